Background: an optimization exercise with open tools, aiming at small area. Do not read the settings as production practice.
RTL that was checked went through simulation tests only; none was proved equivalent to the original.
Runs are listed by start time; runs that overlapped did not see each other's results, and the first one shown may already differ from the original design.
Some runs may be left out. An edit can pass the tests and still lose a function that they never use.
Only the layout flow was run in runs 2, 6 to 8 and 10 to 12; the RTL was not checked for function there.
Power is estimated from default activity; no workload was simulated.

### design.v
module EF
#(
    parameter TAP_N     = 17,  
    parameter DI_IL_W   = 2,  
    parameter DI_FL_W   = 5,  
    parameter DI_W      = DI_IL_W + DI_FL_W + 1,
    parameter C_IL_W    = 2,  
    parameter C_FL_W    = 5,  
    parameter C_W       = C_IL_W + C_FL_W + 1,
    parameter DO_IL_W   = 2,  
    parameter DO_FL_W   = 5,  
    parameter DO_W      = DO_IL_W + DO_FL_W + 1
)
(
    input  wire                 clk, 
    input  wire                 rst_n,
    input  wire                 valid_i,
    input  wire signed [DI_W-1:0]      data_i,
    input  wire  [TAP_N*C_W-1:0] coeff_i,
    output reg                  valid_o,  
    output reg  signed [DO_W-1:0]      data_o    
);
reg [4:0] cnt;
reg signed [7:0] buffer [16:0];
reg signed [19:0] result; 
wire signed [19:0] round;
reg signed [15:0] mut; 
reg signed [7:0] num_i; 
reg signed [7:0] num_c; 
assign round = (20'h00010 & result) + result;
always@(posedge clk or negedge rst_n) 
begin
	if(!rst_n) cnt <= 0;
	else if(cnt == 19) cnt <= 0;
	else if(cnt == 0 && valid_i == 1) cnt <= cnt + 1;
	else if(cnt == 0 && valid_i == 0) cnt <= cnt;
	else cnt <= cnt + 1;
end
always@(posedge clk or negedge rst_n) 
begin
	if(!rst_n)
	begin
	buffer[0] <= 0;
	buffer[1] <= 0;
	buffer[2] <= 0;
	buffer[3] <= 0;
	buffer[4] <= 0;
	buffer[5] <= 0;
	buffer[6] <= 0;
	buffer[7] <= 0;
	buffer[8] <= 0;
	buffer[9] <= 0;
	buffer[10] <= 0;
	buffer[11] <= 0;
	buffer[12] <= 0;
	buffer[13] <= 0;
	buffer[14] <= 0;
	buffer[15] <= 0;
	buffer[16] <= 0;
	end
	else if(cnt == 0 && valid_i == 1) 
			begin
				buffer[0] <= data_i;
				buffer[1] <= buffer[0];
				buffer[2] <= buffer[1];
				buffer[3] <= buffer[2];
				buffer[4] <= buffer[3];
				buffer[5] <= buffer[4];
				buffer[6] <= buffer[5];
				buffer[7] <= buffer[6];
				buffer[8] <= buffer[7];
				buffer[9] <= buffer[8];
				buffer[10] <= buffer[9];
				buffer[11] <= buffer[10];
				buffer[12] <= buffer[11];
				buffer[13] <= buffer[12];
				buffer[14] <= buffer[13];
				buffer[15] <= buffer[14];
				buffer[16] <= buffer[15];
			end
	else begin
		buffer[0] <= buffer[0];
		buffer[1] <= buffer[1];
		buffer[2] <= buffer[2];
		buffer[3] <= buffer[3];
		buffer[4] <= buffer[4];
		buffer[5] <= buffer[5];
		buffer[6] <= buffer[6];
		buffer[7] <= buffer[7];
		buffer[8] <= buffer[8];
		buffer[9] <= buffer[9];
		buffer[10] <= buffer[10];
		buffer[11] <= buffer[11];
		buffer[12] <= buffer[12];
		buffer[13] <= buffer[13];
		buffer[14] <= buffer[14];
		buffer[15] <= buffer[15];
		buffer[16] <= buffer[16];
	end
end
always@(posedge clk or negedge rst_n) 
begin
	if(!rst_n) result <= 0;
	else if(cnt == 2) result <= mut;
	else if(cnt >= 3 && cnt <= 18)
		begin
			result <= result + mut;
		end
 	else result <= result;
end
always@(posedge clk or negedge rst_n) 
begin
	if(!rst_n) valid_o <= 0;
	else if(cnt == 19) valid_o <= 1;
	else valid_o <= 0;
end
always@(posedge clk or negedge rst_n) 
begin
	if(!rst_n) data_o <= 0;
	else if(cnt == 19) 
		begin
			if(round[19] == 1) begin  
				if(round[18:12] == 7'b111_1111) 
				begin
					data_o[6:0] <= round[11:5]; 
					data_o[7] <= 1;
				end
				else begin 
					data_o <= 8'b1000_0000;
				end
			end
			else if(round[19] == 0) begin  
				if(round[18:12] == 7'b000_0000) 
				begin
					data_o[6:0] <= round[11:5]; 
					data_o[7] <= 0;
				end
				else begin 
					data_o <= 8'b0111_1111;
				end
			end
		end
	else data_o <= data_o;
end
always@(posedge clk or negedge rst_n) 
begin
	if(!rst_n) mut <= 0;
    else if(cnt >= 1 && cnt <= 17) mut <=  num_i * num_c;
    else mut <= 0;
end
always@(posedge clk or negedge rst_n) 
begin
	if(!rst_n) num_i <= 0;
	else if(cnt == 0 && valid_i == 1) num_i <= data_i;
	else if(cnt >= 1 && cnt <= 16) num_i <= buffer[cnt];
	else num_i <= 0;
end
always@(posedge clk or negedge rst_n) 
begin
	if(!rst_n) num_c <= 0;
	else if(cnt == 0 && valid_i == 1) num_c <= $signed(coeff_i[C_W*cnt+:C_W]);
	else if(cnt >= 1 && cnt <= 16) num_c <= $signed(coeff_i[C_W*cnt+:C_W]);
	else num_c <= 0;
end
endmodule
### run.sh
#!/bin/bash
# synth_recipe.tcl (not shown) runs the flow's synth.tcl, then flattens the netlist and writes it again
# the make line also repeats each setting of config.mk as NAME=value (left out here)
make -C /OpenROAD-flow-scripts/flow DESIGN_CONFIG=/design/flow/config.mk WORK_HOME=/design/flow/orfs CLKGATE_MAP_FILE= SYNTH_SCRIPT=/design/flow/synth_recipe.tcl finish
### config.mk
export PLATFORM = sky130hd
export DESIGN_NAME = EF
export DESIGN_NICKNAME = EF
export VERILOG_FILES = /design/flow/design.v
export SDC_FILE = /design/flow/constraint.sdc
export NUM_CORES = 4
export LEC_CHECK = 0
export CAP_MARGIN = 20
export CORE_MARGIN = 2
export CORE_UTILIZATION = 40
export SLEW_MARGIN = 20
### constraint.sdc
create_clock -name core_clock -period 5.0 [get_ports {clk}]
set_input_delay 1.0000 -clock core_clock [delete_from_list [all_inputs] [get_ports {clk}]]
set_output_delay 1.0000 -clock core_clock [all_outputs]
set_load 0.01 [all_outputs]
==> flow_metrics.env, run 1 <==
export IMPL_status="timing/DRC/antenna clean"
export IMPL_clockBufferDepth=3
export IMPL_grt_pass1_wl_mm=61.89
export IMPL_worstRegToRegCells=16
export IMPL_dp_cells=2081
export IMPL_ys_seq_elements=202
export IMPL_hold_viol_final=0
export IMPL_gp_congestion=0.8806
export IMPL_n_antenna_cell=0
export IMPL_multi_input_area_um2=7751
export IMPL_tns_ns=0
export IMPL_crit_chain="and2_1, fa_1, inv_1, fa_1, inv_1, fa_1, inv_1, fa_1, inv_1, ha_1, a21oi_1, o21bai_1, a2111oi_1, nor2_1, xor2_1, and2_1"
export IMPL_root_buffer="clkbuf_16"
export IMPL_fin_crit_sh_pct=92.83
export IMPL_routed_wirelength_mm=38.68
export IMPL_cts_tree="built"
export IMPL_worst_path_stages=16
export IMPL_nets=1916
export IMPL_slowest_stage="fa_1"
export IMPL_syn_nets=1792
export IMPL_mostFrequentLayoutCells="nand2_1, dfrtp_1, clkdlybuf4s50_1"
export IMPL_ys_types=68
export IMPL_syn_avg_cell_area_um2=8.775
export IMPL_vdd_drop_max_mv=0.2769
export IMPL_max_cap_viol_count=0
export IMPL_whs_ns=0.4704
export IMPL_drt_iter0_drc=691
export IMPL_setup_violations=0
export IMPL_finClkSkew_ns=0.02542
export IMPL_die_y_um=187.5
export IMPL_cellLeakagePower_nw=7.887
export IMPL_track_usage_pct=22.00
export IMPL_wl_per_cell_um=18.20
export IMPL_area_delta_synth_final_pct=20.60
export IMPL_fill_cells=3268
export IMPL_critPathMaxStageDelay_ns=0.53
export IMPL_clkTransAtPathRegs_ns=0.07
export IMPL_dieArea_um2=35160
export IMPL_cts_max_level=1
export IMPL_final_common_cell="nand2_1"
export IMPL_rows=67
export IMPL_cts_hold_buf=0
export IMPL_worstPathRequired_ns=5.41
export IMPL_cp_end_kind="register"
export IMPL_viasPerCell=5.240
export IMPL_initial_utilization_pct=40.37
export IMPL_grt_pass1_vias=11118
export IMPL_dp_hpwl_mm=28.41
export IMPL_hold_path_class="in2async"
export IMPL_die_w_um=187.5
export IMPL_p_total_mw=7.888
export IMPL_async_flop_share_pct=100.0
export IMPL_ys_seq_area_share_pct=37.53
export IMPL_io_buffers=155
export IMPL_top_level_ports=156
export IMPL_slew_headroom_pct=34.93
export IMPL_grt_ovfl_total=0
export IMPL_critical_path_top_delay_family="adder cells"
export IMPL_syn_area_um2=13470
export IMPL_crit_fanout=8
export IMPL_cts_sinks=202
export IMPL_critPathArrivalTime_ns=5.05
export IMPL_vias=11134
export IMPL_crit_reg2reg_launch="num_i[3]$_DFF_PN0_"
export IMPL_drc=0
export IMPL_synth_main_ff_cell="dfrtp_1"
export IMPL_dpl_cell_area_um2=15450
export IMPL_startpoint_type="register"
export IMPL_rsz0062_at_grt="no"
export IMPL_final_area_um2=16240
export IMPL_fmax_mhz=215.4
export IMPL_core_area_um2=33360
export IMPL_register_area_um2=5057
export IMPL_drive_gt1_share_pct=7.036
export IMPL_ant_nets=0
export IMPL_numCtsBuffers=24
export IMPL_crit_buf_inv=4
export IMPL_tightest_slew_ns=0.9741
export IMPL_fin_util_pct=48.69
export IMPL_post_place_ws_ns=0.2935
export IMPL_grt_max_degree=87
export IMPL_drv_slew=0
export IMPL_ys_warn_count=2
export IMPL_insertion_delay_ns=0.54
export IMPL_syn_inst=1535
export IMPL_setup_ws_ns=0.3585
export IMPL_min_period_ns=4.642
export IMPL_antenna_found_initial=0
export IMPL_instances_no_fill=2125
export IMPL_drt_pass1_iterations=8
export IMPL_postCtsSetupRepairBufs=0
export IMPL_crit_path_start="num_i[3]$_DFF_PN0_"
export IMPL_path_class="reg2reg"
export IMPL_synth_edf_count=0
export IMPL_power_density_nw_per_um2=485.6
-- where the power goes --
group	switching (mW)	internal, mW	total [mW]
Combinational	2.17	1.55	3.71
Clock	0.749	0.989	1.74
Sequential	0.472	1.97	2.44
-- final cells by class --
cell class | instances | area share [%]
multi-input combinational | 1155 | 47.72
sequential | 202 | 31.13
timing repair buffer | 172 | 10.44
clock buffer | 35 | 4.321
tap | 448 | 3.451
inverter | 104 | 2.403
clock inverter | 9 | 0.5392
-- timing repair --
item                                   4_1_cts  5_1_grt
endpoints found under the hold margin        0        0
setup endpoints to repair                    0        2
resized for setup                            0        1
-- synthesized netlist by cell type, types with 15 or more instances --
cell type / n / area, um^2
o21ai_0: 17 / 85.08
nor2b_1: 16 / 100.1
inv_1: 103 / 386.6
a21oi_1: 53 / 265.3
clkbuf_1: 50 / 187.7
ha_1: 54 / 675.7
dfrtp_1: 202 / 5055
a22oi_1: 16 / 120.1
nand2_1: 528 / 1982
and2_1: 51 / 319.1
nor3_1: 18 / 90.09
mux2i_1: 15 / 150.1
xnor2_1: 24 / 210.2
buf_2: 15 / 75.07
nand3_1: 28 / 140.1
mux4_2: 35 / 788.3
nor2_1: 56 / 210.2
fa_1: 56 / 1121
-- layer usage --
metal | wire [um] | share of wire, % | vias to the layer above | GRT usage (%)
li1 | - | - | 5371 | -
met1 | 17880 | 46 | 5524 | 31.26
met2 | 18780 | 49 | 195 | 36.87
met3 | 1329 | 3.4 | 44 | 2.096
met4 | 688 | 1.8 | 0 | 4.391
met5 | 0 | 0 | - | 0
-- path summary, 6_finish.rpt --
kind                                        endpoint  slack (ns)
hold reg to reg            buffer[16][4]$_DFFE_PN0P_        0.48
min in group core_clock    buffer[16][4]$_DFFE_PN0P_        0.48
hold / removal             buffer[13][6]$_DFFE_PN0P_        0.47
max in group asynchronous      data_o[6]$_DFFE_PN0P_        3.46
setup reg to reg                   mut[12]$_DFF_PN0_        0.36
setup / recovery                   mut[12]$_DFF_PN0_        0.36
-- sequential cells by signal, indices dropped and copies added, names as in the netlist --
register and cells:
cnt 5, num_c 8, result 20, num_i 8, buffer 136, valid_o 1
data_o 8, mut 16
-- cell families after synthesis --
family / count (synthesis) / share of synthesized area, %
buf+inv: 178 / 5.100
fa+ha+maj: 110 / 13.34
compound gates: 212 / 10.72
simple gates: 738 / 23.23
xor+xnor: 35 / 2.276
flops: 202 / 37.53
mux: 60 / 7.803
==> inputs of run 2 (changes only) <==
==> design.v (replaced) <==
module EF
#(
    parameter TAP_N     = 17,
    parameter DI_IL_W   = 2,
    parameter DI_FL_W   = 5,
    parameter DI_W      = DI_IL_W + DI_FL_W + 1,
    parameter C_IL_W    = 2,
    parameter C_FL_W    = 5,
    parameter C_W       = C_IL_W + C_FL_W + 1,
    parameter DO_IL_W   = 2,
    parameter DO_FL_W   = 5,
    parameter DO_W      = DO_IL_W + DO_FL_W + 1
)
(
    input  wire                    clk,
    input  wire                    rst_n,
    input  wire                    valid_i,
    input  wire signed [DI_W-1:0]  data_i,
    input  wire [TAP_N*C_W-1:0]    coeff_i,
    output reg                     valid_o,
    output reg  signed [DO_W-1:0]  data_o
);
reg [7:0] ring [0:15];    
reg [7:0] xn;             
reg [3:0] d;              
reg [3:0] cnt;            
reg       busy;           
reg       primed;         
reg signed [19:0] acc;
wire       last = busy & (cnt == 4'd15);
wire       ins  = busy & (d == 4'd0);
wire [7:0] head = primed ? ring[0] : 8'd0;
integer i;
always @(posedge clk) begin
    for (i = 0; i < 15; i = i + 1) ring[i] <= ring[i+1];
    ring[15] <= ins ? xn : head;
    if (valid_i) xn <= data_i;
end
always @(posedge clk or negedge rst_n) begin
    if (!rst_n) begin
        d       <= 4'd0;
        cnt     <= 4'd0;
        busy    <= 1'b0;
        primed  <= 1'b0;
        valid_o <= 1'b0;
    end else begin
        if (!last) d <= d + 4'd1;
        if (busy) cnt <= cnt + 4'd1;
        if (valid_i) busy <= 1'b1;
        else if (last) busy <= 1'b0;
        if (last) primed <= 1'b1;
        valid_o <= last;
    end
end
wire [3:0]        ci  = ~d;             
wire [127:0]      chi = coeff_i[135:8];
wire signed [7:0] cr  = chi[8*ci +: 8];
wire signed [7:0] ma  = valid_i ? data_i : head;
wire signed [7:0] mb  = valid_i ? coeff_i[7:0] : (busy ? cr : 8'd0);
wire signed [15:0] prod = ma * mb;
always @(posedge clk)
    acc <= (valid_i ? 20'sd16 : acc) + prod;
always @(*) begin
    if (!acc[19] && acc[18:12] != 7'h00)      data_o = 8'h7f;
    else if (acc[19] && acc[18:12] != 7'h7f)  data_o = 8'h80;
    else                                      data_o = acc[12:5];
end
endmodule
==> run 2 against run 1 <==
  * Routed wire length down 42%
  * Core utilization up 11 points
  * Worst hold slack worse by 0.15 ns
  * Sequential cell count down 35
  * Clock skew down 0.013 ns
  * Highest routed layer unchanged
  * Synthesized area down 35%
  * Setup slack worse by 1.3 ns
  * Cell count down 38%
  * Maximum frequency down 22%
  * Synthesized cell count down 53%
  * Global-route usage down 1.6 points
  * Register-to-register slack worse by 1.3 ns
  * Now fails the layout checks on setup timing
==> flow_metrics.env, run 2 <==
export IMPL_yosysTopAreaCell="dfxtp_1"
export IMPL_largest_reg_flops=128
export IMPL_numCtsBuffers=17
export IMPL_drv_slew=0
export IMPL_ys_types=52
export IMPL_root_buffer="clkbuf_16"
export IMPL_dieArea_um2=23080
export IMPL_drive_gt1_share_pct=32.40
export IMPL_cts_hold_buf=0
export IMPL_wl_per_cell_um=17.01
export IMPL_reg_top3="ring (128), acc (20), xn (8)"
export IMPL_die_y_um=151.9
export IMPL_grt_pass1_wl_mm=36.92
export IMPL_drc=0
export IMPL_core_area_um2=21620
export IMPL_setup_violations=13
export IMPL_die_w_um=151.9
export IMPL_synth_top_area_share_pct=33.86
export IMPL_top_usage_layer="met2"
export IMPL_ys_warn_count=2
export IMPL_rsz0062_at_grt="yes"
export IMPL_gp_congestion=0.8868
export IMPL_syn_inst=720
export IMPL_top_level_ports=156
export IMPL_synthSimpleGateAreaFrac_pct=8.293
export IMPL_hold_path_class="reg2reg"
export IMPL_ys_seq_area_share_pct=39.75
export IMPL_area_delta_synth_final_pct=47.43
export IMPL_finClkSkew_ns=0.01194
export IMPL_antenna_found_initial=1
export IMPL_met1_usage_pct=29.28
export IMPL_vias=6208
export IMPL_routed_wirelength_mm=22.36
export IMPL_use_met3_pct=3.565
export IMPL_grt_ovfl_total=0
export IMPL_fin_crit_sh_pct=119.6
export IMPL_synth_edf_count=8
export IMPL_cts_sinks=167
export IMPL_viasPerCell=4.725
export IMPL_startpoint_type="input port"
export IMPL_cts_max_level=4
export IMPL_syn_avg_cell_area_um2=12.15
export IMPL_fmax_mhz=167.2
export IMPL_tightest_slew_ns=0.8236
export IMPL_clkTransAtPathRegs_ns=0.07
export IMPL_slew_headroom_pct=44.86
export IMPL_mostFrequentLayoutCells="dfxtp_1, buf_4, dlygate4sd2_1"
export IMPL_io_buffers=155
export IMPL_synth_main_ff_cell="dfxtp_1"
export IMPL_synth_area_top_cells="dfxtp_1, fa_1, ha_1, mux4_1, mux4_2"
export IMPL_n_antenna_cell=0
export IMPL_critPathArrivalTime_ns=6.29
export IMPL_grt_pass1_vias=6856
export IMPL_status="complete, but fails checks"
export IMPL_syn_area_um2=8751
export IMPL_worstPathRequired_ns=5.31
export IMPL_cp_end_kind="register"
export IMPL_crit_fanout=4
export IMPL_synth_top_cells_by_count="dfxtp_1, fa_1, inv_1"
export IMPL_cts_tree="built"
export IMPL_synth_top_family_by_area="adder cells"
export IMPL_insertion_delay_ns=0.42
export IMPL_synth_fa_ha_area_share_pct=27.22
export IMPL_so_violations="setup timing"
export IMPL_use_met2_pct=31.96
export IMPL_async_flop_share_pct=6.587
export IMPL_path_class="in2reg"
export IMPL_drt_pass1_iterations=4
export IMPL_max_cap_viol_count=0
export IMPL_min_period_ns=5.980
export IMPL_setup_ws_ns=-0.9797
export IMPL_final_common_cell="dfxtp_1"
export IMPL_synth_mux_area_share_pct=11.00
export IMPL_track_usage_pct=20.38
export IMPL_synth_most_common_cell="dfxtp_1"
export IMPL_dp_hpwl_mm=17.76
export IMPL_ant_nets=0
export IMPL_clockBufferDepth=2
export IMPL_rows=54
export IMPL_nets=1305
export IMPL_initial_utilization_pct=40.47
export IMPL_synth_compound_area_share_pct=6.034
export IMPL_whs_ns=0.3201
export IMPL_top_register="ring"
export IMPL_syn_nets=1004
export IMPL_grt_max_degree=21
export IMPL_hold_viol_final=0
export IMPL_synth_xor_area_share_pct=2.602
export IMPL_ys_seq_elements=167
export IMPL_drt_iter0_drc=280
-- run 2: worst max-delay path, stage by stage --
cell and delay, ns:
dlygate4sd2_1 0.23, mux4_2 0.49, mux2i_4 0.19, o22ai_2 0.11, a21oi_2 0.20, buf_6 0.16, buf_12 0.10, nor2_4 0.03
fa_1 0.51, fa_1 0.56, fa_1 0.46, fa_1 0.52, ha_4 0.30, ha_4 0.19, a21o_1 0.19, a31o_2 0.25
a31o_4 0.23, a2111oi_4 0.35, nor3_2 0.07, xor2_1 0.16
-- run 2: logic make-up (layout without fill, tap and decap cells) --
group,Yosys count,after routing
AOI/OAI and AO/OA,79,79
xor gates and xnor gates,26,26
adders and majority gates,137,137
buffers and inverters,104,418
DFF,167,167
muxes,50,50
and+or+nand+nor,157,157
-- run 2: layer usage --
layer	vias up	share of wire, %
li1	2987	-
met1	3079	48
met2	112	47
met3	30	3.4
met4	0	1.9
met5	-	0
-- run 2: cell type report --
| type | instances | area (um^2) |
|---|---|---|
| Clock buffer | 17 | 425.4 |
| Clock inverter | 15 | 180.2 |
| Fill cell | 1806 | 8720 |
| Inverter | 82 | 307.8 |
| Multi-Input combinational cell | 449 | 5475 |
| Sequential cell | 167 | 3480 |
| Tap cell | 280 | 350.3 |
| Timing Repair Buffer | 304 | 2683 |
-- run 2: stage by stage --
stage / TNS (ns) / std cells / area (um^2) / util [%] / worst slack [ns]
after global placement: -21.91 / 1246 / 11520 / 53.29 / -1.819
final: -9.519 / 1314 / 12900 / 59.67 / -0.9797
after detailed placement: -22.28 / 1246 / 11520 / 53.29 / -1.820
after global routing: -11.48 / 1314 / 12900 / 59.67 / -1.131
after floorplan: -8.101 / 720 / 8866 / - / -0.9396
after CTS: -10.33 / 1306 / 12640 / 58.44 / -1.012
-- run 2: what timing repair did --
| action | 4_1_cts | 5_1_grt |
|---|---|---|
| endpoints found under the setup margin | 15 | 14 |
| cloned | 1 | 1 |
| gates resized for setup | 267 | 54 |
| setup buffers | 28 | 9 |
| hold endpoints to repair | 0 | 0 |
| pin swaps | 72 | 33 |
-- run 2: worst paths after layout --
path	to	slack, ns	cells past startpoint	startpoint
min reg2reg	ring[10][7]$_DFF_P_	0.32	0	ring[11][7]$_DFF_P_
max reg2reg	acc[14]$_DFF_P_	-0.93	22	d[0]$_DFFE_PN0N_
max in group asynchronous	d[0]$_DFFE_PN0N_	3.67	1	rst_n
min in group asynchronous	cnt[2]$_DFFE_PN0P_	0.93	1	rst_n
min	ring[10][7]$_DFF_P_	0.32	0	ring[11][7]$_DFF_P_
max	acc[14]$_DFF_P_	-0.98	20	coeff_i[132]
Power of run 2 is not shown: default switching activity piles up to over one toggle a cycle in this logic, so the estimate is an artifact.
==> inputs of run 3 (changes only) <==
--- a/design.v
+++ b/design.v
@@ -22,9 +22,11 @@
 );
-reg [7:0] ring [0:15];    
-reg [7:0] xn;             
-reg [3:0] d;              
-reg [3:0] cnt;            
-reg       busy;           
-reg       primed;         
-reg signed [19:0] acc;
+reg [7:0]  ring [0:15];    
+reg [7:0]  xn;             
+reg [7:0]  cb;             
+reg [3:0]  d;              
+reg [3:0]  cnt;            
+reg        v1;             
+reg        busy;           
+reg        primed;         
+reg [19:0] acc;
 wire       last = busy & (cnt == 4'd15);
@@ -42,2 +44,3 @@
         cnt     <= 4'd0;
+        v1      <= 1'b0;
         busy    <= 1'b0;
@@ -48,3 +51,4 @@
         if (busy) cnt <= cnt + 4'd1;
-        if (valid_i) busy <= 1'b1;
+        v1 <= valid_i;
+        if (v1) busy <= 1'b1;
         else if (last) busy <= 1'b0;
@@ -54,10 +58,610 @@
 end
-wire [3:0]        ci  = ~d;             
-wire [127:0]      chi = coeff_i[135:8];
-wire signed [7:0] cr  = chi[8*ci +: 8];
-wire signed [7:0] ma  = valid_i ? data_i : head;
-wire signed [7:0] mb  = valid_i ? coeff_i[7:0] : (busy ? cr : 8'd0);
-wire signed [15:0] prod = ma * mb;
+wire [3:0] ci  = ~(d + 4'd1);
+wire       cgo = 1'b1;
+wire [127:0] chi = coeff_i[135:8];
+wire [7:0]   csel = chi[8*ci +: 8];
+wire [7:0]   cb_d = valid_i ? coeff_i[7:0] : (cgo ? csel : 8'd0);
 always @(posedge clk)
-    acc <= (valid_i ? 20'sd16 : acc) + prod;
+    cb <= cb_d;
+wire [7:0]  ma     = v1 ? xn : head;
+wire [19:0] acc_in = v1 ? 20'h79110 : acc;
+wire [19:0] sum;
+wire pp1;
+wire pp2;
+wire pp3;
+wire pp4;
+wire pp5;
+wire pp6;
+wire pp7;
+wire pp8;
+wire pp9;
+wire pp10;
+wire pp11;
+wire pp12;
+wire pp13;
+wire pp14;
+wire pp15;
+wire pp16;
+wire pp17;
+wire pp18;
+wire pp19;
+wire pp20;
+wire pp21;
+wire pp22;
+wire pp23;
+wire pp24;
+wire pp25;
+wire pp26;
+wire pp27;
+wire pp28;
+wire pp29;
+wire pp30;
+wire pp31;
+wire pp32;
+wire pp33;
+wire pp34;
+wire pp35;
+wire pp36;
+wire pp37;
+wire pp38;
+wire pp39;
+wire pp40;
+wire pp41;
+wire pp42;
+wire pp43;
+wire pp44;
+wire pp45;
+wire pp46;
+wire pp47;
+wire pp48;
+wire pp49;
+wire pp50;
+wire pp51;
+wire pp52;
+wire pp53;
+wire pp54;
+wire pp55;
+wire pp56;
+wire pp57;
+wire pp58;
+wire pp59;
+wire pp60;
+wire pp61;
+wire pp62;
+wire pp63;
+wire pp64;
+wire s65;
+wire c66;
+wire s67;
+wire c68;
+wire s69;
+wire c70;
+wire s71;
+wire c72;
+wire s73;
+wire c74;
+wire s75;
+wire c76;
+wire s77;
+wire c78;
+wire s79;
+wire c80;
+wire s81;
+wire c82;
+wire s83;
+wire c84;
+wire s85;
+wire c86;
+wire s87;
+wire c88;
+wire s89;
+wire c90;
+wire s91;
+wire c92;
+wire s93;
+wire c94;
+wire s95;
+wire c96;
+wire s97;
+wire c98;
+wire s99;
+wire c100;
+wire s101;
+wire c102;
+wire s103;
+wire c104;
+wire s105;
+wire c106;
+wire s107;
+wire c108;
+wire s109;
+wire c110;
+wire s111;
+wire c112;
+wire s113;
+wire c114;
+wire s115;
+wire c116;
+wire s117;
+wire c118;
+wire s119;
+wire c120;
+wire s121;
+wire c122;
+wire s123;
+wire c124;
+wire s125;
+wire c126;
+wire s127;
+wire c128;
+wire s129;
+wire c130;
+wire s131;
+wire c132;
+wire s133;
+wire c134;
+wire s135;
+wire c136;
+wire s137;
+wire c138;
+wire s139;
+wire c140;
+wire s141;
+wire c142;
+wire s143;
+wire c144;
+wire s145;
+wire c146;
+wire s147;
+wire c148;
+wire s149;
+wire c150;
+wire s151;
+wire c152;
+wire s153;
+wire c154;
+wire s155;
+wire c156;
+wire s157;
+wire c158;
+wire s159;
+wire c160;
+wire s161;
+wire c162;
+wire s163;
+wire c164;
+wire s165;
+wire c166;
+wire s167;
+wire c168;
+wire s169;
+wire c170;
+wire s171;
+wire c172;
+wire s173;
+wire c174;
+wire s175;
+wire c176;
+wire g177;
+wire p178;
+wire g179;
+wire p180;
+wire g181;
+wire p182;
+wire g183;
+wire p184;
+wire g185;
+wire p186;
+wire g187;
+wire p188;
+wire g189;
+wire p190;
+wire g191;
+wire p192;
+wire g193;
+wire p194;
+wire g195;
+wire p196;
+wire g197;
+wire p198;
+wire g199;
+wire p200;
+wire g201;
+wire p202;
+wire g203;
+wire p204;
+wire g205;
+wire p206;
+wire g207;
+wire p208;
+wire G209;
+wire P210;
+wire G211;
+wire P212;
+wire G213;
+wire P214;
+wire G215;
+wire P216;
+wire G217;
+wire P218;
+wire G219;
+wire P220;
+wire G221;
+wire P222;
+wire G223;
+wire P224;
+wire G225;
+wire P226;
+wire G227;
+wire P228;
+wire G229;
+wire P230;
+wire G231;
+wire P232;
+wire G233;
+wire P234;
+wire G235;
+wire P236;
+wire G237;
+wire P238;
+wire G239;
+wire P240;
+wire G241;
+wire P242;
+wire G243;
+wire P244;
+wire G245;
+wire P246;
+wire G247;
+wire P248;
+wire G249;
+wire P250;
+wire G251;
+wire P252;
+wire G253;
+wire P254;
+wire G255;
+wire P256;
+wire G257;
+wire P258;
+wire G259;
+wire P260;
+wire G261;
+wire P262;
+wire G263;
+wire P264;
+wire G265;
+wire P266;
+wire G267;
+wire P268;
+wire G269;
+wire P270;
+wire G271;
+wire P272;
+wire G273;
+wire P274;
+wire G275;
+wire P276;
+wire G277;
+wire P278;
+wire G279;
+wire P280;
+wire G281;
+wire P282;
+wire G283;
+wire P284;
+wire G285;
+wire P286;
+wire G287;
+wire P288;
+assign pp1 = ma[0] & cb[0];
+assign pp2 = ma[0] & cb[1];
+assign pp3 = ma[0] & cb[2];
+assign pp4 = ma[0] & cb[3];
+assign pp5 = ma[0] & cb[4];
+assign pp6 = ma[0] & cb[5];
+assign pp7 = ma[0] & cb[6];
+assign pp8 = ~(ma[0] & cb[7]);
+assign pp9 = ma[1] & cb[0];
+assign pp10 = ma[1] & cb[1];
+assign pp11 = ma[1] & cb[2];
+assign pp12 = ma[1] & cb[3];
+assign pp13 = ma[1] & cb[4];
+assign pp14 = ma[1] & cb[5];
+assign pp15 = ma[1] & cb[6];
+assign pp16 = ~(ma[1] & cb[7]);
+assign pp17 = ma[2] & cb[0];
+assign pp18 = ma[2] & cb[1];
+assign pp19 = ma[2] & cb[2];
+assign pp20 = ma[2] & cb[3];
+assign pp21 = ma[2] & cb[4];
+assign pp22 = ma[2] & cb[5];
+assign pp23 = ma[2] & cb[6];
+assign pp24 = ~(ma[2] & cb[7]);
+assign pp25 = ma[3] & cb[0];
+assign pp26 = ma[3] & cb[1];
+assign pp27 = ma[3] & cb[2];
+assign pp28 = ma[3] & cb[3];
+assign pp29 = ma[3] & cb[4];
+assign pp30 = ma[3] & cb[5];
+assign pp31 = ma[3] & cb[6];
+assign pp32 = ~(ma[3] & cb[7]);
+assign pp33 = ma[4] & cb[0];
+assign pp34 = ma[4] & cb[1];
+assign pp35 = ma[4] & cb[2];
+assign pp36 = ma[4] & cb[3];
+assign pp37 = ma[4] & cb[4];
+assign pp38 = ma[4] & cb[5];
+assign pp39 = ma[4] & cb[6];
+assign pp40 = ~(ma[4] & cb[7]);
+assign pp41 = ma[5] & cb[0];
+assign pp42 = ma[5] & cb[1];
+assign pp43 = ma[5] & cb[2];
+assign pp44 = ma[5] & cb[3];
+assign pp45 = ma[5] & cb[4];
+assign pp46 = ma[5] & cb[5];
+assign pp47 = ma[5] & cb[6];
+assign pp48 = ~(ma[5] & cb[7]);
+assign pp49 = ma[6] & cb[0];
+assign pp50 = ma[6] & cb[1];
+assign pp51 = ma[6] & cb[2];
+assign pp52 = ma[6] & cb[3];
+assign pp53 = ma[6] & cb[4];
+assign pp54 = ma[6] & cb[5];
+assign pp55 = ma[6] & cb[6];
+assign pp56 = ~(ma[6] & cb[7]);
+assign pp57 = ~(ma[7] & cb[0]);
+assign pp58 = ~(ma[7] & cb[1]);
+assign pp59 = ~(ma[7] & cb[2]);
+assign pp60 = ~(ma[7] & cb[3]);
+assign pp61 = ~(ma[7] & cb[4]);
+assign pp62 = ~(ma[7] & cb[5]);
+assign pp63 = ~(ma[7] & cb[6]);
+assign pp64 = ma[7] & cb[7];
+assign s65 = pp6 ^ pp13;
+assign c66 = pp6 & pp13;
+assign s67 = pp7 ^ pp14 ^ pp21;
+assign c68 = (pp7 & pp14) | (pp7 & pp21) | (pp14 & pp21);
+assign s69 = pp28 ^ pp35;
+assign c70 = pp28 & pp35;
+assign s71 = pp8 ^ pp15 ^ pp22;
+assign c72 = (pp8 & pp15) | (pp8 & pp22) | (pp15 & pp22);
+assign s73 = pp29 ^ pp36 ^ pp43;
+assign c74 = (pp29 & pp36) | (pp29 & pp43) | (pp36 & pp43);
+assign s75 = pp50 ^ pp57;
+assign c76 = pp50 & pp57;
+assign s77 = pp16 ^ pp23 ^ pp30;
+assign c78 = (pp16 & pp23) | (pp16 & pp30) | (pp23 & pp30);
+assign s79 = pp37 ^ pp44 ^ pp51;
+assign c80 = (pp37 & pp44) | (pp37 & pp51) | (pp44 & pp51);
+assign s81 = pp58 ^ acc_in[8];
+assign c82 = pp58 & acc_in[8];
+assign s83 = pp24 ^ pp31 ^ pp38;
+assign c84 = (pp24 & pp31) | (pp24 & pp38) | (pp31 & pp38);
+assign s85 = pp45 ^ pp52 ^ pp59;
+assign c86 = (pp45 & pp52) | (pp45 & pp59) | (pp52 & pp59);
+assign s87 = pp32 ^ pp39 ^ pp46;
+assign c88 = (pp32 & pp39) | (pp32 & pp46) | (pp39 & pp46);
+assign s89 = pp4 ^ pp11;
+assign c90 = pp4 & pp11;
+assign s91 = pp5 ^ pp12 ^ pp19;
+assign c92 = (pp5 & pp12) | (pp5 & pp19) | (pp12 & pp19);
+assign s93 = pp26 ^ pp33;
+assign c94 = pp26 & pp33;
+assign s95 = s65 ^ pp20 ^ pp27;
+assign c96 = (s65 & pp20) | (s65 & pp27) | (pp20 & pp27);
+assign s97 = pp34 ^ pp41 ^ acc_in[5];
+assign c98 = (pp34 & pp41) | (pp34 & acc_in[5]) | (pp41 & acc_in[5]);
+assign s99 = c66 ^ s67 ^ s69;
+assign c100 = (c66 & s67) | (c66 & s69) | (s67 & s69);
+assign s101 = pp42 ^ pp49 ^ acc_in[6];
+assign c102 = (pp42 & pp49) | (pp42 & acc_in[6]) | (pp49 & acc_in[6]);
+assign s103 = c68 ^ c70 ^ s71;
+assign c104 = (c68 & c70) | (c68 & s71) | (c70 & s71);
+assign s105 = s73 ^ s75 ^ acc_in[7];
+assign c106 = (s73 & s75) | (s73 & acc_in[7]) | (s75 & acc_in[7]);
+assign s107 = c72 ^ c74 ^ c76;
+assign c108 = (c72 & c74) | (c72 & c76) | (c74 & c76);
+assign s109 = s77 ^ s79 ^ s81;
+assign c110 = (s77 & s79) | (s77 & s81) | (s79 & s81);
+assign s111 = c78 ^ c80 ^ c82;
+assign c112 = (c78 & c80) | (c78 & c82) | (c80 & c82);
+assign s113 = s83 ^ s85 ^ acc_in[9];
+assign c114 = (s83 & s85) | (s83 & acc_in[9]) | (s85 & acc_in[9]);
+assign s115 = c84 ^ c86 ^ s87;
+assign c116 = (c84 & c86) | (c84 & s87) | (c86 & s87);
+assign s117 = pp53 ^ pp60 ^ acc_in[10];
+assign c118 = (pp53 & pp60) | (pp53 & acc_in[10]) | (pp60 & acc_in[10]);
+assign s119 = c88 ^ pp40 ^ pp47;
+assign c120 = (c88 & pp40) | (c88 & pp47) | (pp40 & pp47);
+assign s121 = pp54 ^ pp61 ^ acc_in[11];
+assign c122 = (pp54 & pp61) | (pp54 & acc_in[11]) | (pp61 & acc_in[11]);
+assign s123 = pp48 ^ pp55 ^ pp62;
+assign c124 = (pp48 & pp55) | (pp48 & pp62) | (pp55 & pp62);
+assign s125 = pp3 ^ pp10;
+assign c126 = pp3 & pp10;
+assign s127 = s89 ^ pp18 ^ pp25;
+assign c128 = (s89 & pp18) | (s89 & pp25) | (pp18 & pp25);
+assign s129 = c90 ^ s91 ^ s93;
+assign c130 = (c90 & s91) | (c90 & s93) | (s91 & s93);
+assign s131 = c92 ^ c94 ^ s95;
+assign c132 = (c92 & c94) | (c92 & s95) | (c94 & s95);
+assign s133 = c96 ^ c98 ^ s99;
+assign c134 = (c96 & c98) | (c96 & s99) | (c98 & s99);
+assign s135 = c100 ^ c102 ^ s103;
+assign c136 = (c100 & c102) | (c100 & s103) | (c102 & s103);
+assign s137 = c104 ^ c106 ^ s107;
+assign c138 = (c104 & c106) | (c104 & s107) | (c106 & s107);
+assign s139 = c108 ^ c110 ^ s111;
+assign c140 = (c108 & c110) | (c108 & s111) | (c110 & s111);
+assign s141 = c112 ^ c114 ^ s115;
+assign c142 = (c112 & c114) | (c112 & s115) | (c114 & s115);
+assign s143 = c116 ^ c118 ^ s119;
+assign c144 = (c116 & c118) | (c116 & s119) | (c118 & s119);
+assign s145 = c120 ^ c122 ^ s123;
+assign c146 = (c120 & c122) | (c120 & s123) | (c122 & s123);
+assign s147 = c124 ^ pp56 ^ pp63;
+assign c148 = (c124 & pp56) | (c124 & pp63) | (pp56 & pp63);
+assign s149 = pp2 ^ pp9;
+assign c150 = pp2 & pp9;
+assign s151 = s125 ^ pp17 ^ acc_in[2];
+assign c152 = (s125 & pp17) | (s125 & acc_in[2]) | (pp17 & acc_in[2]);
+assign s153 = c126 ^ s127 ^ acc_in[3];
+assign c154 = (c126 & s127) | (c126 & acc_in[3]) | (s127 & acc_in[3]);
+assign s155 = c128 ^ s129 ^ acc_in[4];
+assign c156 = (c128 & s129) | (c128 & acc_in[4]) | (s129 & acc_in[4]);
+assign s157 = c130 ^ s131 ^ s97;
+assign c158 = (c130 & s131) | (c130 & s97) | (s131 & s97);
+assign s159 = c132 ^ s133 ^ s101;
+assign c160 = (c132 & s133) | (c132 & s101) | (s133 & s101);
+assign s161 = c134 ^ s135 ^ s105;
+assign c162 = (c134 & s135) | (c134 & s105) | (s135 & s105);
+assign s163 = c136 ^ s137 ^ s109;
+assign c164 = (c136 & s137) | (c136 & s109) | (s137 & s109);
+assign s165 = c138 ^ s139 ^ s113;
+assign c166 = (c138 & s139) | (c138 & s113) | (s139 & s113);
+assign s167 = c140 ^ s141 ^ s117;
+assign c168 = (c140 & s141) | (c140 & s117) | (s141 & s117);
+assign s169 = c142 ^ s143 ^ s121;
+assign c170 = (c142 & s143) | (c142 & s121) | (s143 & s121);
+assign s171 = c144 ^ s145 ^ acc_in[12];
+assign c172 = (c144 & s145) | (c144 & acc_in[12]) | (s145 & acc_in[12]);
+assign s173 = c146 ^ s147 ^ acc_in[13];
+assign c174 = (c146 & s147) | (c146 & acc_in[13]) | (s147 & acc_in[13]);
+assign s175 = c148 ^ pp64 ^ acc_in[14];
+assign c176 = (c148 & pp64) | (c148 & acc_in[14]) | (pp64 & acc_in[14]);
+assign p178 = pp1 ^ acc_in[0];
+assign g177 = pp1 & acc_in[0];
+assign p180 = s149 ^ acc_in[1];
+assign g179 = s149 & acc_in[1];
+assign p182 = c150 ^ s151;
+assign g181 = c150 & s151;
+assign p184 = c152 ^ s153;
+assign g183 = c152 & s153;
+assign p186 = c154 ^ s155;
+assign g185 = c154 & s155;
+assign p188 = c156 ^ s157;
+assign g187 = c156 & s157;
+assign p190 = c158 ^ s159;
+assign g189 = c158 & s159;
+assign p192 = c160 ^ s161;
+assign g191 = c160 & s161;
+assign p194 = c162 ^ s163;
+assign g193 = c162 & s163;
+assign p196 = c164 ^ s165;
+assign g195 = c164 & s165;
+assign p198 = c166 ^ s167;
+assign g197 = c166 & s167;
+assign p200 = c168 ^ s169;
+assign g199 = c168 & s169;
+assign p202 = c170 ^ s171;
+assign g201 = c170 & s171;
+assign p204 = c172 ^ s173;
+assign g203 = c172 & s173;
+assign p206 = c174 ^ s175;
+assign g205 = c174 & s175;
+assign p208 = c176 ^ acc_in[15];
+assign g207 = c176 & acc_in[15];
+assign G209 = g179 | (p180 & g177);
+assign P210 = p180 & p178;
+assign G211 = g183 | (p184 & g181);
+assign P212 = p184 & p182;
+assign G213 = g187 | (p188 & g185);
+assign P214 = p188 & p186;
+assign G215 = g191 | (p192 & g189);
+assign P216 = p192 & p190;
+assign G217 = g195 | (p196 & g193);
+assign P218 = p196 & p194;
+assign G219 = g199 | (p200 & g197);
+assign P220 = p200 & p198;
+assign G221 = g203 | (p204 & g201);
+assign P222 = p204 & p202;
+assign G223 = g207 | (p208 & g205);
+assign P224 = p208 & p206;
+assign G225 = 1'b0 | (acc_in[17] & 1'b0);
+assign P226 = acc_in[17] & acc_in[16];
+assign G227 = 1'b0 | (acc_in[19] & 1'b0);
+assign P228 = acc_in[19] & acc_in[18];
+assign G229 = g181 | (p182 & G209);
+assign P230 = p182 & P210;
+assign G231 = G211 | (P212 & G209);
+assign P232 = P212 & P210;
+assign G233 = g189 | (p190 & G213);
+assign P234 = p190 & P214;
+assign G235 = G215 | (P216 & G213);
+assign P236 = P216 & P214;
+assign G237 = g197 | (p198 & G217);
+assign P238 = p198 & P218;
+assign G239 = G219 | (P220 & G217);
+assign P240 = P220 & P218;
+assign G241 = g205 | (p206 & G221);
+assign P242 = p206 & P222;
+assign G243 = G223 | (P224 & G221);
+assign P244 = P224 & P222;
+assign G245 = 1'b0 | (acc_in[18] & G225);
+assign P246 = acc_in[18] & P226;
+assign G247 = G227 | (P228 & G225);
+assign P248 = P228 & P226;
+assign G249 = g185 | (p186 & G231);
+assign P250 = p186 & P232;
+assign G251 = G213 | (P214 & G231);
+assign P252 = P214 & P232;
+assign G253 = G233 | (P234 & G231);
+assign P254 = P234 & P232;
+assign G255 = G235 | (P236 & G231);
+assign P256 = P236 & P232;
+assign G257 = g201 | (p202 & G239);
+assign P258 = p202 & P240;
+assign G259 = G221 | (P222 & G239);
+assign P260 = P222 & P240;
+assign G261 = G241 | (P242 & G239);
+assign P262 = P242 & P240;
+assign G263 = G243 | (P244 & G239);
+assign P264 = P244 & P240;
+assign G265 = g193 | (p194 & G255);
+assign P266 = p194 & P256;
+assign G267 = G217 | (P218 & G255);
+assign P268 = P218 & P256;
+assign G269 = G237 | (P238 & G255);
+assign P270 = P238 & P256;
+assign G271 = G239 | (P240 & G255);
+assign P272 = P240 & P256;
+assign G273 = G257 | (P258 & G255);
+assign P274 = P258 & P256;
+assign G275 = G259 | (P260 & G255);
+assign P276 = P260 & P256;
+assign G277 = G261 | (P262 & G255);
+assign P278 = P262 & P256;
+assign G279 = G263 | (P264 & G255);
+assign P280 = P264 & P256;
+assign G281 = 1'b0 | (acc_in[16] & G279);
+assign P282 = acc_in[16] & P280;
+assign G283 = G225 | (P226 & G279);
+assign P284 = P226 & P280;
+assign G285 = G245 | (P246 & G279);
+assign P286 = P246 & P280;
+assign G287 = G247 | (P248 & G279);
+assign P288 = P248 & P280;
+assign sum[0] = p178 ^ 1'b0;
+assign sum[1] = p180 ^ g177;
+assign sum[2] = p182 ^ G209;
+assign sum[3] = p184 ^ G229;
+assign sum[4] = p186 ^ G231;
+assign sum[5] = p188 ^ G249;
+assign sum[6] = p190 ^ G251;
+assign sum[7] = p192 ^ G253;
+assign sum[8] = p194 ^ G255;
+assign sum[9] = p196 ^ G265;
+assign sum[10] = p198 ^ G267;
+assign sum[11] = p200 ^ G269;
+assign sum[12] = p202 ^ G271;
+assign sum[13] = p204 ^ G273;
+assign sum[14] = p206 ^ G275;
+assign sum[15] = p208 ^ G277;
+assign sum[16] = acc_in[16] ^ G279;
+assign sum[17] = acc_in[17] ^ G281;
+assign sum[18] = acc_in[18] ^ G283;
+assign sum[19] = acc_in[19] ^ G285;
+always @(posedge clk)
+    acc <= sum;
 always @(*) begin
==> run 3 against run 2 <==
  * Setup slack improved by 1.1 ns
  * Design area decreased by 20%
  * First-iteration DRC count decreased by 41%
  * Register-to-register slack improved by 1.1 ns
  * Synthesized cell count decreased by 7.8%
  * Sequential cell count increased by 9
  * Routed wire length decreased by 25%
  * The run now finishes clean
  * Non-clock buffer count decreased by 121
  * Critical endpoint is now acc[18]$_DFF_P_
==> flow_metrics.env, run 3 <==
export IMPL_async_flop_share_pct=6.818
export IMPL_syn_area_um2=7671
export IMPL_drive_gt1_share_pct=13.39
export IMPL_synth_most_common_cell="dfxtp_1"
export IMPL_top_register="ring"
export IMPL_crit_fanout=9
export IMPL_critical_path_top_delay_family="adder cells"
export IMPL_initial_utilization_pct=40.87
export IMPL_drc=0
export IMPL_dp_cells=1055
export IMPL_insertion_delay_ns=0.42
export IMPL_setup_violations=0
export IMPL_die_w_um=142.5
export IMPL_fmax_mhz=206.5
export IMPL_synth_top_area_share_pct=40.71
export IMPL_met1_usage_pct=19.80
export IMPL_grt_ovfl_total=0
export IMPL_rsz0062_at_grt="yes"
export IMPL_routed_wirelength_mm=16.73
export IMPL_slew_headroom_pct=52.28
export IMPL_cts_sinks=176
export IMPL_max_cap_viol_count=0
export IMPL_numCtsBuffers=17
export IMPL_mostFrequentLayoutCells="dfxtp_1, clkdlybuf4s50_1, nand2_1"
export IMPL_reg_top3="ring (128), acc (20)"
export IMPL_endpoint="acc[18]$_DFF_P_"
export IMPL_worstRegToRegCells=18
export IMPL_die_y_um=142.5
export IMPL_io_buffers=155
export IMPL_drt_pass1_iterations=4
export IMPL_instances_no_fill=1093
export IMPL_clockBufferDepth=2
export IMPL_ys_seq_elements=176
export IMPL_use_met3_pct=4.610
export IMPL_hold_viol_final=0
export IMPL_ant_nets=0
export IMPL_crit_top_cell="fa_1"
export IMPL_drv_slew=0
export IMPL_slowest_stage="fa_1"
export IMPL_rows=50
export IMPL_n_antenna_cell=0
export IMPL_crit_buf_inv=4
export IMPL_gp_congestion=0.8552
export IMPL_critPathMaxStageDelay_ns=0.53
export IMPL_grt_pass1_wl_mm=27.59
export IMPL_dpl_cell_area_um2=9613
export IMPL_synth_main_ff_cell="dfxtp_1"
export IMPL_reg2reg_setup_slack_ns=0.16
export IMPL_status="timing/DRC/antenna clean"
export IMPL_track_usage_pct=17.60
export IMPL_syn_avg_cell_area_um2=11.55
export IMPL_synth_edf_count=8
export IMPL_startpoint_type="register"
export IMPL_syn_inst=664
export IMPL_crit_path_start="primed$_DFFE_PN0P_"
export IMPL_cts_tree="built"
export IMPL_use_met2_pct=31.93
export IMPL_core_area_um2=18770
export IMPL_largest_reg_flops=128
export IMPL_tightest_slew_ns=0.7157
export IMPL_crit_reg2reg_launch="primed$_DFFE_PN0P_"
export IMPL_worstHoldStart="ring[4][6]$_DFF_P_"
export IMPL_crit_chain="nand2_1, o21ai_2, nand2_1, fa_1, fa_1, inv_1, fa_1, inv_1, fa_1, inv_1, ha_1, a21o_1, a31o_1, a211o_1, o31ai_4, inv_2, and3_4, o32a_1"
export IMPL_viasPerCell=4.747
export IMPL_yosysTopAreaCell="dfxtp_1"
export IMPL_vias=5189
export IMPL_final_area_um2=10290
export IMPL_dieArea_um2=20300
export IMPL_synth_area_top_cells="dfxtp_1, fa_1, mux4_2, ha_1, nand2_1"
export IMPL_ys_seq_area_share_pct=47.76
export IMPL_clkTransAtPathRegs_ns=0.07
export IMPL_wl_per_cell_um=15.30
export IMPL_ys_warn_count=2
export IMPL_synth_top_cells_by_count="dfxtp_1, nand2_1, inv_1"
export IMPL_drt_iter0_drc=165
export IMPL_area_delta_synth_final_pct=34.19
export IMPL_syn_nets=890
export IMPL_path_class="reg2reg"
export IMPL_critPathArrivalTime_ns=5.16
export IMPL_ys_types=43
export IMPL_cp_end_kind="register"
export IMPL_nets=1072
export IMPL_cts_hold_buf=0
export IMPL_root_buffer="clkbuf_16"
export IMPL_antenna_found_initial=0
export IMPL_fill_cells=1612
export IMPL_top_level_ports=156
export IMPL_finClkSkew_ns=0.01081
export IMPL_hold_path_class="reg2reg"
export IMPL_dp_hpwl_mm=13.40
export IMPL_top_usage_layer="met2"
export IMPL_min_period_ns=4.843
export IMPL_reg2reg_to="acc[18]$_DFF_P_"
export IMPL_worstPathRequired_ns=5.31
export IMPL_grt_pass1_vias=5837
export IMPL_final_common_cell="dfxtp_1"
export IMPL_grt_max_degree=36
export IMPL_fin_crit_sh_pct=96.87
export IMPL_worst_path_stages=18
export IMPL_cts_max_level=4
-- run 3: worst min-delay path by stage --
stage	endpoint	slack [ns]	cells after the start
2_1_floorplan	ring[0][0]$_DFF_P_	0.31	0
4_1_cts	ring[3][6]$_DFF_P_	0.32	0
3_3_place_gp	ring[13][2]$_DFF_P_	0.31	0
3_5_place_dp	ring[0][2]$_DFF_P_	0.31	0
6_report	ring[3][6]$_DFF_P_	0.32	0
5_1_grt	ring[11][6]$_DFF_P_	0.33	0
-- run 3: logic make-up (layout without fill, tap and decap cells) --
logic type / count (synthesis) / count (layout) / share of synthesized area, %
AOI/OAI and AO/OA: 65 / 65 / 5.236
DFF: 176 / 176 / 47.76
adders and majority gates: 79 / 79 / 17.97
buffers and inverters: 95 / 290 / 4.697
muxes: 33 / 33 / 9.542
and+or+nand+nor: 196 / 196 / 12.51
xor gates and xnor gates: 20 / 20 / 2.284
-- run 3: metrics by stage --
step	utilization (%)	setup slack (ns)	TNS, ns	hold slack [ns]
3_3_place_gp	51.21	0.02145	0	0.3099
2_1_floorplan	-	0.001186	0	0.3096
5_1_grt	54.85	-0.06261	-0.09464	0.3260
6_report	54.85	0.1567	0	0.3186
3_5_place_dp	51.22	-0.1150	-0.1150	0.3121
4_1_cts	54.41	0.03265	0	0.3226
-- run 3: layout make-up --
type                            count  area, um^2  area share (%)
Timing Repair Buffer              183        1778           17.27
Inverter                           75       281.5           2.735
Sequential cell                   176        3667           35.63
Clock buffer                       21       460.4           4.473
Multi-Input combinational cell    393        3710           36.04
Tap cell                          234       292.8           2.844
Clock inverter                     11       103.9           1.009
-- run 3: timing repair --
action                                  in CTS  in global routing
endpoints found under the setup margin       1                  6
setup buffers                                2                  3
pin swaps                                    0                  3
gates resized for setup                      4                 12
-- run 3: layer usage --
layer  vias up  wire length, um  part of all wire (%)
met5         -                0                     0
met4         0              380                   2.3
met3        22              908                   5.4
met2       147             8666                    52
met1      2480             6770                    40
li1       2540                -                     -
Power of run 3 is not shown: the default activity estimate is doubtful for this run.
==> inputs of run 4 (changes only) <==
--- a/config.mk
+++ b/config.mk
@@ -10,2 +10,3 @@
 export CORE_UTILIZATION = 40
+export CTS_BUF_LIST = sky130_fd_sc_hd__clkbuf_4 sky130_fd_sc_hd__clkbuf_8
 export SLEW_MARGIN = 20
==> run 4 against run 3 <==
  * Synthesized area did not move
  * Clock skew rose by 0.0081 ns
  * Die area did not move
  * Cell count did not move
  * Maximum frequency rose by 0.23%
  * Synthesized cell count did not move
  * Global-route usage fell by 0.084 points
  * Non-clock buffer count did not move
  * Count of clock-buffer cells in the layout did not move
  * Still clean on timing, DRC and antenna
  * Largest cell class unchanged
  * Core utilization fell by 0.84 points
  * Via count rose by 0.89%
  * Sequential share of layout area rose by 0.55 points
==> flow_metrics.env, run 4 <==
export IMPL_min_to="ring[3][6]$_DFF_P_"
export IMPL_dp_hpwl_mm=13.40
export IMPL_final_area_um2=10140
export IMPL_rsz0062_at_grt="yes"
export IMPL_worstHoldStart="ring[4][6]$_DFF_P_"
export IMPL_dieArea_um2=20300
export IMPL_setup_ws_ns=0.1679
export IMPL_ys_seq_area_share_pct=47.76
export IMPL_crit_reg2reg_launch="v1$_DFF_PN0_"
export IMPL_top_register="ring"
export IMPL_cts_max_level=4
export IMPL_setup_violations=0
export IMPL_core_area_um2=18770
export IMPL_crit_path_start="v1$_DFF_PN0_"
export IMPL_crit_fanout=6
export IMPL_slowest_stage="fa_1"
export IMPL_critPathMaxStageDelay_ns=0.56
export IMPL_cp_end_kind="register"
export IMPL_post_place_ws_ns=-0.1150
export IMPL_status="timing/DRC/antenna clean"
export IMPL_gp_congestion=0.8552
export IMPL_root_buffer="clkbuf_8"
export IMPL_crit_buf_inv=4
export IMPL_worstPathRequired_ns=5.36
export IMPL_clkTransAtPathRegs_ns=0.10
export IMPL_drive_gt1_share_pct=14.44
export IMPL_insertion_delay_ns=0.46
export IMPL_drt_iter0_drc=170
export IMPL_rows=50
export IMPL_area_delta_synth_final_pct=32.13
export IMPL_track_usage_pct=17.51
export IMPL_io_buffers=155
export IMPL_synth_edf_count=8
export IMPL_ant_nets=0
export IMPL_reg_top3="ring (128), acc (20)"
export IMPL_wl_per_cell_um=15.20
export IMPL_max_cap_viol_count=0
export IMPL_grt_pass1_wl_mm=27.49
export IMPL_fin_util_pct=54.01
export IMPL_startpoint_type="register"
export IMPL_critPathArrivalTime_ns=5.19
export IMPL_syn_area_um2=7671
export IMPL_numCtsBuffers=17
export IMPL_synth_top_area_share_pct=40.71
export IMPL_min_period_ns=4.832
export IMPL_clockBufferDepth=2
export IMPL_synth_main_ff_cell="dfxtp_1"
export IMPL_vias=5235
export IMPL_routed_wirelength_mm=16.61
export IMPL_crit_top_cell="fa_1"
export IMPL_grt_pass1_vias=5817
export IMPL_initial_utilization_pct=40.87
export IMPL_path_class="reg2reg"
export IMPL_antenna_found_initial=0
export IMPL_die_y_um=142.5
export IMPL_crit_chain="buf_4, nand2_2, o21ai_4, and2_4, fa_1, inv_1, fa_1, inv_1, fa_1, fa_1, ha_1, a21o_1, a31o_1, a211o_1, o31ai_4, inv_2, and3_4, o32a_1"
export IMPL_wl_met3_um=913
export IMPL_grt_ovfl_total=0
export IMPL_wl_met1_mm=6.756
export IMPL_drv_slew=0
export IMPL_yosysTopAreaCell="dfxtp_1"
export IMPL_ys_types=43
export IMPL_grt_max_degree=36
export IMPL_fin_crit_sh_pct=96.64
export IMPL_synth_area_top_cells="dfxtp_1, fa_1, mux4_2, ha_1, nand2_1"
export IMPL_synth_top_cells_by_count="dfxtp_1, nand2_1, inv_1"
export IMPL_drc=0
export IMPL_async_flop_share_pct=6.818
export IMPL_mostFrequentLayoutCells="dfxtp_1, clkdlybuf4s50_1, nand2_1"
export IMPL_nets=1072
export IMPL_die_w_um=142.5
export IMPL_wl_met2_mm=8.626
export IMPL_reg2reg_to="acc[18]$_DFF_P_"
export IMPL_whs_ns=0.3203
export IMPL_largest_reg_flops=128
export IMPL_hold_viol_final=0
export IMPL_worstRegToRegCells=18
export IMPL_fmax_mhz=207.0
export IMPL_syn_avg_cell_area_um2=11.55
export IMPL_top_level_ports=156
export IMPL_ys_warn_count=2
export IMPL_n_antenna_cell=0
export IMPL_hold_path_class="reg2reg"
export IMPL_critical_path_top_delay_family="adder cells"
export IMPL_slew_headroom_pct=51.56
export IMPL_hold_path_depth=0
export IMPL_drt_pass1_iterations=4
export IMPL_viasPerCell=4.790
export IMPL_cts_sinks=176
export IMPL_top_layer_used="met4"
export IMPL_tightest_slew_ns=0.7266
export IMPL_synth_most_common_cell="dfxtp_1"
export IMPL_cts_tree="built"
export IMPL_ys_seq_elements=176
export IMPL_syn_nets=890
export IMPL_final_common_cell="dfxtp_1"
export IMPL_syn_inst=664
export IMPL_finClkSkew_ns=0.01891
export IMPL_dpl_cell_area_um2=9613
export IMPL_reg2reg_setup_slack_ns=0.17
[run 4: cell counts after synthesis]
No cell type changed its count.
[run 4: worst reg2reg max path: stages (launching register included)]
cell,delay (ns)
dfrtp_2,0.45
buf_4,0.17
nand2_2,0.08
o21ai_4,0.08
and2_4,0.17
fa_1,0.53
inv_1,0.05
fa_1,0.53
inv_1,0.06
fa_1,0.56
fa_1,0.43
ha_1,0.22
a21o_1,0.20
a31o_1,0.19
a211o_1,0.29
o31ai_4,0.20
inv_2,0.07
and3_4,0.18
o32a_1,0.29
[run 4: how the worst max path moves through the flow]
stage	endpoint	slack [ns]	cells after the start
floorplan	acc[18]$_DFF_P_	0.001	19
global placement	acc[18]$_DFF_P_	0.02	18
detailed placement	acc[18]$_DFF_P_	-0.11	16
CTS	acc[18]$_DFF_P_	0.02	21
global route	acc[18]$_DFF_P_	-0.02	20
finish	acc[18]$_DFF_P_	0.17	18
[run 4: logic make-up (layout without fill, tap and decap cells)]
group,after synthesis,after routing,share of synthesized area (%)
fa+ha+maj,79,79,17.97
xor+xnor,20,20,2.284
flops,176,176,47.76
buf+inv,95,290,4.697
compound gates,65,65,5.236
mux,33,33,9.542
simple gates,196,196,12.51
[run 4: per-stage QoR]
stage           TNS, ns  std cells
2_1_floorplan         0        664
3_3_place_gp          0       1055
3_5_place_dp    -0.1150       1055
4_1_cts               0       1089
5_1_grt        -0.01712       1093
6_report              0       1093
[run 4: metal layers]
| layer | track usage (%) | vias to the layer above |
|---|---|---|
| met5 | 0 | - |
| met4 | 6.097 | 0 |
| met3 | 4.576 | 25 |
| met2 | 32.01 | 151 |
| met1 | 19.70 | 2526 |
| li1 | - | 2533 |
[run 4: what timing repair did]
item	CTS	global route
pin swaps	0	4
cloned	0	0
endpoints found under the setup margin	1	6
buffers inserted	2	3
hold buffers	0	0
resized for setup	4	22
[run 4: final cells by class]
type                    count  area, um^2
repair buffers            183        1769
fillers                  1639        8632
clock buffers              21       276.5
clock inverters            11       103.9
inverters                  75       281.5
multi-input cells         393        3745
flip-flops and latches    176        3667
well taps                 234       292.8
Power of run 4 is not shown: the default activity estimate is doubtful for this run.
==> inputs of run 5 (changes only) <==
==> flow/run.sh (new file) <==
#!/bin/bash
# The standard layout, with plain buf_1 cells as the port buffers.
set -euo pipefail
bash standard.sh BUFFER_PORTS_ARGS="-buffer_cell sky130_fd_sc_hd__buf_1" finish > make_finish.log 2>&1
==> standard.sh (new file) <==
#!/bin/bash
# synth_recipe.tcl (not shown) runs the flow's synth.tcl, then flattens the netlist and writes it again
# the make line also repeats each setting of config.mk as NAME=value (left out here)
make -C /OpenROAD-flow-scripts/flow DESIGN_CONFIG=/design/flow/config.mk WORK_HOME=/design/flow/orfs CLKGATE_MAP_FILE= SYNTH_SCRIPT=/design/flow/synth_recipe.tcl "${@:-finish}"
removed: run.sh
==> run 5 against run 4 <==
  * Clock skew shrank 0.0058 ns
  * Die area is the same
  * First-iteration DRC count grew 16%
==> flow_metrics.env, run 5 <==
export IMPL_die_y_um=142.5
export IMPL_nets=1077
export IMPL_clockBufferDepth=2
export IMPL_largest_reg_flops=128
export IMPL_top_register="ring"
export IMPL_setup_violations=0
export IMPL_grt_pass1_wl_mm=25.70
export IMPL_routed_wirelength_mm=15.74
export IMPL_synth_top_area_share_pct=40.71
export IMPL_reg2reg_to="acc[18]$_DFF_P_"
export IMPL_cts_sinks=176
export IMPL_viasPerCell=4.738
export IMPL_wl_per_cell_um=14.33
export IMPL_worstPathRequired_ns=5.34
export IMPL_grt_ovfl_total=0
export IMPL_register_area_um2=3667
export IMPL_vias=5202
export IMPL_worstRegToRegCells=19
export IMPL_root_buffer="clkbuf_8"
export IMPL_cts_hold_buf=0
export IMPL_path_class="reg2reg"
export IMPL_syn_inst=664
export IMPL_worstHoldStart="ring[6][2]$_DFF_P_"
export IMPL_fin_crit_sh_pct=96.64
export IMPL_gp_congestion=0.8005
export IMPL_fmax_mhz=207.0
export IMPL_area_delta_synth_final_pct=20.67
export IMPL_tightest_slew_ns=1.079
export IMPL_synth_edf_count=8
export IMPL_dieArea_um2=20300
export IMPL_min_to="ring[5][2]$_DFF_P_"
export IMPL_drv_slew=0
export IMPL_syn_area_um2=7671
export IMPL_finClkSkew_ns=0.01309
export IMPL_grt_pass1_vias=5441
export IMPL_insertion_delay_ns=0.45
export IMPL_io_buffers=155
export IMPL_final_common_cell="dfxtp_1"
export IMPL_ant_nets=0
export IMPL_drt_iter0_drc=197
export IMPL_syn_avg_cell_area_um2=11.55
export IMPL_rows=50
export IMPL_initial_utilization_pct=40.87
export IMPL_n_antenna_cell=0
export IMPL_fill_cells=1770
export IMPL_drive_gt1_share_pct=14.81
export IMPL_hold_path_class="reg2reg"
export IMPL_reg_top3="ring (128), acc (20)"
export IMPL_dp_cells=1057
export IMPL_slew_headroom_pct=27.82
export IMPL_synth_main_ff_cell="dfxtp_1"
export IMPL_synth_top_cells_by_count="dfxtp_1, nand2_1, inv_1"
export IMPL_reg2reg_setup_slack_ns=0.17
export IMPL_hold_path_depth=0
export IMPL_status="timing/DRC/antenna clean"
export IMPL_synth_most_common_cell="dfxtp_1"
export IMPL_numCtsBuffers=17
export IMPL_die_w_um=142.5
export IMPL_synth_area_top_cells="dfxtp_1, fa_1, mux4_2, ha_1, nand2_1"
export IMPL_mostFrequentLayoutCells="dfxtp_1, buf_1, nand2_1"
export IMPL_ys_seq_area_share_pct=47.76
export IMPL_drc=0
export IMPL_core_area_um2=18770
export IMPL_drt_pass1_iterations=4
export IMPL_cts_max_level=4
export IMPL_min_period_ns=4.832
export IMPL_rsz0062_at_grt="yes"
export IMPL_yosysTopAreaCell="dfxtp_1"
export IMPL_dp_hpwl_mm=12.48
export IMPL_crit_reg2reg_launch="primed$_DFFE_PN0P_"
export IMPL_ys_warn_count=2
export IMPL_max_cap_viol_count=0
export IMPL_hold_viol_final=0
export IMPL_startpoint_type="register"
export IMPL_top_level_ports=156
export IMPL_ys_seq_elements=176
export IMPL_cp_end_kind="register"
export IMPL_antenna_found_initial=0
export IMPL_async_flop_share_pct=6.818
export IMPL_critPathArrivalTime_ns=5.17
export IMPL_track_usage_pct=16.42
export IMPL_ys_types=43
export IMPL_grt_max_degree=36
export IMPL_clkTransAtPathRegs_ns=0.09
export IMPL_instances_no_fill=1098
export IMPL_crit_fanout=4
export IMPL_cts_tree="built"
export IMPL_syn_nets=890
export IMPL_multi_input_area_um2=3749
[run 5: cell counts after synthesis]
No cell type changed its count.
[run 5: layer usage]
metal | up-vias | wire (um) | global-route usage [%]
met5 | - | 0 | 0
met4 | 0 | 412 | 6.045
met3 | 27 | 772 | 3.970
met2 | 161 | 7804 | 28.67
met1 | 2467 | 6746 | 19.70
li1 | 2547 | - | -
[run 5: worst max-delay path by stage]
stage | to | from | cells after the start
2_1_floorplan | acc[18]$_DFF_P_ | primed$_DFFE_PN0P_ | 19
3_3_place_gp | acc[18]$_DFF_P_ | v1$_DFF_PN0_ | 16
3_5_place_dp | acc[18]$_DFF_P_ | v1$_DFF_PN0_ | 17
4_1_cts | acc[18]$_DFF_P_ | v1$_DFF_PN0_ | 18
5_1_grt | acc[18]$_DFF_P_ | primed$_DFFE_PN0P_ | 19
6_report | acc[18]$_DFF_P_ | primed$_DFFE_PN0P_ | 19
[run 5: cells by family (layout without fill, tap and decap cells)]
family,after synthesis,in the layout,synth area share (%)
AOI/OAI and AO/OA,65,65,5.236
xor gates and xnor gates,20,20,2.284
adders and majority gates,79,79,17.97
buffers and inverters,95,295,4.697
DFF,176,176,47.76
muxes,33,33,9.542
and+or+nand+nor,196,196,12.51
[run 5: area by class of cell]
| class | count | area share, % |
|---|---|---|
| multi-input combinational | 393 | 40.50 |
| clock buffer | 20 | 2.839 |
| clock inverter | 12 | 1.595 |
| tap | 234 | 3.163 |
| timing repair buffer | 188 | 9.246 |
| inverter | 75 | 3.041 |
| sequential | 176 | 39.62 |
[run 5: timing repair]
item	CTS	global route
pin swaps	0	7
gates resized for setup	5	19
setup buffers	1	8
setup endpoints to repair	2	6
endpoints found under the hold margin	0	0
[run 5: critical path, cell delays in order (launching register included)]
cell and delay, ns:
dfrtp_2 0.40, buf_2 0.15, nand2_1 0.10, o21ai_4 0.21, nand2_2 0.09, fa_2 0.36, fa_1 0.48, inv_1 0.05
fa_1 0.53, inv_1 0.05, fa_1 0.49, inv_1 0.04, ha_1 0.29, a21o_1 0.21, a31o_1 0.23, a211o_1 0.29
o31ai_4 0.21, inv_2 0.06, and3_4 0.18, o32a_1 0.28
[run 5: metrics by stage]
step	area, um^2	TNS (ns)	util [%]	hold WS [ns]	setup WS [ns]
global route	9256	-0.04076	49.32	0.3249	-0.04076
floorplan	7679	0	-	0.3096	0.001186
detailed placement	8658	-0.1429	46.13	0.3121	-0.1206
CTS	9094	0	48.45	0.3254	0.005288
finish	9256	0	49.32	0.3223	0.1680
global placement	8656	-0.02793	46.12	0.3098	-0.02793
Power of run 5 is not shown: the default activity estimate is doubtful for this run.
==> inputs of run 6 (changes only) <==
--- a/design.v
+++ b/design.v
@@ -420,114 +420,58 @@
 assign pp64 = ma[7] & cb[7];
-assign s65 = pp6 ^ pp13;
-assign c66 = pp6 & pp13;
-assign s67 = pp7 ^ pp14 ^ pp21;
-assign c68 = (pp7 & pp14) | (pp7 & pp21) | (pp14 & pp21);
-assign s69 = pp28 ^ pp35;
-assign c70 = pp28 & pp35;
-assign s71 = pp8 ^ pp15 ^ pp22;
-assign c72 = (pp8 & pp15) | (pp8 & pp22) | (pp15 & pp22);
-assign s73 = pp29 ^ pp36 ^ pp43;
-assign c74 = (pp29 & pp36) | (pp29 & pp43) | (pp36 & pp43);
-assign s75 = pp50 ^ pp57;
-assign c76 = pp50 & pp57;
-assign s77 = pp16 ^ pp23 ^ pp30;
-assign c78 = (pp16 & pp23) | (pp16 & pp30) | (pp23 & pp30);
-assign s79 = pp37 ^ pp44 ^ pp51;
-assign c80 = (pp37 & pp44) | (pp37 & pp51) | (pp44 & pp51);
-assign s81 = pp58 ^ acc_in[8];
-assign c82 = pp58 & acc_in[8];
-assign s83 = pp24 ^ pp31 ^ pp38;
-assign c84 = (pp24 & pp31) | (pp24 & pp38) | (pp31 & pp38);
-assign s85 = pp45 ^ pp52 ^ pp59;
-assign c86 = (pp45 & pp52) | (pp45 & pp59) | (pp52 & pp59);
-assign s87 = pp32 ^ pp39 ^ pp46;
-assign c88 = (pp32 & pp39) | (pp32 & pp46) | (pp39 & pp46);
-assign s89 = pp4 ^ pp11;
-assign c90 = pp4 & pp11;
-assign s91 = pp5 ^ pp12 ^ pp19;
-assign c92 = (pp5 & pp12) | (pp5 & pp19) | (pp12 & pp19);
-assign s93 = pp26 ^ pp33;
-assign c94 = pp26 & pp33;
-assign s95 = s65 ^ pp20 ^ pp27;
-assign c96 = (s65 & pp20) | (s65 & pp27) | (pp20 & pp27);
-assign s97 = pp34 ^ pp41 ^ acc_in[5];
-assign c98 = (pp34 & pp41) | (pp34 & acc_in[5]) | (pp41 & acc_in[5]);
-assign s99 = c66 ^ s67 ^ s69;
-assign c100 = (c66 & s67) | (c66 & s69) | (s67 & s69);
-assign s101 = pp42 ^ pp49 ^ acc_in[6];
-assign c102 = (pp42 & pp49) | (pp42 & acc_in[6]) | (pp49 & acc_in[6]);
-assign s103 = c68 ^ c70 ^ s71;
-assign c104 = (c68 & c70) | (c68 & s71) | (c70 & s71);
-assign s105 = s73 ^ s75 ^ acc_in[7];
-assign c106 = (s73 & s75) | (s73 & acc_in[7]) | (s75 & acc_in[7]);
-assign s107 = c72 ^ c74 ^ c76;
-assign c108 = (c72 & c74) | (c72 & c76) | (c74 & c76);
-assign s109 = s77 ^ s79 ^ s81;
-assign c110 = (s77 & s79) | (s77 & s81) | (s79 & s81);
-assign s111 = c78 ^ c80 ^ c82;
-assign c112 = (c78 & c80) | (c78 & c82) | (c80 & c82);
-assign s113 = s83 ^ s85 ^ acc_in[9];
-assign c114 = (s83 & s85) | (s83 & acc_in[9]) | (s85 & acc_in[9]);
-assign s115 = c84 ^ c86 ^ s87;
-assign c116 = (c84 & c86) | (c84 & s87) | (c86 & s87);
-assign s117 = pp53 ^ pp60 ^ acc_in[10];
-assign c118 = (pp53 & pp60) | (pp53 & acc_in[10]) | (pp60 & acc_in[10]);
-assign s119 = c88 ^ pp40 ^ pp47;
-assign c120 = (c88 & pp40) | (c88 & pp47) | (pp40 & pp47);
-assign s121 = pp54 ^ pp61 ^ acc_in[11];
-assign c122 = (pp54 & pp61) | (pp54 & acc_in[11]) | (pp61 & acc_in[11]);
-assign s123 = pp48 ^ pp55 ^ pp62;
-assign c124 = (pp48 & pp55) | (pp48 & pp62) | (pp55 & pp62);
-assign s125 = pp3 ^ pp10;
-assign c126 = pp3 & pp10;
-assign s127 = s89 ^ pp18 ^ pp25;
-assign c128 = (s89 & pp18) | (s89 & pp25) | (pp18 & pp25);
-assign s129 = c90 ^ s91 ^ s93;
-assign c130 = (c90 & s91) | (c90 & s93) | (s91 & s93);
-assign s131 = c92 ^ c94 ^ s95;
-assign c132 = (c92 & c94) | (c92 & s95) | (c94 & s95);
-assign s133 = c96 ^ c98 ^ s99;
-assign c134 = (c96 & c98) | (c96 & s99) | (c98 & s99);
-assign s135 = c100 ^ c102 ^ s103;
-assign c136 = (c100 & c102) | (c100 & s103) | (c102 & s103);
-assign s137 = c104 ^ c106 ^ s107;
-assign c138 = (c104 & c106) | (c104 & s107) | (c106 & s107);
-assign s139 = c108 ^ c110 ^ s111;
-assign c140 = (c108 & c110) | (c108 & s111) | (c110 & s111);
-assign s141 = c112 ^ c114 ^ s115;
-assign c142 = (c112 & c114) | (c112 & s115) | (c114 & s115);
-assign s143 = c116 ^ c118 ^ s119;
-assign c144 = (c116 & c118) | (c116 & s119) | (c118 & s119);
-assign s145 = c120 ^ c122 ^ s123;
-assign c146 = (c120 & c122) | (c120 & s123) | (c122 & s123);
-assign s147 = c124 ^ pp56 ^ pp63;
-assign c148 = (c124 & pp56) | (c124 & pp63) | (pp56 & pp63);
-assign s149 = pp2 ^ pp9;
-assign c150 = pp2 & pp9;
-assign s151 = s125 ^ pp17 ^ acc_in[2];
-assign c152 = (s125 & pp17) | (s125 & acc_in[2]) | (pp17 & acc_in[2]);
-assign s153 = c126 ^ s127 ^ acc_in[3];
-assign c154 = (c126 & s127) | (c126 & acc_in[3]) | (s127 & acc_in[3]);
-assign s155 = c128 ^ s129 ^ acc_in[4];
-assign c156 = (c128 & s129) | (c128 & acc_in[4]) | (s129 & acc_in[4]);
-assign s157 = c130 ^ s131 ^ s97;
-assign c158 = (c130 & s131) | (c130 & s97) | (s131 & s97);
-assign s159 = c132 ^ s133 ^ s101;
-assign c160 = (c132 & s133) | (c132 & s101) | (s133 & s101);
-assign s161 = c134 ^ s135 ^ s105;
-assign c162 = (c134 & s135) | (c134 & s105) | (s135 & s105);
-assign s163 = c136 ^ s137 ^ s109;
-assign c164 = (c136 & s137) | (c136 & s109) | (s137 & s109);
-assign s165 = c138 ^ s139 ^ s113;
-assign c166 = (c138 & s139) | (c138 & s113) | (s139 & s113);
-assign s167 = c140 ^ s141 ^ s117;
-assign c168 = (c140 & s141) | (c140 & s117) | (s141 & s117);
-assign s169 = c142 ^ s143 ^ s121;
-assign c170 = (c142 & s143) | (c142 & s121) | (s143 & s121);
-assign s171 = c144 ^ s145 ^ acc_in[12];
-assign c172 = (c144 & s145) | (c144 & acc_in[12]) | (s145 & acc_in[12]);
-assign s173 = c146 ^ s147 ^ acc_in[13];
-assign c174 = (c146 & s147) | (c146 & acc_in[13]) | (s147 & acc_in[13]);
-assign s175 = c148 ^ pp64 ^ acc_in[14];
-assign c176 = (c148 & pp64) | (c148 & acc_in[14]) | (pp64 & acc_in[14]);
+EF_ha u_s65 (.a(pp6), .b(pp13), .s(s65), .co(c66));
+EF_fa u_s67 (.a(pp7), .b(pp14), .c(pp21), .s(s67), .co(c68));
+EF_ha u_s69 (.a(pp28), .b(pp35), .s(s69), .co(c70));
+EF_fa u_s71 (.a(pp8), .b(pp15), .c(pp22), .s(s71), .co(c72));
+EF_fa u_s73 (.a(pp29), .b(pp36), .c(pp43), .s(s73), .co(c74));
+EF_ha u_s75 (.a(pp50), .b(pp57), .s(s75), .co(c76));
+EF_fa u_s77 (.a(pp16), .b(pp23), .c(pp30), .s(s77), .co(c78));
+EF_fa u_s79 (.a(pp37), .b(pp44), .c(pp51), .s(s79), .co(c80));
+EF_ha u_s81 (.a(pp58), .b(acc_in[8]), .s(s81), .co(c82));
+EF_fa u_s83 (.a(pp24), .b(pp31), .c(pp38), .s(s83), .co(c84));
+EF_fa u_s85 (.a(pp45), .b(pp52), .c(pp59), .s(s85), .co(c86));
+EF_fa u_s87 (.a(pp32), .b(pp39), .c(pp46), .s(s87), .co(c88));
+EF_ha u_s89 (.a(pp4), .b(pp11), .s(s89), .co(c90));
+EF_fa u_s91 (.a(pp5), .b(pp12), .c(pp19), .s(s91), .co(c92));
+EF_ha u_s93 (.a(pp26), .b(pp33), .s(s93), .co(c94));
+EF_fa u_s95 (.a(s65), .b(pp20), .c(pp27), .s(s95), .co(c96));
+EF_fa u_s97 (.a(pp34), .b(pp41), .c(acc_in[5]), .s(s97), .co(c98));
+EF_fa u_s99 (.a(c66), .b(s67), .c(s69), .s(s99), .co(c100));
+EF_fa u_s101 (.a(pp42), .b(pp49), .c(acc_in[6]), .s(s101), .co(c102));
+EF_fa u_s103 (.a(c68), .b(c70), .c(s71), .s(s103), .co(c104));
+EF_fa u_s105 (.a(s73), .b(s75), .c(acc_in[7]), .s(s105), .co(c106));
+EF_fa u_s107 (.a(c72), .b(c74), .c(c76), .s(s107), .co(c108));
+EF_fa u_s109 (.a(s77), .b(s79), .c(s81), .s(s109), .co(c110));
+EF_fa u_s111 (.a(c78), .b(c80), .c(c82), .s(s111), .co(c112));
+EF_fa u_s113 (.a(s83), .b(s85), .c(acc_in[9]), .s(s113), .co(c114));
+EF_fa u_s115 (.a(c84), .b(c86), .c(s87), .s(s115), .co(c116));
+EF_fa u_s117 (.a(pp53), .b(pp60), .c(acc_in[10]), .s(s117), .co(c118));
+EF_fa u_s119 (.a(c88), .b(pp40), .c(pp47), .s(s119), .co(c120));
+EF_fa u_s121 (.a(pp54), .b(pp61), .c(acc_in[11]), .s(s121), .co(c122));
+EF_fa u_s123 (.a(pp48), .b(pp55), .c(pp62), .s(s123), .co(c124));
+EF_ha u_s125 (.a(pp3), .b(pp10), .s(s125), .co(c126));
+EF_fa u_s127 (.a(s89), .b(pp18), .c(pp25), .s(s127), .co(c128));
+EF_fa u_s129 (.a(c90), .b(s91), .c(s93), .s(s129), .co(c130));
+EF_fa u_s131 (.a(c92), .b(c94), .c(s95), .s(s131), .co(c132));
+EF_fa u_s133 (.a(c96), .b(c98), .c(s99), .s(s133), .co(c134));
+EF_fa u_s135 (.a(c100), .b(c102), .c(s103), .s(s135), .co(c136));
+EF_fa u_s137 (.a(c104), .b(c106), .c(s107), .s(s137), .co(c138));
+EF_fa u_s139 (.a(c108), .b(c110), .c(s111), .s(s139), .co(c140));
+EF_fa u_s141 (.a(c112), .b(c114), .c(s115), .s(s141), .co(c142));
+EF_fa u_s143 (.a(c116), .b(c118), .c(s119), .s(s143), .co(c144));
+EF_fa u_s145 (.a(c120), .b(c122), .c(s123), .s(s145), .co(c146));
+EF_fa u_s147 (.a(c124), .b(pp56), .c(pp63), .s(s147), .co(c148));
+EF_ha u_s149 (.a(pp2), .b(pp9), .s(s149), .co(c150));
+EF_fa u_s151 (.a(s125), .b(pp17), .c(acc_in[2]), .s(s151), .co(c152));
+EF_fa u_s153 (.a(c126), .b(s127), .c(acc_in[3]), .s(s153), .co(c154));
+EF_fa u_s155 (.a(c128), .b(s129), .c(acc_in[4]), .s(s155), .co(c156));
+EF_fa u_s157 (.a(c130), .b(s131), .c(s97), .s(s157), .co(c158));
+EF_fa u_s159 (.a(c132), .b(s133), .c(s101), .s(s159), .co(c160));
+EF_fa u_s161 (.a(c134), .b(s135), .c(s105), .s(s161), .co(c162));
+EF_fa u_s163 (.a(c136), .b(s137), .c(s109), .s(s163), .co(c164));
+EF_fa u_s165 (.a(c138), .b(s139), .c(s113), .s(s165), .co(c166));
+EF_fa u_s167 (.a(c140), .b(s141), .c(s117), .s(s167), .co(c168));
+EF_fa u_s169 (.a(c142), .b(s143), .c(s121), .s(s169), .co(c170));
+EF_fa u_s171 (.a(c144), .b(s145), .c(acc_in[12]), .s(s171), .co(c172));
+EF_fa u_s173 (.a(c146), .b(s147), .c(acc_in[13]), .s(s173), .co(c174));
+EF_fa u_s175 (.a(c148), .b(pp64), .c(acc_in[14]), .s(s175), .co(c176));
 assign p178 = pp1 ^ acc_in[0];
@@ -672 +616,9 @@
 endmodule
+module EF_fa (input wire a, input wire b, input wire c, output wire s, output wire co);
+assign s  = a ^ b ^ c;
+assign co = (a & b) | (a & c) | (b & c);
+endmodule
+module EF_ha (input wire a, input wire b, output wire s, output wire co);
+assign s  = a ^ b;
+assign co = a & b;
+endmodule
--- a/config.mk
+++ b/config.mk
@@ -12 +12,3 @@
 export SLEW_MARGIN = 20
+export SYNTH_HIERARCHICAL = 1
+export SYNTH_MINIMUM_KEEP_SIZE = 0
==> run 6 against run 5 <==
  * Die area shrank 2.2%
  * Non-clock buffer count down 21
  * Via count is 4.7% lower
  * Routed wire length up 2.3%
  * Sequential cell count stayed put
  * Design area shrank 5.2%
  * Setup slack improved by 0.17 ns
  * Critical path depth down 3
  * Maximum frequency grew 3.6%
  * Sequential share of layout area up 2.2 points
==> flow_metrics.env, run 6 <==
export IMPL_clkTransAtPathRegs_ns=0.10
export IMPL_drt_iter0_drc=161
export IMPL_rows=50
export IMPL_vias=4955
export IMPL_cts_max_level=4
export IMPL_whs_ns=0.3235
export IMPL_synth_most_common_cell="dfxtp_1"
export IMPL_antenna_found_initial=0
export IMPL_wl_per_cell_um=16.00
export IMPL_tightest_slew_ns=1.060
export IMPL_core_area_um2=18520
export IMPL_dp_hpwl_mm=12.73
export IMPL_crit_fanout=9
export IMPL_final_common_cell="dfxtp_1"
export IMPL_final_area_um2=8773
export IMPL_startpoint_type="register"
export IMPL_cp_end_kind="register"
export IMPL_grt_pass1_wl_mm=26.37
export IMPL_slew_headroom_pct=29.32
export IMPL_hold_path_class="reg2reg"
export IMPL_cts_tree="built"
export IMPL_die_w_um=140.9
export IMPL_ys_seq_area_share_pct=48.88
export IMPL_synth_main_ff_cell="dfxtp_1"
export IMPL_setup_violations=0
export IMPL_initial_utilization_pct=40.47
export IMPL_dieArea_um2=19850
export IMPL_area_delta_synth_final_pct=17.06
export IMPL_top_register="ring"
export IMPL_drive_gt1_share_pct=12.31
export IMPL_syn_inst=593
export IMPL_drc=0
export IMPL_grt_ovfl_total=0
export IMPL_clockBufferDepth=2
export IMPL_numCtsBuffers=17
export IMPL_fin_crit_sh_pct=93.31
export IMPL_rsz0062_at_grt="no"
export IMPL_n_antenna_cell=0
export IMPL_syn_avg_cell_area_um2=12.64
export IMPL_synth_area_top_cells="dfxtp_1, fa_1, mux4_2, nor2b_1, ha_1"
export IMPL_largest_reg_flops=128
export IMPL_syn_nets=819
export IMPL_synth_top_cells_by_count="dfxtp_1, nand2_1, nor2b_1"
export IMPL_grt_pass1_vias=5441
export IMPL_yosysTopAreaCell="dfxtp_1"
export IMPL_path_class="reg2reg"
export IMPL_ys_types=40
export IMPL_cts_hold_buf=0
export IMPL_die_y_um=140.9
export IMPL_status="timing/DRC/antenna clean"
export IMPL_track_usage_pct=17.23
export IMPL_drt_pass1_iterations=4
export IMPL_syn_area_um2=7495
export IMPL_synth_top_area_share_pct=41.67
export IMPL_drv_slew=0
export IMPL_root_buffer="clkbuf_8"
export IMPL_critPathArrivalTime_ns=5.02
export IMPL_max_cap_viol_count=0
export IMPL_dp_cells=974
export IMPL_fmax_mhz=214.3
export IMPL_min_period_ns=4.665
export IMPL_finClkSkew_ns=0.01387
export IMPL_mostFrequentLayoutCells="dfxtp_1, buf_1, nand2_1"
export IMPL_synth_edf_count=8
export IMPL_grt_max_degree=36
export IMPL_reg_top3="ring (128), acc (20)"
export IMPL_insertion_delay_ns=0.46
export IMPL_top_level_ports=156
export IMPL_nets=985
export IMPL_cts_sinks=176
export IMPL_async_flop_share_pct=6.818
export IMPL_ys_seq_elements=176
export IMPL_dpl_cell_area_um2=8353
export IMPL_gp_congestion=0.9198
export IMPL_routed_wirelength_mm=16.10
export IMPL_ant_nets=0
export IMPL_ys_warn_count=8
export IMPL_hold_viol_final=0
export IMPL_io_buffers=155
export IMPL_viasPerCell=4.925
export IMPL_worstPathRequired_ns=5.36
export IMPL_instances_no_fill=1006
export IMPL_tns_ns=0
## run 6: critical path, stage by stage (launching register included)
cell,delay (ns)
dfrtp_1,0.49
nand2_1,0.15
nor2_1,0.05
a21oi_1,0.35
nor2b_1,0.10
ha_1,0.34
fa_1,0.56
fa_1,0.44
fa_1,0.47
ha_1,0.33
a21oi_1,0.16
o21ai_2,0.13
and2_1,0.20
o21ai_0,0.15
nand2b_1,0.09
fa_1,0.38
xor2_1,0.18
## run 6: per-stage QoR
stage               setup slack, ns  utilization (%)
detailed placement           0.2750            45.11
floorplan                    0.5338                -
finish                       0.3345            47.38
global route               0.008130            47.38
global placement             0.3885            45.11
CTS                          0.2468            47.37
## run 6: worst paths after layout
path / from / endpoint / slack (ns) / cells after the start
max: primed$_DFFE_PN0P_ / acc[9]$_DFF_P_ / 0.33 / 16
min: ring[10][1]$_DFF_P_ / ring[9][1]$_DFF_P_ / 0.32 / 0
max reg2reg: primed$_DFFE_PN0P_ / acc[9]$_DFF_P_ / 0.33 / 16
min reg2reg: ring[10][1]$_DFF_P_ / ring[9][1]$_DFF_P_ / 0.32 / 0
max in group asynchronous: rst_n / d[0]$_DFFE_PN0N_ / 3.92 / 1
min in group asynchronous: rst_n / d[3]$_DFFE_PN0N_ / 0.57 / 1
## run 6: timing repair
| item | CTS | global route |
|---|---|---|
| endpoints found under the hold margin | 0 | 0 |
| setup endpoints to repair | 0 | 6 |
| gates resized for setup | 0 | 1 |
| buffers inserted | 0 | 0 |
## run 6: layout make-up
class / count / area, um^2
clock buffer: 18 / 247.7
sequential: 176 / 3666
multi-input combinational: 386 / 3682
inverter: 11 / 41.29
tap: 234 / 292.8
fill: 1710 / 9744
clock inverter: 14 / 171.4
timing repair buffer: 167 / 671.9
## run 6: metal layers
layer	vias up	track usage, %	routed length (um)
li1	2345	-	-
met1	2426	19.31	6474
met2	153	31.42	8592
met3	31	2.989	609
met4	0	8.842	421
met5	-	0	0
## run 6: cells by family (layout without fill, tap and decap cells)
kind of cell	count (synthesis)	after routing	share of synthesized area, %
adders and majority gates	79	79	18.40
buffers and inverters	31	210	1.987
AOI/OAI and AO/OA	70	70	5.910
muxes	34	34	9.900
and+or+nand+nor	183	183	12.39
xor gates and xnor gates	20	20	2.538
DFF	176	176	48.88
## run 6: per-module statistics from Yosys, one instance, submodules excluded
module,flip-flops and latches,cell area [um^2],times used,cells inside
EF_fa,0,20.02,48,1
EF_ha,0,12.51,8,1
EF,176,6434,1,537
Power of run 6 is not shown: the default activity estimate is doubtful for this run.
==> inputs of run 7 (changes only) <==
--- a/config.mk
+++ b/config.mk
@@ -10,3 +10,5 @@
 export CORE_UTILIZATION = 40
-export CTS_BUF_LIST = sky130_fd_sc_hd__clkbuf_4 sky130_fd_sc_hd__clkbuf_8
+export CTS_BUF_LIST = sky130_fd_sc_hd__clkbuf_8
+export CTS_CLUSTER_DIAMETER = 60
+export CTS_CLUSTER_SIZE = 30
 export SLEW_MARGIN = 20
==> run 7 against run 6 <==
  * Still clean
  * Sequential share of layout area unchanged
  * Synthesized cell count unchanged
  * Sequential cell count unchanged
  * Synthesized area unchanged
  * Non-clock buffer count unchanged
  * Highest routed layer unchanged
==> flow_metrics.env, run 7 <==
export IMPL_synth_top_cells_by_count="dfxtp_1, nand2_1, nor2b_1"
export IMPL_rsz0062_at_grt="no"
export IMPL_crit_chain="nand2_1, nor2_1, a21oi_1, nor2b_1, ha_1, fa_1, fa_1, fa_1, ha_1, a21oi_1, o21ai_2, and2_1, o21ai_0, nand2b_1, fa_1, xor2_1"
export IMPL_nets=985
export IMPL_ant_nets=0
export IMPL_drt_pass1_iterations=4
export IMPL_wl_met1_mm=6.474
export IMPL_finClkSkew_ns=0.01387
export IMPL_top_register="ring"
export IMPL_clkTransAtPathRegs_ns=0.10
export IMPL_drv_slew=0
export IMPL_area_delta_synth_final_pct=17.06
export IMPL_initial_utilization_pct=40.47
export IMPL_dp_hpwl_mm=12.73
export IMPL_final_common_cell="dfxtp_1"
export IMPL_dpl_cell_area_um2=8353
export IMPL_synth_area_top_cells="dfxtp_1, fa_1, mux4_2, nor2b_1, ha_1"
export IMPL_syn_avg_cell_area_um2=12.64
export IMPL_clockBufferDepth=2
export IMPL_fill_cells=1710
export IMPL_max_cap_viol_count=0
export IMPL_cts_resized_gates=0
export IMPL_fmax_mhz=214.3
export IMPL_top_level_ports=156
export IMPL_synth_mux_area_share_pct=9.900
export IMPL_synth_fa_ha_area_share_pct=18.40
export IMPL_synth_top_area_share_pct=41.67
export IMPL_cts_sinks=176
export IMPL_reg2reg_setup_slack_ns=0.33
export IMPL_worstPathRequired_ns=5.36
export IMPL_viasPerCell=4.925
export IMPL_synth_top_family_by_area="adder cells"
export IMPL_startpoint_type="register"
export IMPL_die_y_um=140.9
export IMPL_critPathMaxStageDelay_ns=0.56
export IMPL_postCtsSetupRepairBufs=0
export IMPL_ys_seq_elements=176
export IMPL_path_class="reg2reg"
export IMPL_ys_types=40
export IMPL_ys_seq_area_share_pct=48.88
export IMPL_root_buffer="clkbuf_8"
export IMPL_top_layer_used="met4"
export IMPL_synth_main_ff_cell="dfxtp_1"
export IMPL_grt_ovfl_total=0
export IMPL_insertion_delay_ns=0.46
export IMPL_rows=50
export IMPL_tns_ns=0
export IMPL_cts_tree="built"
export IMPL_n_antenna_cell=0
export IMPL_vias=4955
export IMPL_grt_pass1_vias=5441
export IMPL_synth_compound_area_share_pct=5.910
export IMPL_whs_ns=0.3235
export IMPL_cts_max_level=4
export IMPL_drive_gt1_share_pct=12.31
export IMPL_grt_max_degree=36
export IMPL_min_period_ns=4.665
export IMPL_slew_headroom_pct=29.32
export IMPL_drc=0
export IMPL_fin_crit_sh_pct=93.31
export IMPL_numCtsBuffers=17
export IMPL_hold_viol_final=0
export IMPL_drt_iter0_drc=161
export IMPL_io_buffers=155
export IMPL_cts_hold_buf=0
export IMPL_synth_most_common_cell="dfxtp_1"
export IMPL_routed_wirelength_mm=16.10
export IMPL_tightest_slew_ns=1.060
export IMPL_core_area_um2=18520
export IMPL_reg_top3="ring (128), acc (20)"
export IMPL_crit_reg2reg_launch="primed$_DFFE_PN0P_"
export IMPL_antenna_found_initial=0
export IMPL_syn_area_um2=7495
export IMPL_critPathArrivalTime_ns=5.02
export IMPL_wl_met2_mm=8.592
export IMPL_slowest_stage="fa_1"
export IMPL_wl_met3_um=609
export IMPL_crit_fanout=9
export IMPL_synthSimpleGateAreaFrac_pct=12.39
export IMPL_die_w_um=140.9
export IMPL_mostFrequentLayoutCells="dfxtp_1, buf_1, nand2_1"
export IMPL_final_area_um2=8773
export IMPL_yosysTopAreaCell="dfxtp_1"
export IMPL_status="timing/DRC/antenna clean"
export IMPL_async_flop_share_pct=6.818
export IMPL_setup_violations=0
export IMPL_grt_pass1_wl_mm=26.37
export IMPL_syn_nets=819
export IMPL_worstHoldStart="ring[10][1]$_DFF_P_"
export IMPL_crit_top_cell="fa_1"
export IMPL_syn_inst=593
export IMPL_track_usage_pct=17.23
export IMPL_critical_path_top_delay_family="adder cells"
export IMPL_largest_reg_flops=128
export IMPL_fin_util_pct=47.38
export IMPL_crit_buf_inv=0
export IMPL_synth_edf_count=8
export IMPL_hold_path_class="reg2reg"
export IMPL_crit_path_start="primed$_DFFE_PN0P_"
export IMPL_wl_per_cell_um=16.00
export IMPL_synth_xor_area_share_pct=2.538
export IMPL_gp_congestion=0.9198
export IMPL_ys_warn_count=8
export IMPL_dieArea_um2=19850
export IMPL_cp_end_kind="register"
[run 7: cell counts in the layout (fill, tap and decap cells not counted)]
No cell type changed its count.
[run 7: layout make-up]
| cell class | instances | area [um^2] | area share (%) |
|---|---|---|---|
| multi-input cells | 386 | 3682 | 41.97 |
| flip-flops and latches | 176 | 3666 | 41.79 |
| repair buffers | 167 | 671.9 | 7.658 |
| well taps | 234 | 292.8 | 3.337 |
| clock buffers | 18 | 247.7 | 2.824 |
| clock inverters | 14 | 171.4 | 1.954 |
| inverters | 11 | 41.29 | 0.4706 |
[run 7: per-module statistics from Yosys (local to each module, per instance)]
module	flip-flops and latches	times used	area [um^2]
EF_fa	0	48	20.02
EF_ha	0	8	12.51
EF	176	1	6434
[run 7: logic make-up (layout without fill, tap and decap cells)]
family                   Yosys count  after routing
adder cells (fa/ha/maj)           79             79
AO/OA/AOI/OAI                     70             70
flip-flops                       176            176
multiplexers                      34             34
AND/OR/NAND/NOR                  183            183
XOR/XNOR                          20             20
buffers and inverters             31            210
[run 7: final timing paths]
check / to / depth (start not counted)
max: acc[9]$_DFF_P_ / 16
min: ring[9][1]$_DFF_P_ / 0
max reg2reg: acc[9]$_DFF_P_ / 16
min reg2reg: ring[9][1]$_DFF_P_ / 0
max in group asynchronous: d[0]$_DFFE_PN0N_ / 1
min in group asynchronous: d[3]$_DFFE_PN0N_ / 1
[run 7: metrics by stage]
stage | worst slack (ns) | instances
after CTS | 0.2468 | 1006
after global placement | 0.3885 | 974
after detailed placement | 0.2750 | 974
after global routing | 0.008130 | 1006
after floorplan | 0.5338 | 593
final | 0.3345 | 1006
[run 7: routing by layer]
metal | vias up | global-route usage (%)
li1 | 2345 | -
met1 | 2426 | 19.31
met2 | 153 | 31.42
met3 | 31 | 2.989
met4 | 0 | 8.842
met5 | - | 0
Power of run 7 is not shown: the default activity estimate is doubtful for this run.
==> inputs of run 8 (changes only) <==
--- a/config.mk
+++ b/config.mk
@@ -10,5 +10,5 @@
 export CORE_UTILIZATION = 40
-export CTS_BUF_LIST = sky130_fd_sc_hd__clkbuf_8
-export CTS_CLUSTER_DIAMETER = 60
-export CTS_CLUSTER_SIZE = 30
+export CTS_BUF_LIST = sky130_fd_sc_hd__clkbuf_16
+export CTS_CLUSTER_DIAMETER = 100
+export CTS_CLUSTER_SIZE = 50
 export SLEW_MARGIN = 20
==> run 8 against run 7 <==
  * Still clean on timing, DRC and antenna
  * Count of clock-buffer cells in the layout stayed put
  * Maximum frequency is 0.42% lower
  * Core utilization is 0.95 points higher
  * Via count is 0.77% higher
  * Register-to-register slack worse by 0.02 ns
  * Die area stayed put
  * Sequential share of layout area is 0.82 points lower
  * Global-route usage is 0.052 points higher
  * Cell count stayed put
  * Critical path type unchanged
==> flow_metrics.env, run 8 <==
export IMPL_n_antenna_cell=0
export IMPL_ys_seq_area_share_pct=48.88
export IMPL_worstPathRequired_ns=5.31
export IMPL_fin_crit_sh_pct=93.70
export IMPL_rsz0062_at_grt="no"
export IMPL_top_register="ring"
export IMPL_synth_main_ff_cell="dfxtp_1"
export IMPL_ys_types=40
export IMPL_hold_path_class="reg2reg"
export IMPL_reg_top3="ring (128), acc (20)"
export IMPL_async_flop_share_pct=6.818
export IMPL_drt_pass1_iterations=4
export IMPL_worstHoldStart="ring[4][0]$_DFF_P_"
export IMPL_rows=50
export IMPL_ys_warn_count=8
export IMPL_numCtsBuffers=17
export IMPL_initial_utilization_pct=40.47
export IMPL_drt_iter0_drc=153
export IMPL_crit_fanout=9
export IMPL_crit_reg2reg_launch="primed$_DFFE_PN0P_"
export IMPL_area_delta_synth_final_pct=19.42
export IMPL_status="timing/DRC/antenna clean"
export IMPL_dpl_cell_area_um2=8353
export IMPL_core_area_um2=18520
export IMPL_routed_wirelength_mm=16.22
export IMPL_cts_max_level=4
export IMPL_syn_avg_cell_area_um2=12.64
export IMPL_fmax_mhz=213.4
export IMPL_syn_nets=819
export IMPL_grt_ovfl_total=0
export IMPL_largest_reg_flops=128
export IMPL_grt_pass1_vias=5441
export IMPL_max_cap_viol_count=0
export IMPL_final_common_cell="dfxtp_1"
export IMPL_crit_path_start="primed$_DFFE_PN0P_"
export IMPL_cp_end_kind="register"
export IMPL_synth_edf_count=8
export IMPL_synth_top_area_share_pct=41.67
export IMPL_ys_seq_elements=176
export IMPL_tns_ns=0
export IMPL_slew_headroom_pct=29.03
export IMPL_hold_viol_final=0
export IMPL_clkTransAtPathRegs_ns=0.07
export IMPL_synth_most_common_cell="dfxtp_1"
export IMPL_die_w_um=140.9
export IMPL_path_class="reg2reg"
export IMPL_drive_gt1_share_pct=12.18
export IMPL_clockBufferDepth=2
export IMPL_startpoint_type="register"
export IMPL_ant_nets=0
export IMPL_mostFrequentLayoutCells="dfxtp_1, buf_1, nand2_1"
export IMPL_grt_max_degree=36
export IMPL_min_period_ns=4.685
export IMPL_antenna_found_initial=0
export IMPL_fin_util_pct=48.33
export IMPL_top_level_ports=156
export IMPL_wl_per_cell_um=16.13
export IMPL_setup_violations=0
export IMPL_drv_slew=0
export IMPL_cts_sinks=176
export IMPL_dp_hpwl_mm=12.73
export IMPL_insertion_delay_ns=0.42
export IMPL_syn_inst=593
export IMPL_critPathArrivalTime_ns=5.00
export IMPL_nets=985
export IMPL_viasPerCell=4.963
export IMPL_vias=4993
export IMPL_cts_tree="built"
export IMPL_synth_area_top_cells="dfxtp_1, fa_1, mux4_2, nor2b_1, ha_1"
export IMPL_yosysTopAreaCell="dfxtp_1"
export IMPL_dieArea_um2=19850
export IMPL_root_buffer="clkbuf_16"
export IMPL_drc=0
export IMPL_grt_pass1_wl_mm=26.48
export IMPL_tightest_slew_ns=1.065
export IMPL_final_area_um2=8950
export IMPL_syn_area_um2=7495
export IMPL_track_usage_pct=17.28
export IMPL_io_buffers=155
export IMPL_synth_top_cells_by_count="dfxtp_1, nand2_1, nor2b_1"
export IMPL_finClkSkew_ns=0.008145
export IMPL_die_y_um=140.9
export IMPL_gp_congestion=0.9198
==> run 8: layer usage <==
layer  up-vias  wire, um  GRT usage, %
li1       2347         -             -
met1      2457      6584         19.56
met2       163      8644         31.40
met3        26       627         3.295
met4         0       365         8.211
met5         -         0             0
==> run 8: cell type report <==
| type | instances | area, um^2 |
|---|---|---|
| multi-input combinational | 386 | 3682 |
| timing repair buffer | 167 | 671.9 |
| sequential | 176 | 3666 |
| tap | 234 | 292.8 |
| clock buffer | 18 | 450.4 |
| fill | 1689 | 9568 |
| inverter | 11 | 41.29 |
| clock inverter | 14 | 145.1 |
==> run 8: through the flow <==
stage	cells	hold slack (ns)	setup slack, ns
2_1_floorplan	593	0.3096	0.5338
6_report	1006	0.3243	0.3150
3_3_place_gp	974	0.3095	0.3885
5_1_grt	1006	0.3295	0.01640
3_5_place_dp	974	0.3121	0.2750
4_1_cts	1006	0.3246	0.2478
==> run 8: path summary, 6_finish.rpt <==
check                      depth (start not counted)            endpoint  slack (ns)
setup / recovery                                  16      acc[9]$_DFF_P_        0.31
hold / removal                                     0  ring[3][0]$_DFF_P_        0.32
min in group asynchronous                          1  primed$_DFFE_PN0P_        0.60
hold reg to reg                                    0  ring[3][0]$_DFF_P_        0.32
max in group asynchronous                          1    d[0]$_DFFE_PN0N_        3.91
setup reg to reg                                  16      acc[9]$_DFF_P_        0.31
==> run 8: cells by family (layout without fill, tap and decap cells) <==
family          count (synthesis)  after routing  synth area share (%)
compound gates                 70             70                 5.910
xor+xnor                       20             20                 2.538
fa+ha+maj                      79             79                 18.40
buf+inv                        31            210                 1.987
flops                         176            176                 48.88
mux                            34             34                 9.900
simple gates                  183            183                 12.39
==> run 8: per-module statistics from Yosys (local to each module, per instance) <==
| module | cell area [um^2] | times used | cells | flip-flops and latches |
|---|---|---|---|---|
| EF_ha | 12.51 | 8 | 1 | 0 |
| EF | 6434 | 1 | 537 | 176 |
| EF_fa | 20.02 | 48 | 1 | 0 |
==> run 8: repair_timing <==
| item | 4_1_cts | 5_1_grt |
|---|---|---|
| endpoints found under the setup margin | 0 | 5 |
| resized for setup | 0 | 1 |
| buffers inserted | 0 | 0 |
| hold buffers | 0 | 0 |
==> run 8: worst max-delay path, cell delays in order, from the launching register on <==
cell and delay (ns):
dfrtp_1 0.49, nand2_1 0.16, nor2_1 0.06, a21oi_1 0.36, nor2b_1 0.10, ha_1 0.34, fa_1 0.56, fa_1 0.44
fa_1 0.47, ha_1 0.33, a21oi_1 0.16, o21ai_2 0.13, and2_1 0.20, o21ai_0 0.15, nand2b_1 0.09, fa_1 0.38
xor2_1 0.17
Power of run 8 is not shown: the default activity estimate is doubtful for this run.
==> inputs of run 9 (changes only) <==
--- a/design.v
+++ b/design.v
@@ -588,3 +588,3 @@
 assign P288 = P248 & P280;
-assign sum[0] = p178 ^ 1'b0;
+assign sum[0] = p178;
 assign sum[1] = p180 ^ g177;
@@ -610,6 +610,7 @@
     acc <= sum;
+wire [19:0] acc_t = acc;    
 always @(*) begin
-    if (!acc[19] && acc[18:12] != 7'h00)      data_o = 8'h7f;
-    else if (acc[19] && acc[18:12] != 7'h7f)  data_o = 8'h80;
-    else                                      data_o = acc[12:5];
+    if (!acc_t[19] && acc_t[18:12] != 7'h00)      data_o = 8'h7f;
+    else if (acc_t[19] && acc_t[18:12] != 7'h7f)  data_o = 8'h80;
+    else                                          data_o = acc_t[12:5];
 end
--- a/config.mk
+++ b/config.mk
@@ -10,5 +10,3 @@
 export CORE_UTILIZATION = 40
-export CTS_BUF_LIST = sky130_fd_sc_hd__clkbuf_16
-export CTS_CLUSTER_DIAMETER = 100
-export CTS_CLUSTER_SIZE = 50
+export CTS_BUF_LIST = sky130_fd_sc_hd__clkbuf_4 sky130_fd_sc_hd__clkbuf_8
 export SLEW_MARGIN = 20
==> run 9 against run 8 <==
  * Clock skew up 0.0021 ns
  * Register-to-register slack better by 0.03 ns
  * Worst hold slack got worse by 0.00071 ns
  * Critical path depth is 1 higher
  * Non-clock buffer count is the same
  * Setup slack better by 0.029 ns
==> flow_metrics.env, run 9 <==
export IMPL_io_buffers=155
export IMPL_hold_path_class="reg2reg"
export IMPL_synth_main_ff_cell="dfxtp_1"
export IMPL_crit_top_cell="fa_1"
export IMPL_syn_area_um2=7495
export IMPL_grt_pass1_vias=5421
export IMPL_syn_inst=593
export IMPL_postCtsSetupRepairBufs=0
export IMPL_routed_wirelength_mm=15.93
export IMPL_wl_per_cell_um=15.83
export IMPL_cts_sinks=176
export IMPL_synth_area_top_cells="dfxtp_1, fa_1, mux4_2, nor2b_1, ha_1"
export IMPL_synth_most_common_cell="dfxtp_1"
export IMPL_crit_reg2reg_launch="primed$_DFFE_PN0P_"
export IMPL_grt_max_degree=35
export IMPL_drt_iter0_drc=243
export IMPL_met1_usage_pct=18.25
export IMPL_ys_types=40
export IMPL_synth_fa_ha_area_share_pct=18.40
export IMPL_root_buffer="clkbuf_8"
export IMPL_dp_hpwl_mm=12.72
export IMPL_slew_headroom_pct=28.59
export IMPL_worstPathRequired_ns=5.35
export IMPL_crit_fanout=9
export IMPL_startpoint_type="register"
export IMPL_drv_slew=0
export IMPL_setup_violations=0
export IMPL_min_period_ns=4.656
export IMPL_tns_ns=0
export IMPL_numCtsBuffers=17
export IMPL_reg2reg_setup_slack_ns=0.34
export IMPL_slowest_stage="fa_1"
export IMPL_rsz0062_at_grt="no"
export IMPL_dieArea_um2=19850
export IMPL_async_flop_share_pct=6.818
export IMPL_drt_pass1_iterations=5
export IMPL_min_to="ring[14][7]$_DFF_P_"
export IMPL_max_cap_viol_count=0
export IMPL_clkTransAtPathRegs_ns=0.10
export IMPL_clockBufferDepth=2
export IMPL_worstRegToRegCells=17
export IMPL_use_met3_pct=3.872
export IMPL_fin_crit_sh_pct=93.12
export IMPL_worstHoldStart="ring[15][7]$_DFF_P_"
export IMPL_viasPerCell=4.934
export IMPL_gp_congestion=0.9270
export IMPL_status="timing/DRC/antenna clean"
export IMPL_synth_edf_count=8
export IMPL_synthSimpleGateAreaFrac_pct=12.39
export IMPL_cts_tree="built"
export IMPL_crit_chain="nand2_1, nor2_1, a21oi_1, buf_4, nand2b_1, fa_1, fa_1, fa_1, fa_1, ha_1, a21oi_1, o21ai_0, a22oi_2, o211a_4, inv_1, ha_1, xnor2_1"
export IMPL_largest_reg_flops=128
export IMPL_grt_pass1_wl_mm=25.97
export IMPL_ys_warn_count=8
export IMPL_n_antenna_cell=0
export IMPL_cts_resized_gates=0
export IMPL_hold_viol_final=0
export IMPL_top_register="ring"
export IMPL_final_common_cell="dfxtp_1"
export IMPL_tightest_slew_ns=1.071
export IMPL_nets=985
export IMPL_rows=50
export IMPL_reg_top3="ring (128), acc (20)"
export IMPL_ys_seq_elements=176
export IMPL_drc=0
export IMPL_syn_avg_cell_area_um2=12.64
export IMPL_ant_nets=0
export IMPL_synth_mux_area_share_pct=9.900
export IMPL_synth_top_area_share_pct=41.67
export IMPL_path_class="reg2reg"
export IMPL_use_met2_pct=31.94
export IMPL_reg2reg_to="acc[17]$_DFF_P_"
export IMPL_grt_ovfl_total=0
export IMPL_core_area_um2=18520
export IMPL_cts_max_level=4
export IMPL_area_delta_synth_final_pct=17.01
export IMPL_synth_top_cells_by_count="dfxtp_1, nand2_1, nor2b_1"
export IMPL_ys_seq_area_share_pct=48.88
export IMPL_drive_gt1_share_pct=12.18
export IMPL_cts_hold_buf=0
export IMPL_track_usage_pct=16.98
export IMPL_critPathArrivalTime_ns=5.01
export IMPL_initial_utilization_pct=40.47
export IMPL_syn_nets=819
export IMPL_antenna_found_initial=0
export IMPL_insertion_delay_ns=0.45
export IMPL_die_w_um=140.9
export IMPL_die_y_um=140.9
export IMPL_fmax_mhz=214.8
export IMPL_synth_compound_area_share_pct=5.910
export IMPL_vias=4964
export IMPL_synth_xor_area_share_pct=2.538
export IMPL_critPathMaxStageDelay_ns=0.59
export IMPL_synth_top_family_by_area="adder cells"
export IMPL_hold_path_depth=0
export IMPL_cp_end_kind="register"
export IMPL_top_usage_layer="met2"
export IMPL_yosysTopAreaCell="dfxtp_1"
export IMPL_finClkSkew_ns=0.01022
export IMPL_mostFrequentLayoutCells="dfxtp_1, buf_1, nand2_1"
export IMPL_top_level_ports=156
==> run 9: per-module statistics from Yosys, one instance, submodules excluded <==
| module | flip-flops and latches | cells inside | area [um^2] |
|---|---|---|---|
| EF_ha | 0 | 1 | 12.51 |
| EF | 176 | 537 | 6434 |
| EF_fa | 0 | 1 | 20.02 |
==> run 9: cell type report <==
class                           instances  area [um^2]
Clock buffer                           18        241.5
Tap cell                              234        292.8
Inverter                               11        41.29
Sequential cell                       176         3665
Multi-Input combinational cell        386         3682
Fill cell                            1687         9748
Timing Repair Buffer                  167        671.9
Clock inverter                         14        175.2
==> run 9: through the flow <==
| step | worst slack (ns) | hold slack (ns) | util (%) | cells | area (um^2) |
|---|---|---|---|---|---|
| finish | 0.3442 | 0.3236 | 47.36 | 1006 | 8770 |
| global route | 0.01367 | 0.3246 | 47.36 | 1006 | 8770 |
| CTS | 0.3429 | 0.3148 | 47.36 | 1006 | 8770 |
| detailed placement | 0.3370 | 0.3121 | 45.11 | 974 | 8353 |
| global placement | 0.4259 | 0.3100 | 45.11 | 974 | 8353 |
| floorplan | 0.5338 | 0.3096 | - | 593 | 7495 |
==> run 9: cell families after synthesis <==
| logic type | Yosys count |
|---|---|
| adder cells (fa/ha/maj) | 79 |
| flip-flops | 176 |
| buffers and inverters | 31 |
| XOR/XNOR | 20 |
| multiplexers | 34 |
| AO/OA/AOI/OAI | 70 |
| AND/OR/NAND/NOR | 183 |
==> run 9: worst max-delay path by stage <==
stage / endpoint / startpoint / slack (ns)
after global placement: acc[17]$_DFF_P_ / v1$_DFF_PN0_ / 0.43
after global routing: acc[14]$_DFF_P_ / v1$_DFF_PN0_ / 0.01
final: acc[17]$_DFF_P_ / primed$_DFFE_PN0P_ / 0.34
after detailed placement: acc[17]$_DFF_P_ / v1$_DFF_PN0_ / 0.34
after CTS: acc[17]$_DFF_P_ / v1$_DFF_PN0_ / 0.34
after floorplan: acc[9]$_DFF_P_ / v1$_DFF_PN0_ / 0.53
==> run 9: critical path, delay by kind of cell, from the launching register on <==
family / cells / cell delay (ns)
fa+ha+maj: 6 / 2.50
flops: 1 / 0.51
buf+inv: 2 / 0.26
simple gates: 3 / 0.39
compound gates: 5 / 0.77
xor+xnor: 1 / 0.13
==> run 9: per-layer routing <==
layer,vias up,routed length (um)
met5,-,0
met4,0,507
met3,31,680
met2,174,8474
met1,2415,6265
li1,2344,-
Power of run 9 is not shown: the default activity estimate is doubtful for this run.
==> inputs of run 10 (changes only) <==
--- a/design.v
+++ b/design.v
@@ -24,3 +24,3 @@
 reg [7:0]  xn;             
-reg [7:0]  cb;             
+reg [7:0]  cbn;            
 reg [3:0]  d;              
@@ -64,3 +64,4 @@
 always @(posedge clk)
-    cb <= cb_d;
+    cbn <= ~cb_d;
+wire [7:0] cb = ~cbn;
 wire [7:0]  ma     = v1 ? xn : head;
==> run 10 against run 9 <==
  * Design area is 1.7% lower
  * Critical path depth down 1
  * Register-to-register slack about the same
  * Sequential cell count is the same
  * Highest routed layer unchanged
  * Core utilization grew 0.33 points
  * Count of clock-buffer cells in the layout fell by 1
  * Maximum frequency increased by 0.24%
  * Critical path type unchanged
  * Synthesized area is 0.92% lower
  * Global-route usage is 0.39 points higher
  * Worst hold slack worse by 0.010 ns
==> flow_metrics.env, run 10 <==
export IMPL_antenna_found_initial=0
export IMPL_worstHoldStart="ring[13][5]$_DFF_P_"
export IMPL_core_area_um2=18090
export IMPL_critPathArrivalTime_ns=4.99
export IMPL_ys_warn_count=8
export IMPL_syn_area_um2=7426
export IMPL_final_area_um2=8625
export IMPL_die_y_um=140.3
export IMPL_crit_fanout=15
export IMPL_grt_pass1_vias=5406
export IMPL_min_to="ring[12][5]$_DFF_P_"
export IMPL_synth_main_ff_cell="dfxtp_1"
export IMPL_viasPerCell=4.972
export IMPL_largest_reg_flops=128
export IMPL_ys_types=40
export IMPL_grt_pass1_wl_mm=26.41
export IMPL_slew_headroom_pct=54.79
export IMPL_setup_violations=0
export IMPL_setup_ws_ns=0.3551
export IMPL_cts_tree="built"
export IMPL_register_area_um2=3667
export IMPL_numCtsBuffers=17
export IMPL_ant_nets=0
export IMPL_synth_area_top_cells="dfxtp_1, fa_1, mux4_2, ha_1, dfrtp_1"
export IMPL_drc=0
export IMPL_io_buffers=155
export IMPL_multi_input_area_um2=3581
export IMPL_postCtsSetupRepairBufs=0
export IMPL_tightest_slew_ns=0.6781
export IMPL_top_register="ring"
export IMPL_drive_gt1_share_pct=14.55
export IMPL_synth_most_common_cell="dfxtp_1"
export IMPL_hold_path_class="reg2reg"
export IMPL_ys_seq_area_share_pct=49.33
export IMPL_path_class="reg2reg"
export IMPL_cts_sinks=176
export IMPL_nets=969
export IMPL_synth_edf_count=8
export IMPL_final_common_cell="dfxtp_1"
export IMPL_dpl_cell_area_um2=8243
export IMPL_vias=4897
export IMPL_whs_ns=0.3135
export IMPL_finClkSkew_ns=0.01687
export IMPL_syn_inst=583
export IMPL_insertion_delay_ns=0.46
export IMPL_fmax_mhz=215.3
export IMPL_crit_reg2reg_launch="v1$_DFF_PN0_"
export IMPL_async_flop_share_pct=6.818
export IMPL_worstPathRequired_ns=5.35
export IMPL_hold_path_depth=0
export IMPL_dieArea_um2=19670
export IMPL_synth_top_area_share_pct=42.06
export IMPL_n_antenna_cell=0
export IMPL_synth_top_cells_by_count="dfxtp_1, nor2_1, fa_1"
export IMPL_drt_pass1_iterations=15
export IMPL_worstRegToRegCells=16
export IMPL_reg2reg_setup_slack_ns=0.36
export IMPL_yosysTopAreaCell="dfxtp_1"
export IMPL_top_level_ports=156
export IMPL_post_place_ws_ns=0.2760
export IMPL_max_cap_viol_count=0
export IMPL_track_usage_pct=17.37
export IMPL_wl_per_cell_um=16.30
export IMPL_drt_iter0_drc=271
export IMPL_routed_wirelength_mm=16.06
export IMPL_fin_crit_sh_pct=92.90
export IMPL_rsz0062_at_grt="no"
export IMPL_area_delta_synth_final_pct=16.14
export IMPL_tns_ns=0
export IMPL_syn_avg_cell_area_um2=12.74
export IMPL_grt_ovfl_total=0
export IMPL_status="timing/DRC/antenna clean"
export IMPL_die_w_um=140.3
export IMPL_gp_congestion=0.9502
export IMPL_rows=49
export IMPL_ys_seq_elements=176
export IMPL_mostFrequentLayoutCells="dfxtp_1, buf_1, nor2_1"
export IMPL_startpoint_type="register"
export IMPL_reg2reg_to="acc[17]$_DFF_P_"
export IMPL_clockBufferDepth=2
export IMPL_drv_slew=0
export IMPL_reg_top3="ring (128), acc (20)"
export IMPL_initial_utilization_pct=41.06
export IMPL_min_period_ns=4.645
export IMPL_fill_cells=1627
export IMPL_cp_end_kind="register"
export IMPL_syn_nets=809
export IMPL_cts_max_level=4
export IMPL_hold_viol_final=0
export IMPL_dp_hpwl_mm=12.93
export IMPL_clkTransAtPathRegs_ns=0.11
export IMPL_grt_max_degree=36
export IMPL_root_buffer="clkbuf_8"
## run 10: critical path, cell delays in order, from the launching register on
cell and delay [ns]:
dfrtp_2 0.51, buf_4 0.25, a21oi_1 0.08, buf_4 0.17
nor2_1 0.15, fa_1 0.46, fa_1 0.42, fa_1 0.58
fa_1 0.42, ha_1 0.34, a21oi_1 0.23, o21ai_0 0.15
a22oi_2 0.16, o211a_4 0.21, inv_1 0.07, ha_1 0.22
xnor2_1 0.13
## run 10: repair_timing
item | CTS | global route
hold buffers | 0 | 0
resized for setup | 0 | 2
endpoints found under the setup margin | 0 | 2
## run 10: modules after synthesis (local to each module, per instance)
module / cells / flip-flops and latches / times used / area (um^2)
EF: 527 / 176 / 1 / 6365
EF_fa: 1 / 0 / 48 / 20.02
EF_ha: 1 / 0 / 8 / 12.51
## run 10: worst max-delay path by stage
stage                  startpoint              end  slack, ns  cells past startpoint
3_3_place_gp   primed$_DFFE_PN0P_  acc[17]$_DFF_P_       0.41                     16
4_1_cts        primed$_DFFE_PN0P_  acc[17]$_DFF_P_       0.26                     16
6_report             v1$_DFF_PN0_  acc[17]$_DFF_P_       0.36                     16
5_1_grt        primed$_DFFE_PN0P_  acc[17]$_DFF_P_       0.05                     16
3_5_place_dp   primed$_DFFE_PN0P_  acc[17]$_DFF_P_       0.28                     16
2_1_floorplan        v1$_DFF_PN0_  acc[17]$_DFF_P_       0.51                     15
## run 10: logic make-up (layout without fill, tap and decap cells)
family	Yosys count	count (layout)	share of synthesized area (%)
xor+xnor	20	20	2.612
fa+ha+maj	79	79	18.57
compound gates	70	70	6.234
simple gates	159	159	9.705
flops	176	176	49.33
buf+inv	37	210	2.477
mux	42	42	11.07
## run 10: area by class of cell
| cell class | instances | share of cell area, % |
|---|---|---|
| multi-input cells | 370 | 41.52 |
| repair buffers | 167 | 7.791 |
| well taps | 229 | 3.322 |
| flip-flops and latches | 176 | 42.52 |
| inverters | 11 | 0.4787 |
| clock buffers | 17 | 2.713 |
| clock inverters | 15 | 1.654 |
## run 10: per-layer routing
metal / part of all wire, % / track usage, %
met4: 3.4 / 7.762
met2: 52 / 31.17
met1: 40 / 19.96
met3: 4.9 / 3.658
met5: 0 / 0
## run 10: stage by stage
step	std cells	utilization (%)
2_1_floorplan	583	-
3_3_place_gp	953	45.58
3_5_place_dp	953	45.58
4_1_cts	985	47.66
5_1_grt	985	47.69
6_report	985	47.69
Power of run 10 is not shown: the default activity estimate is doubtful for this run.
==> inputs of run 11 (changes only) <==
--- a/config.mk
+++ b/config.mk
@@ -9,3 +9,3 @@
 export CORE_MARGIN = 2
-export CORE_UTILIZATION = 40
+export CORE_UTILIZATION = 65
 export CTS_BUF_LIST = sky130_fd_sc_hd__clkbuf_4 sky130_fd_sc_hd__clkbuf_8
==> run 11 against run 10 <==
  * Still clean on timing, DRC and antenna
  * First-iteration DRC count down 5.9%
  * Clock skew is 0.00094 ns lower
  * Non-clock buffer count down 1
  * Sequential cell count unchanged
  * Largest cell class unchanged
  * Highest routed layer unchanged
==> flow_metrics.env, run 11 <==
export IMPL_vias=4860
export IMPL_top_register="ring"
export IMPL_yosysTopAreaCell="dfxtp_1"
export IMPL_gp_congestion=0.8776
export IMPL_tns_ns=0
export IMPL_grt_pass1_vias=5095
export IMPL_clockBufferDepth=2
export IMPL_min_period_ns=4.696
export IMPL_post_place_ws_ns=0.2353
export IMPL_grt_pass1_wl_mm=24.78
export IMPL_dp_hpwl_mm=11.82
export IMPL_wl_met3_um=884
export IMPL_numCtsBuffers=17
export IMPL_synth_area_top_cells="dfxtp_1, fa_1, mux4_2, ha_1, dfrtp_1"
export IMPL_nets=968
export IMPL_critPathArrivalTime_ns=5.05
export IMPL_path_class="reg2reg"
export IMPL_ys_seq_area_share_pct=49.33
export IMPL_syn_nets=809
export IMPL_fin_crit_sh_pct=93.93
export IMPL_viasPerCell=5.406
export IMPL_track_usage_pct=26.27
export IMPL_finClkSkew_ns=0.01593
export IMPL_routed_wirelength_mm=15.04
export IMPL_rsz0062_at_grt="no"
export IMPL_register_area_um2=3666
export IMPL_crit_fanout=23
export IMPL_drt_iter0_drc=255
export IMPL_syn_inst=583
export IMPL_drv_slew=0
export IMPL_fill_cells=791
export IMPL_dieArea_um2=12300
export IMPL_synth_edf_count=8
export IMPL_cts_sinks=176
export IMPL_slowest_stage="dfrtp_2"
export IMPL_root_buffer="clkbuf_8"
export IMPL_syn_avg_cell_area_um2=12.74
export IMPL_syn_area_um2=7426
export IMPL_startpoint_type="register"
export IMPL_largest_reg_flops=128
export IMPL_wl_per_cell_um=16.73
export IMPL_ys_warn_count=8
export IMPL_tightest_slew_ns=0.7298
export IMPL_crit_chain="buf_4, a21oi_1, nor2_1, fa_1, fa_1, fa_1, fa_1, ha_1, a21oi_1, o21ai_0, a22oi_2, o211a_4, inv_1, ha_1, xnor2_1"
export IMPL_cts_hold_buf=0
export IMPL_rows=39
export IMPL_wl_met1_mm=6.060
export IMPL_async_flop_share_pct=6.818
export IMPL_critical_path_top_delay_family="adder cells"
export IMPL_antenna_found_initial=1
export IMPL_top_level_ports=156
export IMPL_crit_buf_inv=2
export IMPL_mostFrequentLayoutCells="dfxtp_1, buf_1, nor2_1"
export IMPL_drive_gt1_share_pct=14.30
export IMPL_die_w_um=110.9
export IMPL_grt_ovfl_total=0
export IMPL_final_common_cell="dfxtp_1"
export IMPL_synth_top_cells_by_count="dfxtp_1, nor2_1, fa_1"
export IMPL_hold_path_class="reg2reg"
export IMPL_synth_main_ff_cell="dfxtp_1"
export IMPL_cts_tree="built"
export IMPL_synth_most_common_cell="dfxtp_1"
export IMPL_reg_top3="ring (128), acc (20)"
export IMPL_die_y_um=110.9
export IMPL_crit_top_cell="fa_1"
export IMPL_core_area_um2=11270
export IMPL_drc=0
export IMPL_insertion_delay_ns=0.45
export IMPL_io_buffers=155
export IMPL_cp_end_kind="register"
export IMPL_reg2reg_setup_slack_ns=0.30
export IMPL_top_layer_used="met4"
export IMPL_multi_input_area_um2=3581
export IMPL_synth_top_area_share_pct=42.06
export IMPL_area_delta_synth_final_pct=15.27
export IMPL_ant_nets=0
export IMPL_cts_max_level=4
export IMPL_hold_viol_final=0
export IMPL_worstPathRequired_ns=5.36
export IMPL_slew_headroom_pct=51.00
export IMPL_wl_met2_mm=7.717
export IMPL_drt_pass1_iterations=5
export IMPL_critPathMaxStageDelay_ns=0.51
export IMPL_setup_ws_ns=0.3035
export IMPL_max_cap_viol_count=0
export IMPL_setup_violations=0
export IMPL_status="timing/DRC/antenna clean"
export IMPL_ys_seq_elements=176
export IMPL_clkTransAtPathRegs_ns=0.10
export IMPL_ys_types=40
export IMPL_initial_utilization_pct=65.88
export IMPL_fmax_mhz=212.9
export IMPL_grt_max_degree=36
run 11: cell counts after synthesis:
Identical to the previous run, type by type.
run 11: final timing paths:
check	cells after the start	to	start
setup / recovery	15	acc[17]$_DFF_P_	v1$_DFF_PN0_
hold / removal	0	ring[14][6]$_DFF_P_	ring[15][6]$_DFF_P_
setup reg to reg	15	acc[17]$_DFF_P_	v1$_DFF_PN0_
hold reg to reg	0	ring[14][6]$_DFF_P_	ring[15][6]$_DFF_P_
max in group asynchronous	1	v1$_DFF_PN0_	rst_n
min in group asynchronous	1	valid_o$_DFF_PN0_	rst_n
run 11: logic make-up after synthesis:
kind of cell             after synthesis  share of synthesized area [%]
XOR/XNOR                              20                          2.612
AO/OA/AOI/OAI                         70                          6.234
adder cells (fa/ha/maj)               79                          18.57
multiplexers                          42                          11.07
flip-flops                           176                          49.33
buffers and inverters                 37                          2.477
AND/OR/NAND/NOR                      159                          9.705
run 11: stage by stage:
stage          utilization (%)  instance area, um^2  hold slack, ns  std cells
2_1_floorplan                -                 7426          0.3096        583
3_3_place_gp             72.11                 8128          0.3118        866
3_5_place_dp             72.11                 8128          0.3121        866
4_1_cts                  75.88                 8553          0.3259        898
5_1_grt                  75.94                 8559          0.3267        899
6_report                 75.94                 8559          0.3235        899
run 11: per-module statistics from Yosys (local to each module, per instance):
module	cells	cell area, um^2	flops+latches	times used
EF_ha	1	12.51	0	8
EF_fa	1	20.02	0	48
EF	527	6365	176	1
run 11: cell type report:
cell class	instances	area share [%]
antenna	1	0.02924
inverter	11	0.4824
clock buffer	19	2.982
timing repair buffer	166	7.762
tap	143	2.090
sequential	176	42.83
multi-input combinational	370	41.84
clock inverter	13	1.988
run 11: repair_timing:
item / CTS / global route
setup endpoints to repair: 0 / 2
setup buffers: 0 / 0
resized for setup: 0 / 1
run 11: layer usage:
metal	vias up	global-route usage (%)
li1	2307	-
met1	2338	31.96
met2	196	45.81
met3	19	5.850
met4	0	10.33
met5	-	0
run 11: worst reg2reg max path, delay by kind of cell, from the launching register on:
family,cells,cell delay (ns)
buf+inv,2,0.32
simple gates,1,0.13
fa+ha+maj,6,2.41
xor+xnor,1,0.12
compound gates,5,1.12
flops,1,0.51
Power of run 11 is not shown: the default activity estimate is doubtful for this run.
==> inputs of run 12 (changes only) <==
==> flow/run.sh (replaced) <==
#!/bin/bash
# The standard layout, with plain buf_1 cells as the port buffers and power
# recovery (downsizing of cells off the critical paths) after global routing.
set -euo pipefail
bash standard.sh BUFFER_PORTS_ARGS="-buffer_cell sky130_fd_sc_hd__buf_1" RECOVER_POWER=100 finish > make_finish.log 2>&1
--- a/config.mk
+++ b/config.mk
@@ -9,3 +9,3 @@
 export CORE_MARGIN = 2
-export CORE_UTILIZATION = 65
+export CORE_UTILIZATION = 40
 export CTS_BUF_LIST = sky130_fd_sc_hd__clkbuf_4 sky130_fd_sc_hd__clkbuf_8
==> run 12 against run 11 <==
  * Now fails the layout checks on capacitance limit, slew limit
  * Sequential cell count is the same
  * Maximum frequency up 0.94%
  * Clock skew is 0.0010 ns higher
  * First-iteration DRC count decreased by 5.5%
  * Design area grew 0.54%
  * Sequential share of layout area fell by 0.22 points
  * Critical endpoint unchanged
  * Largest cell class unchanged
==> flow_metrics.env, run 12 <==
export IMPL_reg_top3="ring (128), acc (20)"
export IMPL_hold_path_class="reg2reg"
export IMPL_synth_area_top_cells="dfxtp_1, fa_1, mux4_2, ha_1, dfrtp_1"
export IMPL_ys_types=40
export IMPL_async_flop_share_pct=6.818
export IMPL_die_y_um=140.3
export IMPL_nets=969
export IMPL_track_usage_pct=17.37
export IMPL_cts_resized_gates=0
export IMPL_gp_congestion=0.9502
export IMPL_cts_sinks=176
export IMPL_grt_max_degree=36
export IMPL_dp_cells=953
export IMPL_drc=0
export IMPL_top_level_ports=156
export IMPL_max_cap_viol_count=1
export IMPL_viasPerCell=4.958
export IMPL_postCtsSetupRepairBufs=0
export IMPL_numCtsBuffers=17
export IMPL_syn_inst=583
export IMPL_ant_nets=0
export IMPL_largest_reg_flops=128
export IMPL_multi_input_area_um2=3573
export IMPL_clkTransAtPathRegs_ns=0.10
export IMPL_fin_crit_sh_pct=93.05
export IMPL_drt_iter0_drc=241
export IMPL_instances_no_fill=985
export IMPL_root_buffer="clkbuf_8"
export IMPL_cp_end_kind="register"
export IMPL_so_violations="capacitance limit, slew limit"
export IMPL_cts_tree="built"
export IMPL_yosysTopAreaCell="dfxtp_1"
export IMPL_initial_utilization_pct=41.06
export IMPL_tightest_slew_ns=2.499
export IMPL_n_antenna_cell=0
export IMPL_ys_seq_elements=176
export IMPL_min_period_ns=4.652
export IMPL_dp_hpwl_mm=12.93
export IMPL_io_buffers=155
export IMPL_tns_ns=0
export IMPL_syn_nets=809
export IMPL_setup_violations=0
export IMPL_register_area_um2=3667
export IMPL_cts_max_level=4
export IMPL_cts_hold_buf=0
export IMPL_worstPathRequired_ns=5.35
export IMPL_routed_wirelength_mm=16.00
export IMPL_rows=49
export IMPL_synth_main_ff_cell="dfxtp_1"
export IMPL_insertion_delay_ns=0.46
export IMPL_grt_ovfl_total=0
export IMPL_synth_edf_count=8
export IMPL_hold_viol_final=0
export IMPL_drt_pass1_iterations=15
export IMPL_final_common_cell="dfxtp_1"
export IMPL_core_area_um2=18090
export IMPL_slew_headroom_pct=-66.63
export IMPL_top_register="ring"
export IMPL_rsz0062_at_grt="no"
export IMPL_antenna_found_initial=0
export IMPL_path_class="reg2reg"
export IMPL_ys_seq_area_share_pct=49.33
export IMPL_hold_path_depth=0
export IMPL_vias=4884
export IMPL_worstRegToRegCells=16
export IMPL_status="complete, but fails checks"
export IMPL_fill_cells=1632
export IMPL_drive_gt1_share_pct=13.89
export IMPL_synth_top_cells_by_count="dfxtp_1, nor2_1, fa_1"
export IMPL_synth_most_common_cell="dfxtp_1"
export IMPL_fmax_mhz=214.9
export IMPL_ys_warn_count=8
export IMPL_grt_pass1_vias=5406
export IMPL_die_w_um=140.3
export IMPL_clockBufferDepth=2
export IMPL_grt_pass1_wl_mm=26.41
export IMPL_finClkSkew_ns=0.01696
export IMPL_wl_per_cell_um=16.24
export IMPL_crit_fanout=9
export IMPL_area_delta_synth_final_pct=15.89
export IMPL_syn_avg_cell_area_um2=12.74
export IMPL_critPathArrivalTime_ns=5.00
export IMPL_startpoint_type="register"
export IMPL_dieArea_um2=19670
export IMPL_drv_slew=36
export IMPL_synth_top_area_share_pct=42.06
export IMPL_mostFrequentLayoutCells="dfxtp_1, buf_1, nor2_1"
export IMPL_syn_area_um2=7426
-- run 12: cell counts after synthesis --
Identical to the previous run, type by type.
-- run 12: final timing paths --
check,from,end,slack (ns)
max,primed$_DFFE_PN0P_,acc[17]$_DFF_P_,0.35
min,ring[13][5]$_DFF_P_,ring[12][5]$_DFF_P_,0.31
max reg2reg,primed$_DFFE_PN0P_,acc[17]$_DFF_P_,0.35
min reg2reg,ring[13][5]$_DFF_P_,ring[12][5]$_DFF_P_,0.31
max in group asynchronous,rst_n,d[0]$_DFFE_PN0N_,3.97
min in group asynchronous,rst_n,cnt[2]$_DFFE_PN0P_,0.55
-- run 12: per-module statistics from Yosys, one instance, submodules excluded --
module | flops+latches | copies in the design | cells
EF_ha | 0 | 8 | 1
EF_fa | 0 | 48 | 1
EF | 176 | 1 | 527
-- run 12: worst max-delay path, cell delays in order (launching register included) --
cell and delay (ns):
dfrtp_2 0.45, nand2_1 0.11, nor2_1 0.11, a21oi_1 0.09, or2_2 0.32, fa_1 0.46
fa_1 0.47, fa_1 0.57, fa_1 0.42, ha_1 0.33, a21oi_1 0.26, o21ai_0 0.15
a22oi_2 0.16, o211a_4 0.21, inv_1 0.07, ha_1 0.22, xnor2_1 0.13
-- run 12: layout make-up --
type	count	area share, %
Tap cell	229	3.329
Clock inverter	15	1.657
Timing Repair Buffer	167	7.677
Multi-Input combinational cell	370	41.52
Clock buffer	17	2.719
Inverter	11	0.4798
Sequential cell	176	42.61
-- run 12: per-layer routing --
metal	up-vias	global-route usage (%)	wire, um
met1	2341	19.96	6373
met5	-	0	0
met4	0	7.762	524
li1	2305	-	-
met3	36	3.658	764
met2	202	31.17	8336
-- run 12: cells by family after synthesis --
group           count (synthesis)  share of synthesized area, %
simple gates                  159                         9.705
flops                         176                         49.33
compound gates                 70                         6.234
mux                            42                         11.07
buf+inv                        37                         2.477
xor+xnor                       20                         2.612
fa+ha+maj                      79                         18.57
-- run 12: through the flow --
stage | setup slack [ns] | utilization, % | instance area [um^2] | hold slack [ns]
2_1_floorplan | 0.5052 | - | 7426 | 0.3096
3_3_place_gp | 0.4088 | 45.58 | 8243 | 0.3103
3_5_place_dp | 0.2760 | 45.58 | 8243 | 0.3121
4_1_cts | 0.2589 | 47.66 | 8620 | 0.3136
5_1_grt | 0.05014 | 47.58 | 8606 | 0.3141
6_report | 0.3475 | 47.58 | 8606 | 0.3137
Power of run 12 is not shown: the default activity estimate is doubtful for this run.

-- what the ideal ports hide --
No port has a modelled driver above. Below, the same layouts with a new extraction and two added sets of constraints.
Step 1 sets driving cells, clkbuf_16 on the clock port and buf_2 on the other inputs (assumed; they add their load-dependent delay and slew).
Step 2 also shifts input and output timing later by t, the mid clock arrival at the registers, as if the neighbouring blocks saw the same clock.
Three values: ideal, step 1, step 2; two values: the first two.
run | t, ns | setup slack, ns | worst hold slack (ns) | cell pins on the clock port's net
run 1 | 0.577 | 0.358 / 0.358 / 0.358 | 0.470 / 0.458 / 0.478 | 1
run 2 | 0.460 | -0.980 / -0.968 / -1.428 | 0.320 / 0.320 / 0.320 | 1
run 3 | 0.458 | 0.157 / 0.157 / 0.157 | 0.319 / 0.319 / 0.319 | 1
run 4 | 0.484 | 0.168 / 0.168 / 0.168 | 0.320 / 0.320 / 0.320 | 1
run 5 | 0.478 | 0.168 / 0.168 / 0.168 | 0.322 / 0.322 / 0.322 | 1
run 6 | 0.489 | 0.335 / 0.335 / 0.335 | 0.323 / 0.323 / 0.323 | 1
run 7 | 0.489 | 0.335 / 0.335 / 0.335 | 0.323 / 0.323 / 0.323 | 1
run 8 | 0.464 | 0.315 / 0.315 / 0.315 | 0.324 / 0.324 / 0.324 | 1
run 9 | 0.479 | 0.344 / 0.344 / 0.344 | 0.324 / 0.324 / 0.324 | 1
run 10 | 0.481 | 0.355 / 0.355 / 0.355 | 0.313 / 0.313 / 0.313 | 1
run 11 | 0.482 | 0.304 / 0.304 / 0.304 | 0.324 / 0.324 / 0.324 | 1
run 12 | 0.482 | 0.348 / 0.348 / 0.348 | 0.314 / 0.314 / 0.314 | 1
The setup slack of run 2, which loses most, moves by +0.012 ns with the drivers and by -0.448 ns with both steps.
